Context: an optimization exercise on an open-source flow, tuned for a short achievable clock period and few clock cycles per item. The choices shown serve that exercise and are no tape-out recipe. RTL that was checked went through simulation tests only; none was proved equivalent to the original. Order is by start time. A run may have started before the one above it ended, and the first run may already hold edits. The series may have gaps, and a smaller design here may also do less where the tests do not look. For runs 2 and 5 to 8, only the layout was checked, not whether the RTL still works. No driver is modelled on the clock port, so clocking that relies on it looks cheaper here than on a real chip. Power figures rest on the tool's default switching activity, not on a simulated workload.

File: design/flow/design.v
`timescale 1ns / 1ps
module regfile(
	input clk,
	input rst,
	input [2:0] address_a,
	input [2:0] address_b,
	input wire write_enable,
	input signed [15:0] write_data,
	output reg signed [15:0] data_a,
	output reg signed [15:0] data_b
	);
	reg signed [15:0] regs [7:0];
	integer i;
	always @ (posedge clk) begin
		if (rst) begin
			for (i = 0; i < 8; i = i + 1)
				regs[i] <= 0;
		end else if (write_enable == 1) begin
			regs[address_a] <= write_data;
		end
		data_a <= regs[address_a];
		data_b <= regs[address_b];
	end
endmodule
`timescale 1ns / 1ps
module alu(
	input clk,
	input [3:0] opcode,
	input signed [15:0] a,
	input signed [15:0] b,
	input signed [15:0] immediate,
	output reg zero,
	output reg signed [15:0] alu_result
   );
	reg signed [15:0] result_next;
	reg zero_next;
	always @ (posedge clk) begin
		zero_next = 0;
		result_next = alu_result;
		case (opcode) 
			4'b0010:begin
						result_next = a + b; 
					end
			4'b0011:begin
						result_next = a + (-b); 
						if (result_next == 0) begin
							zero_next = 1;
						end
					end
			4'b1010:begin
						result_next = a + immediate; 
					end
			4'b1011:begin
						result_next = a + (-immediate); 
						if (result_next == 0) begin
							zero_next = 1;
						end
					end
		endcase
		zero <= zero_next;
		alu_result <= result_next;
	end
endmodule
`timescale 1ns / 1ps
module processor(
	input clk,
	input rst,
	input [15:0] instruction,
	output reg [3:0] address,
	output reg [15:0] result,
	output reg retire
	);
	parameter rom_size = 16;
	parameter step_cycles = 4;
	reg [31:0] timer;
	reg zero;
	wire [3:0] opcode = instruction[15:12];
	wire [2:0] reg_a = instruction[11:9];
	wire [2:0] reg_b = instruction[8:6];
	wire signed [7:0] immediate = instruction[7:0];
	wire [3:0] jmp_addr = instruction[11:8];
	reg write_enable;
	reg signed [15:0] write_data;
	wire signed [15:0] data_a;
	wire signed [15:0] data_b;
	wire signed [15:0] alu_result;
	wire alu_zero;
	reg [31:0] timer_next;
	reg [3:0] address_next;
	reg zero_next;
	regfile _regfile(
		.clk(clk),
		.rst(rst),
		.address_a(reg_a),
		.address_b(reg_b),
		.write_enable(write_enable),
		.write_data(write_data),
		.data_a(data_a),
		.data_b(data_b)
	);
	alu _alu(
		.clk(clk),
		.opcode(opcode),
		.a(data_a),
		.b(data_b),
		.immediate(immediate),
		.zero(alu_zero),
		.alu_result(alu_result)
	);
	always @ (posedge clk) begin
		if (rst) begin
			timer <= 0;
			address <= 0;
			zero <= 0;
			write_enable <= 0;
			write_data <= 0;
			result <= 0;
			retire <= 0;
		end else begin
			timer_next = timer + 1;
			timer <= timer_next;
			retire <= 0;
			if (timer_next % step_cycles == 0) begin
				address_next = (address + 1) % rom_size;
				zero_next = zero;
				case (opcode) 
					4'b0001:begin
								write_data <= immediate;
								write_enable <= 1;
							end
					4'b0010:begin
								write_data <= alu_result; 
								write_enable <= 1;
							end
					4'b1010:begin
								write_data <= alu_result; 
								write_enable <= 1;
							end
					4'b0011:begin
								write_data <= alu_result;
								zero_next = alu_zero;
								write_enable <= 1;
							end
					4'b1011:begin
								write_data <= alu_result;
								zero_next = alu_zero;
								write_enable <= 1;
							end
					4'b1000:begin
								address_next = jmp_addr % rom_size;
							end
					4'b1100:begin
								if (zero == 1) begin
									address_next = jmp_addr % rom_size;
								end
							end
					4'b1110:begin
								write_data <= data_b;
								write_enable <= 1;
							end
					4'b1111:begin
							end
					default:begin
							end
				endcase
				address <= address_next;
				zero <= zero_next;
				result <= {address_next, 3'b000, zero_next, data_a[7:0]};
				retire <= 1;
			end
		end
	end
endmodule
File: design/flow/run.sh
#!/bin/bash
# synth_recipe.tcl (not shown) runs the flow's synth.tcl, then flattens the netlist and writes it again
# the make line also repeats each setting of config.mk as NAME=value (left out here)
make -C /OpenROAD-flow-scripts/flow DESIGN_CONFIG=/design/flow/config.mk WORK_HOME=/design/flow/orfs CLKGATE_MAP_FILE= SYNTH_SCRIPT=/design/flow/synth_recipe.tcl finish
File: design/flow/config.mk
export PLATFORM = sky130hd
export DESIGN_NAME = processor
export DESIGN_NICKNAME = processor
export VERILOG_FILES = /design/flow/design.v
export SDC_FILE = /design/flow/constraint.sdc
export NUM_CORES = 4
export LEC_CHECK = 0
export CAP_MARGIN = 20
export CORE_MARGIN = 2
export CORE_UTILIZATION = 40
export SLEW_MARGIN = 20
File: design/flow/constraint.sdc
create_clock -name core_clock -period 5.5 [get_ports {clk}]
set_input_delay 1.1000 -clock core_clock [delete_from_list [all_inputs] [get_ports {clk}]]
set_output_delay 1.1000 -clock core_clock [all_outputs]
set_load 0.01 [all_outputs]
==> results of run 1 <==
[cell usage after synthesis, types with 2 or more instances]
cell and n:
nor4_1 5, dfxtp_1 66, nor3_1 24, nand2b_1 12, a221oi_1 11, o211ai_1 3
ha_1 49, nor3b_1 3, nor4b_1 2, a31oi_1 5, mux2_2 18, nand3_1 10
mux4_2 32, and2_1 134, xnor2_1 24, xor2_1 14, nor2_1 69, inv_1 40
fa_1 3, o21ai_0 31, buf_1 3, a211oi_1 14, nand2_1 65, o41ai_1 4
or2_2 10, and3_1 9, edfxtp_1 144, mux2i_1 15, a21o_1 12, o21a_1 5
o31ai_1 3, a311oi_1 8, a21oi_1 33, clkbuf_1 50, o31a_1 2, nor2b_1 11
o21bai_1 8, nand4_1 20, a22oi_1 74, buf_4 8, or3_1 3, a2111o_1 2
[worst max-delay path, cell delays in order]
cell             delay, ns
clkdlybuf4s50_1       0.54
nor2b_1               0.23
nand2_1               0.44
o21ai_0               0.34
ha_1                  0.30
and3_1                0.20
a2111o_1              0.47
a221oi_1              0.42
o31ai_1               0.19
o41ai_1               0.34
xnor2_1               0.12
nand2_1               0.07
o21ai_0               0.07
[metal layers]
layer  wire, µm  global-route usage (%)
met1      15100                    30.0
met2      15300                    35.2
met3       1990                    3.42
met4        835                    5.92
met5          0                       0
[cell type report]
type / count / share of cell area [%]
multi-input cells: 768 / 43.4
inverters: 41 / 1.16
clock inverters: 6 / 0.338
well taps: 384 / 3.61
flip-flops and latches: 210 / 42.4
clock buffers: 35 / 5.21
repair buffers: 57 / 3.85
[metrics by stage]
stage	instances	hold slack (ns)	utilization, %	area, µm²
2_1_floorplan	1082	0.399	-	11800
4_1_cts	1500	0.425	46.1	13300
6_report	1501	0.421	46.1	13300
5_1_grt	1501	0.464	46.1	13300
3_5_place_dp	1459	0.415	43.5	12600
3_3_place_gp	1459	0.407	43.5	12600
[flip-flops by register name (all words and copies together), names as in the netlist]
register / count
_alu.alu_result: 16
_regfile.regs: 128
timer: 2
write_enable: 1
result: 10
_regfile.data_b: 16
_regfile.data_a: 16
address: 3
_alu.zero: 1
write_data: 16
retire: 1
[worst paths after layout]
kind,startpoint,endpoint,cells past startpoint
worst max-delay path,instruction[12],_alu.alu_result[15],13
worst min-delay path,timer[0],timer[0],1
worst max register to register,_regfile.data_a[1],_alu.zero,10
worst min register to register,timer[0],timer[0],1
[report_power, final]
group | switching, W | internal [W]
combinational | 0.000455 | 0.000330
clock | 0.000620 | 0.000872
sequential | 0.0000769 | 0.00178
[cell families after synthesis]
family | Yosys count
AO/OA/AOI/OAI | 225
XOR/XNOR | 38
adder cells (fa/ha/maj) | 52
buffers and inverters | 104
flip-flops | 210
multiplexers | 65
other | 1
AND/OR/NAND/NOR | 385
==> flow_summary.ini, run 1 <==
[run_status]
run_status = no timing/DRC/antenna violations

[route]
wl_per_cell_um = 22.2
drtAntennaViolNets = 0
wirelength_um = 33300
vias = 8634
drc_errors = 0
first_pass_iters = 6
vias_per_cell = 5.75
drtIter0Drc = 824

[clock_network]
cts_buffers = 24
cts.sinks = 210
cts_max_level = 1
ctsResizeCount = 0
cts-root-buf = clkbuf_16
cts_tree = built
clk_pin_slew_ns = 0.06
insertion_delay_ns = 0.53
cts_buffer_depth = 3
post_cts_buffers = 0
hold_buffers = 0

[power]
power_w = 0.00413
leakage_nw = 5.04
power.density_nw_per_um2 = 310
irDropWorstVdd_v = 0.000174

[synthesis]
synth_cells = 1080
synth_xor_area_share_pct = 2.82
yosysWarnings = 4
ys_seq_elements = 210
synth_top_area_cell = edfxtp_1
synth_top_family_by_area = simple AND/OR/NAND/NOR gates
synth_compound_gate_area_share_pct = 13.5
muxShareOfSynthArea_pct = 9.10
yosys.area_share.simple_pct = 17.4
synth.area.top_cells = edfxtp_1, dfxtp_1, and2_1
synth.distinct_cells = 64
synth_area_um2 = 11800
synth_flop_cell = edfxtp_1
synthArstFlopShare_pct = 0
synth_edf_count = 144
syn_area_per_cell_um2 = 10.9
yosysSeqAreaShare_pct = 47.8
yosys.area_share.adder_pct = 5.70
synth_top_area_share_pct = 36.6

[finish]
layout_commonest_cell = edfxtp_1
regArea_um2 = 5650
num-fill-cells = 2686
final_cell_mix = edfxtp_1, and2_1, a22oi_1
area_growth_pct = 12.8
n_antenna_cell = 0
finalNetCount = 1172
drive_gt1_share_pct = 12.1
multi_input_area_um2 = 5790

[job]
maxCapViolCount = 0

[sta]
worst_slack_ns = 0.902
fin_crit_sh_pct = 83.6
drv_slew = 0
finClkSkew_ns = 0.0187
max_freq_mhz = 218
maxSlewHeadroom_pct = 30.9
tightestPinTransition_ns = 1.04
finalHoldViolCount = 0
finalSetupTns_ns = 0
rsz0062_at_grt = no
setup-violations-final = 0
period_needed_ns = 4.60

[floorplanning]
dieArea_um2 = 30900
fp-row-count = 62
die_h_um = 176
start_util_pct = 40.9
core_area_um2 = 28900
ios = 39
fp.dieW_um = 176

[placed_design]
post-dp-hpwl_um = 22100
dp_slack_ns = 0.379
portBuffers = 35
globalplace.congestion = 0.886

[global_routing]
grt_pass1_wl_um = 50800
grtUsageTotal_pct = 21.6
antenna_found_initial = 0
grt_start_max_net_pins = 43
grt_pass1_vias = 8467
grt_overflow = 0

[worst_setup_path]
path_max_fanout = 22
critical_path_arrival_ns = 4.85
setup.worst_path.end_class = flop
path_class = primary input to flop
required_ns = 5.75
rrSetupSlack_ns = 1.96
cp-start-kind = primary input

[hold_path]
hold_class = flop to flop
Testbench counts, summed over its fixed seeds: cycles 76,896, instrs 19,200.
==> inputs of run 2 (changes only) <==
==> design/flow/design.v (replaced) <==
`timescale 1ns / 1ps
module regfile(
	input clk,
	input rst,
	input [2:0] waddr,
	input [15:0] wdata,
	input [2:0] raddr,
	output [15:0] rdata
	);
	reg [15:0] regs [7:0];
	integer i;
	always @ (posedge clk) begin
		if (rst) begin
			for (i = 0; i < 8; i = i + 1)
				regs[i] <= 0;
		end else begin
			regs[waddr] <= wdata;
		end
	end
	assign rdata = regs[raddr];
endmodule
`timescale 1ns / 1ps
module alu(
	input [15:0] wd,
	input [15:0] x,
	input cin,
	input [15:0] k,
	input s_sum,
	input s_shl,
	input s_k,
	input s_hold,
	input z,
	input z_cmp,
	input z_one,
	output [15:0] wd_next,
	output z_next
	);
	wire [15:0] sum = wd + x + {15'd0, cin};
	wire eq = &(wd ^ x);
	assign wd_next = ({16{s_sum}} & sum) |
	                 ({16{s_shl}} & {wd[14:0], 1'b0}) |
	                 ({16{s_k}} & k) |
	                 ({16{s_hold}} & wd);
	assign z_next = z_one | (z_cmp & eq) | (~z_one & ~z_cmp & z);
endmodule
`timescale 1ns / 1ps
module processor(
	input clk,
	input rst,
	input [15:0] instruction,
	output reg [3:0] address,
	output reg [15:0] result,
	output reg retire
	);
	wire [3:0] opcode = instruction[15:12];
	wire [2:0] reg_a = instruction[11:9];
	wire [2:0] reg_b = instruction[8:6];
	wire [15:0] immediate = {{8{instruction[7]}}, instruction[7:0]};
	wire [3:0] jmp_addr = instruction[11:8];
	reg [15:0] wd;
	reg zero;
	reg e_valid;
	reg [15:0] e_x;
	reg e_cin;
	reg [15:0] e_k;
	reg e_sum, e_shl, e_k_sel, e_hold;
	reg e_zcmp, e_zone;
	wire [15:0] wd_next;
	wire zero_next;
	wire [15:0] data_b;
	regfile _regfile(
		.clk(clk),
		.rst(rst),
		.waddr(reg_a),
		.wdata(wd_next),
		.raddr(reg_b),
		.rdata(data_b)
	);
	alu _alu(
		.wd(wd),
		.x(e_x),
		.cin(e_cin),
		.k(e_k),
		.s_sum(e_sum),
		.s_shl(e_shl),
		.s_k(e_k_sel),
		.s_hold(e_hold),
		.z(zero),
		.z_cmp(e_zcmp),
		.z_one(e_zone),
		.wd_next(wd_next),
		.z_next(zero_next)
	);
	wire same = (reg_a == reg_b);
	reg [15:0] d_x;
	reg d_cin;
	reg [15:0] d_k;
	reg d_sum, d_shl, d_k_sel, d_hold;
	reg d_zcmp, d_zone;
	reg d_jump;
	always @(*) begin
		d_x = data_b;
		d_cin = 0;
		d_k = immediate;
		d_sum = 0;
		d_shl = 0;
		d_k_sel = 0;
		d_hold = 0;
		d_zcmp = 0;
		d_zone = 0;
		d_jump = 0;
		case (opcode)
			4'b0001: d_k_sel = 1;
			4'b0010: begin
				if (same) d_shl = 1;
				else d_sum = 1;
			end
			4'b1010: begin
				d_x = immediate;
				d_sum = 1;
			end
			4'b0011: begin
				d_x = ~data_b;
				d_cin = 1;
				if (same) begin
					d_k = 0;
					d_k_sel = 1;
					d_zone = 1;
				end else begin
					d_sum = 1;
					d_zcmp = 1;
				end
			end
			4'b1011: begin
				d_x = ~immediate;
				d_cin = 1;
				d_sum = 1;
				d_zcmp = 1;
			end
			4'b1000: begin
				d_hold = 1;
				d_jump = 1;
			end
			4'b1100: begin
				d_hold = 1;
				d_jump = zero_next;
			end
			4'b1110: begin
				d_k = data_b;
				if (same) d_hold = 1;
				else d_k_sel = 1;
			end
			default: d_hold = 1;
		endcase
	end
	always @(posedge clk) begin
		if (rst) begin
			address <= 0;
			wd <= 0;
			zero <= 0;
			e_valid <= 0;
			e_x <= 0;
			e_cin <= 0;
			e_k <= 0;
			e_sum <= 0;
			e_shl <= 0;
			e_k_sel <= 0;
			e_hold <= 1;
			e_zcmp <= 0;
			e_zone <= 0;
			result <= 0;
			retire <= 0;
		end else begin
			address <= d_jump ? jmp_addr : address + 4'd1;
			wd <= wd_next;
			zero <= zero_next;
			e_valid <= 1;
			e_x <= d_x;
			e_cin <= d_cin;
			e_k <= d_k;
			e_sum <= d_sum;
			e_shl <= d_shl;
			e_k_sel <= d_k_sel;
			e_hold <= d_hold;
			e_zcmp <= d_zcmp;
			e_zone <= d_zone;
			result <= {address, 3'b000, zero_next, wd[7:0]};
			retire <= e_valid;
		end
	end
endmodule
--- a/design/flow/config.mk
+++ b/design/flow/config.mk
@@ -5,7 +5,9 @@
 export SDC_FILE = /design/flow/constraint.sdc
 export NUM_CORES = 4
 export LEC_CHECK = 0
+export ABC_CLOCK_PERIOD_IN_PS = 1800
 export CAP_MARGIN = 20
 export CORE_MARGIN = 2
 export CORE_UTILIZATION = 40
+export SETUP_SLACK_MARGIN = 3.6
 export SLEW_MARGIN = 20
==> run 2 against run 1 <==
Still clean on timing, DRC and antenna. Sequential power down 6%. Hold slack improved by 0.017 ns. Die area is 20% lower. Sequential share of layout area fell by 2.0 points. First-iteration DRC count shrank 22%. Cell count shrank 15%. Non-clock buffer count is 85 higher. Largest cell class is now registers.
==> flow_summary.ini, run 2 <==
[sta]
maxSlewHeadroom_pct = 44.9
max_freq_mhz = 387
fin_crit_sh_pct = 47.0
finalSetupTns_ns = 0
finClkSkew_ns = 0.0308
tightestPinTransition_ns = 0.825
setup-violations-final = 0
fin_hold_ws_ns = 0.438
rsz0062_at_grt = yes
period_needed_ns = 2.59
finalHoldViolCount = 0
drv_slew = 0

[power]
irDropWorstVdd_v = 0.000179
leakage_nw = 4.99
power.density_nw_per_um2 = 296

[finish]
final_cell_mix = edfxtp_1, nor2_1, buf_4
num-fill-cells = 1894
n_antenna_cell = 0
top_register = _regfile.regs
postLayoutCellArea_um2 = 13300
drive_gt1_share_pct = 42.7
finalNetCount = 972
largest_reg_flops = 128
area_growth_pct = 41.4
layout_commonest_cell = edfxtp_1
final_cells = 1272

[clock_network]
cts.sinks = 202
cts-root-buf = clkbuf_16
cts_buffer_depth = 3
cts_tree = built
hold_buffers = 0
insertion_delay_ns = 0.54
cts_max_level = 1
cts_buffers = 24
clk_pin_slew_ns = 0.06

[floorplanning]
fp-row-count = 56
fp.dieW_um = 157
start_util_pct = 40.4
ios = 39
core_area_um2 = 23300
dieArea_um2 = 24700
die_h_um = 157

[global_routing]
antenna_found_initial = 0
grt_pass1_wl_um = 40900
grt_overflow = 0
grtUsageTotal_pct = 22.0
grt_pass1_vias = 6877
grt_start_max_net_pins = 45

[worst_setup_path]
required_ns = 5.80
cp_slowest_stage_delay_ns = 0.40
critPathTopFamily = compound AO/OA/AOI/OAI gates
crit_cells = 12
critical_path_arrival_ns = 2.88
cp_common_cell = fa_2
setup.worst_path.end_class = flop
cp-start-kind = flop
crit_path_top_delay_cell = fa_2
path_cells = fa_2, inv_2, fa_2, nor2b_4, o2111ai_4, buf_6, nand2_4, a31o_4, a211oi_4, buf_4, clkbuf_16, nor2_1
r2r_cells = 12
path_class = flop to flop
path_buf_inv = 4
path_max_fanout = 4

[hold_path]
hold_class = flop to flop
hold-path-cell-count = 1

[synthesis]
synth_top_area_share_pct = 40.9
yosysWarnings = 2
syn_area_per_cell_um2 = 11.6
ys_seq_elements = 202
synth.distinct_cells = 63
synth_flop_cell = edfxtp_1
synth_top_area_cell = edfxtp_1
synth_edf_count = 128
synth_area_um2 = 9400
yosysMostFrequentCell = nor2_1
synthArstFlopShare_pct = 0
synth_cells = 810
synth.area.top_cells = edfxtp_1, dfxtp_1, mux4_2
synthTopCellsByCount = nor2_1, edfxtp_1, dfxtp_1, a21oi_1, nand2_1
yosysSeqAreaShare_pct = 56.6

[route]
drtAntennaViolNets = 0
drtIter0Drc = 642
wl_per_cell_um = 21.7
vias = 7062
drc_errors = 0
first_pass_iters = 5
vias_per_cell = 5.55
wirelength_um = 27600

[run_status]
run_status = no timing/DRC/antenna violations

[placed_design]
post-dp-hpwl_um = 16300
portBuffers = 35
placed_cells = 1119
globalplace.congestion = 0.823
place_area_um2 = 10500

[job]
maxCapViolCount = 0
run 2: changes by cell type in the layout (fill, tap and decap cells not counted), sizes merged, moves of 19 or more:
| cell | delta |
|---|---|
| a21oi | +32 |
| buf | +106 |
| nor2 | +73 |
| nor3 | -20 |
| ha | -33 |
| a22oi | -59 |
| and2 | -131 |
| xnor2 | -19 |
| clkdlybuf4s50 | -27 |
run 2: what timing repair did:
action / 4_1_cts / 5_1_grt
hold endpoints to repair: 0 / 0
pin swaps: 47 / 41
setup endpoints to repair: 343 / 241
buffers inserted: 62 / 33
gates cloned: 11 / 4
resized for setup: 244 / 83
run 2: cell families (layout without fill, tap and decap cells):
group | Yosys count | after routing | share of synthesized area [%]
AO/OA/AOI/OAI | 151 | 152 | 11.1
XOR/XNOR | 17 | 17 | 1.58
adder cells (fa/ha/maj) | 18 | 18 | 2.55
buffers and inverters | 80 | 212 | 3.62
flip-flops | 202 | 202 | 56.6
multiplexers | 60 | 60 | 10.9
other | 1 | 3 | 0.0399
AND/OR/NAND/NOR | 281 | 289 | 13.6
run 2: final timing paths:
path	startpoint	to	slack, ns
setup / recovery	e_x[0]	_regfile.regs[3][8]	2.91
setup reg to reg	e_x[0]	_regfile.regs[3][8]	2.91
hold / removal	e_valid	retire	0.44
hold reg to reg	e_valid	retire	0.44
run 2: layer usage:
layer	part of all wire, %	up-vias	global-route usage [%]
met4	2.0	0	6.19
met3	6.6	40	3.44
met2	48	255	35.6
met1	44	3537	30.8
met5	0	-	0
li1	-	3230	-
run 2: stage by stage:
stage,utilization [%],power (W),setup slack (ns)
6_report,57.2,0.00393,2.91
5_1_grt,57.2,0.00405,2.84
4_1_cts,54.3,0.00389,2.99
3_5_place_dp,45.0,0.00215,1.80
3_3_place_gp,45.0,0.00215,1.77
2_1_floorplan,-,0.00205,3.02
run 2: area by class of cell:
cell class                      instances  area, µm²  share of cell area [%]
Timing Repair Buffer                  142       1570                    11.8
Sequential cell                       202       5370                    40.4
Inverter                               27        114                   0.856
Clock buffer                           34        668                    5.03
Clock inverter                          9        156                    1.18
Multi-Input combinational cell        539       5030                    37.8
Tap cell                              319        399                    3.00
run 2: power by group:
| part | switching (W) | internal (W) | total, W |
|---|---|---|---|
| registers | 0.0000399 | 0.00169 | 0.00173 |
| clock network | 0.000639 | 0.000996 | 0.00163 |
| logic | 0.000305 | 0.000266 | 0.000571 |
| total | 0.000984 | 0.00295 | 0.00393 |
run 2: worst reg2reg max path, cell delays in order, from the launching register on:
cell and delay (ns):
dfxtp_2 0.33, fa_2 0.40, inv_2 0.07, fa_2 0.23, nor2b_4 0.06, o2111ai_4 0.23, buf_6 0.14, nand2_4 0.05
a31o_4 0.29, a211oi_4 0.22, buf_4 0.17, clkbuf_16 0.14, nor2_1 0.04
==> inputs of run 3 (changes only) <==
--- a/design/flow/design.v
+++ b/design/flow/design.v
@@ -35,8 +35,29 @@
 	output [15:0] wd_next,
 	output z_next
 	);
-	wire [15:0] sum = wd + x + {15'd0, cin};
-	wire eq = &(wd ^ x);
+	wire [15:0] p = wd ^ x;
+	reg [16:0] g_l, p_l;
+	reg [16:0] g_n, p_n;
+	integer i, d;
+	always @(*) begin
+		g_l = {wd & x, cin};
+		p_l = {p, 1'b0};
+		for (d = 1; d < 17; d = d * 2) begin
+			for (i = 0; i < 17; i = i + 1) begin
+				if (i >= d) begin
+					g_n[i] = g_l[i] | (p_l[i] & g_l[i - d]);
+					p_n[i] = p_l[i] & p_l[i - d];
+				end else begin
+					g_n[i] = g_l[i];
+					p_n[i] = p_l[i];
+				end
+			end
+			g_l = g_n;
+			p_l = p_n;
+		end
+	end
+	wire [15:0] sum = p ^ g_l[15:0];
+	wire eq = &p;
 	assign wd_next = ({16{s_sum}} & sum) |
 	                 ({16{s_shl}} & {wd[14:0], 1'b0}) |
 	                 ({16{s_k}} & k) |
@@ -67,14 +88,15 @@
 	reg e_zcmp, e_zone;
 	wire [15:0] wd_next;
 	wire zero_next;
-	wire [15:0] data_b;
+	wire [15:0] rf_b;
+	reg [2:0] e_ra;
 	regfile _regfile(
 		.clk(clk),
 		.rst(rst),
-		.waddr(reg_a),
-		.wdata(wd_next),
+		.waddr(e_ra),
+		.wdata(wd),
 		.raddr(reg_b),
-		.rdata(data_b)
+		.rdata(rf_b)
 	);
 	alu _alu(
 		.wd(wd),
@@ -91,6 +113,7 @@
 		.wd_next(wd_next),
 		.z_next(zero_next)
 	);
+	wire [15:0] data_b = (reg_b == e_ra) ? wd : rf_b;
 	wire same = (reg_a == reg_b);
 	reg [15:0] d_x;
 	reg d_cin;
@@ -159,6 +182,7 @@
 			wd <= 0;
 			zero <= 0;
 			e_valid <= 0;
+			e_ra <= 0;
 			e_x <= 0;
 			e_cin <= 0;
 			e_k <= 0;
@@ -175,6 +199,7 @@
 			wd <= wd_next;
 			zero <= zero_next;
 			e_valid <= 1;
+			e_ra <= reg_a;
 			e_x <= d_x;
 			e_cin <= d_cin;
 			e_k <= d_k;
--- a/design/flow/config.mk
+++ b/design/flow/config.mk
@@ -5,7 +5,7 @@
 export SDC_FILE = /design/flow/constraint.sdc
 export NUM_CORES = 4
 export LEC_CHECK = 0
-export ABC_CLOCK_PERIOD_IN_PS = 1800
+export ABC_CLOCK_PERIOD_IN_PS = 1000
 export CAP_MARGIN = 20
 export CORE_MARGIN = 2
 export CORE_UTILIZATION = 40
==> run 3 against run 2 <==
Still clean. Via count decreased by 9.0%. Final area decreased by 5.7%. Synthesized cell count shrank 3.2%. Area after synthesis stayed put. Utilization is 3.3 points lower. Worst setup slack improved by 0.52 ns. Sequential share of layout area increased by 3.2 points. Total power decreased by 4.9%. Clock-buffer cell count increased by 4. Maximum frequency increased by 25%. Register-to-register slack improved by 0.56 ns.
==> flow_summary.ini, run 3 <==
[worst_setup_path]
cp-start-kind = flop
r2r-start = e_x[6]
crit_path_top_delay_cell = dfxtp_2
required_ns = 4.40
setup.worst_path.end_class = primary output
cp-startpoint = address[3]
critPathTopFamily = flip-flops
r2r_cells = 9
path_buf_inv = 1
crit_path_end = address[3]
path_class = flop to primary output
critical_path_arrival_ns = 0.97
cp_slowest_stage_delay_ns = 0.35
crit_cells = 1
path_max_fanout = 3
rrSetupSlack_ns = 3.47
reg2reg_to = wd[15]
path_cells = buf_6

[global_routing]
grt_pass1_vias = 6468
grt_overflow = 0
antenna_found_initial = 0
grt_pass1_wl_um = 37400
grt_start_max_net_pins = 24
grtUsageTotal_pct = 19.6

[route]
drc_errors = 0
vias = 6426
drtIter0Drc = 533
drtAntennaViolNets = 0
first_pass_iters = 6
wirelength_um = 23800
wl_per_cell_um = 19.6
vias_per_cell = 5.28

[synthesis]
syn_area_per_cell_um2 = 12.0
synth_cells = 784
synthArstFlopShare_pct = 0
ys_seq_elements = 205
synth_flop_cell = edfxtp_1
synth.distinct_cells = 53
synth_edf_count = 128
synth_top_area_share_pct = 40.9
synthTopCellsByCount = edfxtp_1, nor2_1, dfxtp_1, and2_1, nand2_1
yosysMostFrequentCell = edfxtp_1
synth_area_um2 = 9400
synth_top_area_cell = edfxtp_1
synth.area.top_cells = edfxtp_1, dfxtp_1, mux4_2
yosysSeqAreaShare_pct = 57.3
yosysWarnings = 3

[placed_design]
post-dp-hpwl_um = 14600
globalplace.congestion = 0.800
portBuffers = 35

[sta]
rsz0062_at_grt = yes
finClkSkew_ns = 0.0241
tightestPinTransition_ns = 0.574
drv_slew = 0
finalHoldViolCount = 0
setup-violations-final = 0
finalSetupTns_ns = 0
fin_crit_sh_pct = 37.6
fin_hold_ws_ns = 0.441
period_needed_ns = 2.07
maxSlewHeadroom_pct = 61.7
max_freq_mhz = 484

[floorplanning]
ios = 39
die_h_um = 157
start_util_pct = 40.4
fp.dieW_um = 157
dieArea_um2 = 24700
fp-row-count = 56
core_area_um2 = 23300

[clock_network]
cts_tree = built
cts_buffer_depth = 3
cts-root-buf = clkbuf_16
clk_pin_slew_ns = 0.06
cts.sinks = 205
insertion_delay_ns = 0.53
cts_buffers = 23
cts_max_level = 1

[finish]
regArea_um2 = 5470
largest_reg_flops = 128
multi_input_area_um2 = 4660
n_antenna_cell = 0
drive_gt1_share_pct = 37.5
finalNetCount = 915
area_growth_pct = 33.3
num-fill-cells = 1972
layout_commonest_cell = edfxtp_1
final_cell_mix = edfxtp_1, nor2_1, and2_1
top_register = _regfile.regs

[power]
irDropWorstVdd_v = 0.000277
power.density_nw_per_um2 = 298
leakage_nw = 4.69

[run_status]
run_status = no timing/DRC/antenna violations

[job]
maxCapViolCount = 0

[hold_path]
hold_class = flop to flop
[run 3: how the worst min path moves through the flow]
stage                  from  endpoint  slack [ns]  depth (start not counted)
finish              e_valid    retire        0.44                          1
global route        e_valid    retire        0.46                          1
CTS                 e_valid    retire        0.45                          1
detailed placement  e_valid    retire        0.43                          1
global placement    e_valid    retire        0.43                          1
floorplan           e_valid    retire        0.41                          1
[run 3: cell families after synthesis]
| kind of cell | share of synthesized area [%] |
|---|---|
| other cells | 0.0399 |
| buf+inv | 3.18 |
| flops | 57.3 |
| mux | 10.6 |
| simple gates | 14.1 |
| compound gates | 9.55 |
| xor+xnor | 2.89 |
| fa+ha+maj | 2.34 |
[run 3: worst register-to-register path: cells and delay by family, from the launching register on]
family | cells | cell delay [ns]
AOI/OAI and AO/OA | 5 | 0.87
DFF | 1 | 0.34
buffers and inverters | 2 | 0.29
xor gates and xnor gates | 1 | 0.16
adders and majority gates | 1 | 0.27
[run 3: repair_timing]
item | 4_1_cts | 5_1_grt
buffers inserted | 33 | 35
gates resized for setup | 248 | 82
endpoints found under the setup margin | 306 | 229
hold buffers | 0 | 0
pin swaps | 44 | 45
gates cloned | 10 | 0
[run 3: routing by layer]
metal / up-vias / part of all wire [%] / routed length (µm) / track usage [%]
met1: 3140 / 46 / 10900 / 28.1
li1: 3092 / - / - / -
met2: 165 / 48 / 11400 / 31.4
met5: - / 0 / 0 / 0
met4: 0 / 1.4 / 338 / 4.16
met3: 29 / 4.6 / 1090 / 3.11
[run 3: stage by stage]
step                utilization, %  std cells  total power [W]  area, µm²  setup WS [ns]
CTS                           51.3       1181          0.00370      11900           3.42
detailed placement            43.9       1096          0.00217      10200           1.88
global placement              43.9       1096          0.00217      10200           1.82
global route                  53.9       1216          0.00387      12500           3.33
floorplan                        -        786          0.00207       9800           3.11
finish                        53.9       1216          0.00374      12500           3.43
[run 3: layout make-up]
cell class / instances / area share (%)
flip-flops and latches: 205 / 43.6
well taps: 319 / 3.18
clock buffers: 38 / 5.28
inverters: 16 / 0.579
clock inverters: 4 / 0.309
multi-input cells: 518 / 37.2
repair buffers: 116 / 9.87
[run 3: report_power, final]
part,internal [W],switching (W)
registers,0.00171,0.0000508
clock network,0.000827,0.000616
logic,0.000258,0.000277
total,0.00280,0.000944
Testbench counts for the RTL of run 3, summed over its fixed seeds: cycles 19,392, instrs 19,200.
==> inputs of run 4 (changes only) <==
--- a/design/flow/config.mk
+++ b/design/flow/config.mk
@@ -5,7 +5,7 @@
 export SDC_FILE = /design/flow/constraint.sdc
 export NUM_CORES = 4
 export LEC_CHECK = 0
-export ABC_CLOCK_PERIOD_IN_PS = 1000
+export ABC_CLOCK_PERIOD_IN_PS = 1800
 export CAP_MARGIN = 20
 export CORE_MARGIN = 2
 export CORE_UTILIZATION = 40
==> run 4 against run 3 <==
Highest routed layer unchanged. Cell count is the same. Utilization is the same. Area after synthesis is the same. Clock skew is the same. Die area is the same. Combinational power is essentially flat. Sequential power is essentially flat. Sequential share of layout area is the same.
==> flow_summary.ini, run 4 <==
[worst_setup_path]
crit_path_top_delay_cell = dfxtp_2
reg2reg_to = wd[15]
cp_slowest_stage_delay_ns = 0.35
critical_path_arrival_ns = 0.97
setup.worst_path.end_class = primary output
r2r-start = e_x[6]
rrSetupSlack_ns = 3.47
path_class = flop to primary output
cp-start-kind = flop
path_buf_inv = 1
required_ns = 4.40
path_max_fanout = 3
path_cells = buf_6
r2r_cells = 9
critPathTopFamily = flip-flops

[synthesis]
syn_area_per_cell_um2 = 12.0
synth_edf_count = 128
yosysWarnings = 3
synth.distinct_cells = 53
yosysMostFrequentCell = edfxtp_1
ys_seq_elements = 205
synth_flop_cell = edfxtp_1
synth_top_area_cell = edfxtp_1
synth.area.top_cells = edfxtp_1, dfxtp_1, mux4_2
synth_top_area_share_pct = 40.9
yosysSeqAreaShare_pct = 57.3
synthArstFlopShare_pct = 0
synth_area_um2 = 9400
synth_cells = 784
synthTopCellsByCount = edfxtp_1, nor2_1, dfxtp_1, and2_1, nand2_1

[clock_network]
cts-root-buf = clkbuf_16
cts_buffers = 23
hold_buffers = 0
cts_buffer_depth = 3
insertion_delay_ns = 0.53
cts_tree = built
cts_max_level = 1
clk_pin_slew_ns = 0.06
cts.sinks = 205

[floorplanning]
fp-row-count = 56
dieArea_um2 = 24700
fp.dieW_um = 157
die_h_um = 157
ios = 39
start_util_pct = 40.4
core_area_um2 = 23300

[sta]
finalHoldViolCount = 0
rsz0062_at_grt = yes
finClkSkew_ns = 0.0241
max_freq_mhz = 484
period_needed_ns = 2.07
setup-violations-final = 0
maxSlewHeadroom_pct = 61.7
finalSetupTns_ns = 0
tightestPinTransition_ns = 0.574
fin_hold_ws_ns = 0.441
fin_crit_sh_pct = 37.6
drv_slew = 0

[route]
vias_per_cell = 5.28
drtAntennaViolNets = 0
wirelength_um = 23800
drc_errors = 0
vias = 6426
wl_per_cell_um = 19.6
first_pass_iters = 6
drtIter0Drc = 533

[power]
leakage_nw = 4.69
irDropWorstVdd_v = 0.000277
power.density_nw_per_um2 = 298

[finish]
postLayoutCellArea_um2 = 12500
layout_commonest_cell = edfxtp_1
drive_gt1_share_pct = 37.5
largest_reg_flops = 128
final_cell_mix = edfxtp_1, nor2_1, and2_1
n_antenna_cell = 0
finalNetCount = 915
top_register = _regfile.regs
fin_util_pct = 53.9
area_growth_pct = 33.3

[global_routing]
grt_start_max_net_pins = 24
grtUsageTotal_pct = 19.6
grt_pass1_wl_um = 37400
grt_overflow = 0
grt_pass1_vias = 6468
antenna_found_initial = 0

[placed_design]
globalplace.congestion = 0.800
post-dp-hpwl_um = 14600
portBuffers = 35
place_area_um2 = 10200

[hold_path]
hold-path-cell-count = 1
hold_path_end = retire
hold_class = flop to flop
holdCritStartpoint = e_valid

[job]
maxCapViolCount = 0

[run_status]
run_status = no timing/DRC/antenna violations
[run 4: per-stage QoR]
stage               power (W)  cells  setup slack (ns)
CTS                   0.00370   1181              3.42
global placement      0.00217   1096              1.82
floorplan             0.00207    786              3.11
detailed placement    0.00217   1096              1.88
global route          0.00387   1216              3.33
finish                0.00374   1216              3.43
[run 4: layout make-up]
class / instances / area (µm²)
Fill cell: 1972 / 10700
Tap cell: 319 / 399
Inverter: 16 / 72.6
Multi-Input combinational cell: 518 / 4660
Sequential cell: 205 / 5470
Clock buffer: 38 / 662
Clock inverter: 4 / 38.8
Timing Repair Buffer: 116 / 1240
[run 4: how the worst max path moves through the flow]
stage,from,end,slack (ns),depth (start not counted)
floorplan,instruction[6],e_x[2],3.11,7
global placement,instruction[12],e_x[2],1.82,5
detailed placement,instruction[12],e_x[2],1.88,5
CTS,address[3],address[3],3.42,1
global route,wd[6],address[2],3.33,7
finish,address[3],address[3],3.43,1
[run 4: kinds of logic (layout without fill, tap and decap cells)]
family	Yosys count	in the layout	share of synthesized area (%)
simple gates	275	276	14.1
flops	205	205	57.3
compound gates	130	131	9.55
buf+inv	65	174	3.18
mux	60	60	10.6
xor+xnor	31	31	2.89
fa+ha+maj	17	17	2.34
other cells	1	3	0.0399
[run 4: report_power, final]
group | internal (W) | leakage (nW) | switching [W] | total [W]
Clock | 0.000827 | 0.341 | 0.000616 | 0.00144
Combinational | 0.000258 | 2.35 | 0.000277 | 0.000535
Sequential | 0.00171 | 2.00 | 0.0000508 | 0.00176
Total | 0.00280 | 4.69 | 0.000944 | 0.00374
[run 4: what timing repair did]
item | in CTS | in global routing
endpoints found under the setup margin | 306 | 229
setup buffers | 33 | 35
resized for setup | 248 | 82
pin swaps | 44 | 45
gates cloned | 10 | 0
[run 4: per-layer routing]
| layer | vias to the layer above | track usage, % | part of all wire [%] |
|---|---|---|---|
| met5 | - | 0 | 0 |
| met4 | 0 | 4.16 | 1.4 |
| met3 | 29 | 3.11 | 4.6 |
| li1 | 3092 | - | - |
| met1 | 3140 | 28.1 | 46 |
| met2 | 165 | 31.4 | 48 |
==> inputs of run 5 (changes only) <==
--- a/design/flow/design.v
+++ b/design/flow/design.v
@@ -2,6 +2,7 @@
 module regfile(
 	input clk,
 	input rst,
+	input write_enable,
 	input [2:0] waddr,
 	input [15:0] wdata,
 	input [2:0] raddr,
@@ -13,7 +14,7 @@
 		if (rst) begin
 			for (i = 0; i < 8; i = i + 1)
 				regs[i] <= 0;
-		end else begin
+		end else if (write_enable) begin
 			regs[waddr] <= wdata;
 		end
 	end
@@ -73,14 +74,19 @@
 	output reg [15:0] result,
 	output reg retire
 	);
-	wire [3:0] opcode = instruction[15:12];
-	wire [2:0] reg_a = instruction[11:9];
-	wire [2:0] reg_b = instruction[8:6];
-	wire [15:0] immediate = {{8{instruction[7]}}, instruction[7:0]};
-	wire [3:0] jmp_addr = instruction[11:8];
+	wire [3:0] f_op = instruction[15:12];
+	wire f_jmp = (f_op == 4'b1000);
+	wire f_br = (f_op == 4'b1100);
+	wire [3:0] f_tgt = instruction[11:8];
+	reg [15:0] ir;
+	reg d_valid;
+	reg d_pend;		 
+	reg [3:0] d_pcn;	 
 	reg [15:0] wd;
 	reg zero;
 	reg e_valid;
+	reg [2:0] e_ra;
+	reg [3:0] e_pcn;
 	reg [15:0] e_x;
 	reg e_cin;
 	reg [15:0] e_k;
@@ -88,11 +94,20 @@
 	reg e_zcmp, e_zone;
 	wire [15:0] wd_next;
 	wire zero_next;
+	wire [3:0] opcode = ir[15:12];
+	wire [2:0] reg_a = ir[11:9];
+	wire [2:0] reg_b = ir[8:6];
+	wire [15:0] immediate = {{8{ir[7]}}, ir[7:0]};
+	wire [3:0] jmp_addr = ir[11:8];
+	wire d_subop = d_valid & ((opcode == 4'b0011) | (opcode == 4'b1011));
+	wire mispredict = d_valid & d_pend & zero_next;
+	wire f_taken = f_jmp | (f_br & ~d_subop & zero_next);
+	wire [3:0] f_next = f_taken ? f_tgt : address + 4'd1;
 	wire [15:0] rf_b;
-	reg [2:0] e_ra;
 	regfile _regfile(
 		.clk(clk),
 		.rst(rst),
+		.write_enable(e_valid),
 		.waddr(e_ra),
 		.wdata(wd),
 		.raddr(reg_b),
@@ -113,14 +128,13 @@
 		.wd_next(wd_next),
 		.z_next(zero_next)
 	);
-	wire [15:0] data_b = (reg_b == e_ra) ? wd : rf_b;
+	wire [15:0] data_b = (e_valid && reg_b == e_ra) ? wd : rf_b;
 	wire same = (reg_a == reg_b);
 	reg [15:0] d_x;
 	reg d_cin;
 	reg [15:0] d_k;
 	reg d_sum, d_shl, d_k_sel, d_hold;
 	reg d_zcmp, d_zone;
-	reg d_jump;
 	always @(*) begin
 		d_x = data_b;
 		d_cin = 0;
@@ -131,58 +145,57 @@
 		d_hold = 0;
 		d_zcmp = 0;
 		d_zone = 0;
-		d_jump = 0;
-		case (opcode)
-			4'b0001: d_k_sel = 1;
-			4'b0010: begin
-				if (same) d_shl = 1;
-				else d_sum = 1;
-			end
-			4'b1010: begin
-				d_x = immediate;
-				d_sum = 1;
-			end
-			4'b0011: begin
-				d_x = ~data_b;
-				d_cin = 1;
-				if (same) begin
-					d_k = 0;
-					d_k_sel = 1;
-					d_zone = 1;
-				end else begin
+		if (!d_valid) begin
+			d_hold = 1;
+		end else begin
+			case (opcode)
+				4'b0001: d_k_sel = 1;
+				4'b0010: begin
+					if (same) d_shl = 1;
+					else d_sum = 1;
+				end
+				4'b1010: begin
+					d_x = immediate;
+					d_sum = 1;
+				end
+				4'b0011: begin
+					d_x = ~data_b;
+					d_cin = 1;
+					if (same) begin
+						d_k = 0;
+						d_k_sel = 1;
+						d_zone = 1;
+					end else begin
+						d_sum = 1;
+						d_zcmp = 1;
+					end
+				end
+				4'b1011: begin
+					d_x = ~immediate;
+					d_cin = 1;
 					d_sum = 1;
 					d_zcmp = 1;
 				end
-			end
-			4'b1011: begin
-				d_x = ~immediate;
-				d_cin = 1;
-				d_sum = 1;
-				d_zcmp = 1;
-			end
-			4'b1000: begin
-				d_hold = 1;
-				d_jump = 1;
-			end
-			4'b1100: begin
-				d_hold = 1;
-				d_jump = zero_next;
-			end
-			4'b1110: begin
-				d_k = data_b;
-				if (same) d_hold = 1;
-				else d_k_sel = 1;
-			end
-			default: d_hold = 1;
-		endcase
+				4'b1110: begin
+					d_k = data_b;
+					if (same) d_hold = 1;
+					else d_k_sel = 1;
+				end
+				default: d_hold = 1;
+			endcase
+		end
 	end
 	always @(posedge clk) begin
 		if (rst) begin
 			address <= 0;
+			d_valid <= 0;
+			d_pend <= 0;
+			d_pcn <= 0;
 			wd <= 0;
 			zero <= 0;
 			e_valid <= 0;
 			e_ra <= 0;
+			e_pcn <= 0;
 			e_x <= 0;
 			e_cin <= 0;
 			e_k <= 0;
@@ -195,11 +208,13 @@
 			result <= 0;
 			retire <= 0;
 		end else begin
-			address <= d_jump ? jmp_addr : address + 4'd1;
-			wd <= wd_next;
-			zero <= zero_next;
-			e_valid <= 1;
+			address <= mispredict ? jmp_addr : f_next;
+			d_valid <= ~mispredict;
+			d_pend <= f_br & d_subop;
+			d_pcn <= f_next;
+			e_valid <= d_valid;
 			e_ra <= reg_a;
+			e_pcn <= (d_pend & zero_next) ? jmp_addr : d_pcn;
 			e_x <= d_x;
 			e_cin <= d_cin;
 			e_k <= d_k;
@@ -209,8 +224,12 @@
 			e_hold <= d_hold;
 			e_zcmp <= d_zcmp;
 			e_zone <= d_zone;
-			result <= {address, 3'b000, zero_next, wd[7:0]};
+			wd <= wd_next;
+			zero <= zero_next;
+			result <= {e_pcn, 3'b000, zero_next, wd[7:0]};
 			retire <= e_valid;
 		end
 	end
+	always @(posedge clk)
+		ir <= instruction;
 endmodule
==> run 5 against run 4 <==
Final area increased by 10%. Utilization down 2.1 points. Global-route usage is 2.3 points higher. Non-clock buffer count is 2 higher. Critical path type unchanged. Largest power group unchanged. Register-to-register slack better by 0.02 ns. Cell count grew 11%. Highest routed layer unchanged.
==> flow_summary.ini, run 5 <==
[worst_setup_path]
cp-startpoint = retire
path_max_fanout = 1
path_buf_inv = 1
r2r_cells = 6
cp_slowest_stage_delay_ns = 0.36
path_cells = buf_6
crit_path_top_delay_cell = dfxtp_2
r2r-start = ir[6]
critical_path_arrival_ns = 0.99
cp-start-kind = flop
rrSetupSlack_ns = 3.49
required_ns = 4.40
critPathTopFamily = flip-flops
path_class = flop to primary output
setup.worst_path.end_class = primary output
reg2reg_to = e_x[5]

[sta]
period_needed_ns = 2.09
finalSetupTns_ns = 0
worst_slack_ns = 3.41
finalHoldViolCount = 0
finClkSkew_ns = 0.0171
maxSlewHeadroom_pct = 51.6
setup-violations-final = 0
rsz0062_at_grt = yes
drv_slew = 0
fin_hold_ws_ns = 0.442
fin_crit_sh_pct = 38.0
tightestPinTransition_ns = 0.726
max_freq_mhz = 478

[placed_design]
place_area_um2 = 11300
globalplace.congestion = 0.822
dp_slack_ns = 2.16
post-dp-hpwl_um = 18400
portBuffers = 35

[synthesis]
synthArstFlopShare_pct = 0
yosysMostFrequentCell = edfxtp_1
synth_top_area_cell = edfxtp_1
syn_area_per_cell_um2 = 11.9
synth_edf_count = 128
synth.area.top_cells = edfxtp_1, dfxtp_1, and2_1
synth_area_um2 = 10800
synth_top_area_share_pct = 35.7
yosysSeqAreaShare_pct = 54.8
synth.distinct_cells = 66
synthTopCellsByCount = edfxtp_1, and2_1, dfxtp_1, nor2_1, a21oi_1
synth_flop_cell = edfxtp_1
yosysWarnings = 3
ys_seq_elements = 231
synth_cells = 902

[clock_network]
cts_buffer_depth = 3
clk_pin_slew_ns = 0.06
cts.sinks = 231
cts_max_level = 1
cts-root-buf = clkbuf_16
hold_buffers = 0
cts_buffers = 25
cts_tree = built
insertion_delay_ns = 0.53

[power]
irDropWorstVdd_v = 0.000177
p_switching_w = 0.000982
leakage_nw = 5.12
share_comb_of_total_power_pct = 11.0
p_int_w = 0.00306
clkPwrFrac_pct = 40.8
p_seq_share_pct = 48.2
switching_share_pct = 24.3
power.density_nw_per_um2 = 292

[hold_path]
holdCritStartpoint = e_pcn[1]
hold-path-cell-count = 1
hold_class = flop to flop
hold_path_end = result[13]

[finish]
finalNetCount = 1026
fin_util_pct = 51.8
postLayoutCellArea_um2 = 13800
n_antenna_cell = 0
area_growth_pct = 28.4
num-fill-cells = 2304
layout_commonest_cell = edfxtp_1
top_register = _regfile.regs
regArea_um2 = 6000
drive_gt1_share_pct = 34.4
multi_input_area_um2 = 5360
final_cell_mix = edfxtp_1, and2_1, dfxtp_1
largest_reg_flops = 128

[floorplanning]
die_h_um = 168
core_area_um2 = 26700
fp.dieW_um = 168
start_util_pct = 40.3
fp-row-count = 60
ios = 39
dieArea_um2 = 28300

[global_routing]
grt_pass1_vias = 7316
antenna_found_initial = 1
grt_start_max_net_pins = 59
grt_overflow = 0
grtUsageTotal_pct = 21.9
grt_pass1_wl_um = 46200

[route]
vias_per_cell = 5.76
drtIter0Drc = 773
drc_errors = 0
wirelength_um = 32400
wl_per_cell_um = 24.0
drtAntennaViolNets = 0
vias = 7782
first_pass_iters = 6

[job]
maxCapViolCount = 0

[run_status]
run_status = no timing/DRC/antenna violations
[run 5: changes by cell type after synthesis, moves of 13 or more]
cell	delta
dfxtp_1	+26
nor2_1	-30
and2_1	+55
o21ai_1	-39
o21ai_0	+21
nand2_1	-16
o22ai_1	-13
a21oi_1	+30
clkbuf_1	+14
[run 5: metal layers]
metal	vias up	GRT usage [%]	wire (µm)
li1	3515	-	-
met1	3840	31.8	13900
met2	360	33.5	14700
met3	67	3.46	2740
met4	0	7.27	1020
met5	-	0	0
[run 5: what timing repair did]
action,4_1_cts,5_1_grt
setup buffers,62,14
endpoints found under the setup margin,346,177
pin swaps,45,32
gates cloned,8,9
gates resized for setup,245,75
[run 5: power groups by stage]
stage | clock (W) | sequential (W) | combinational [W]
3_3_place_gp | 0 | 0.00200 | 0.000284
2_1_floorplan | 0 | 0.00195 | 0.000239
6_report | 0.00165 | 0.00195 | 0.000443
4_1_cts | 0.00166 | 0.00195 | 0.000402
3_5_place_dp | 0 | 0.00200 | 0.000286
5_1_grt | 0.00173 | 0.00195 | 0.000470
[run 5: logic make-up (layout without fill, tap and decap cells)]
group	count (synthesis)	in the layout	synth area share (%)
other	1	3	0.0348
adders and majority gates	17	17	2.04
xor gates and xnor gates	20	20	1.63
muxes	64	64	10.5
and+or+nand+nor	327	340	16.5
buffers and inverters	81	173	3.64
DFF	231	231	54.8
AOI/OAI and AO/OA	161	161	10.8
[run 5: how the worst max path moves through the flow]
stage | endpoint | slack (ns) | cells past startpoint
after global routing | address[3] | 3.38 | 8
after global placement | _regfile.regs[6][9] | 2.24 | 5
final | retire | 3.41 | 1
after detailed placement | _regfile.regs[6][12] | 2.16 | 5
after floorplan | _regfile.regs[0][0] | 3.31 | 5
after CTS | retire | 3.39 | 1
[run 5: stage by stage]
step                      std cells  total power (W)
after CTS                      1327          0.00401
after global routing           1350          0.00415
final                          1350          0.00404
after global placement         1212          0.00229
after floorplan                 904          0.00219
after detailed placement       1212          0.00229
[run 5: final cells by class]
cell class                      count  share of cell area [%]
Clock inverter                      5                   0.353
Multi-Input combinational cell    605                    38.8
Sequential cell                   231                    43.4
Tap cell                          341                    3.08
Clock buffer                       40                    5.36
Timing Repair Buffer              118                    8.70
Inverter                           10                   0.326
==> inputs of run 6 (changes only) <==
--- a/design/flow/config.mk
+++ b/design/flow/config.mk
@@ -8,6 +8,8 @@
 export ABC_CLOCK_PERIOD_IN_PS = 1800
 export CAP_MARGIN = 20
 export CORE_MARGIN = 2
-export CORE_UTILIZATION = 40
+export CORE_UTILIZATION = 60
+export CTS_CLUSTER_DIAMETER = 80
+export CTS_CLUSTER_SIZE = 25
 export SETUP_SLACK_MARGIN = 3.6
 export SLEW_MARGIN = 20
==> run 6 against run 5 <==
Still clean. Total power decreased by 16%. Final area decreased by 2.6%. Sequential cell count unchanged. Maximum frequency increased by 1.5%. Clock-buffer cell count decreased by 24. Hold slack improved by 0.0022 ns. Clock power decreased by 39%. Worst setup slack improved by 0.030 ns. Register-to-register slack about the same. First-iteration DRC count increased by 35%. Wire length decreased by 4.0%. Die area decreased by 33%. Largest cell class unchanged.
==> flow_summary.ini, run 6 <==
[clock_network]
clk_pin_slew_ns = 0.11
cts_buffers = 13
cts.sinks = 231
hold_buffers = 0
cts_max_level = 1
cts_tree = built
cts_buffer_depth = 3
insertion_delay_ns = 0.48
cts-root-buf = clkbuf_16

[finish]
multi_input_area_um2 = 5270
top_register = _regfile.regs
postLayoutCellArea_um2 = 13500
num-fill-cells = 1042
drive_gt1_share_pct = 34.7
largest_reg_flops = 128
final_cells = 1231
n_antenna_cell = 0
layout_commonest_cell = edfxtp_1
finalNetCount = 1036
area_growth_pct = 25.1
final_cell_mix = edfxtp_1, and2_1, buf_4
regArea_um2 = 6010

[placed_design]
place_area_um2 = 11200
globalplace.congestion = 0.869
portBuffers = 35
post-dp-hpwl_um = 18300
placed_cells = 1097

[sta]
rsz0062_at_grt = yes
fin_hold_ws_ns = 0.444
tightestPinTransition_ns = 0.726
finalHoldViolCount = 0
maxSlewHeadroom_pct = 51.5
period_needed_ns = 2.06
fin_crit_sh_pct = 37.5
setup-violations-final = 0
max_freq_mhz = 485
finClkSkew_ns = 0.0237
finalSetupTns_ns = 0
drv_slew = 0

[synthesis]
synthTopCellsByCount = edfxtp_1, and2_1, dfxtp_1, nor2_1, a21oi_1
synthArstFlopShare_pct = 0
synth_top_area_cell = edfxtp_1
synth_flop_cell = edfxtp_1
synth.distinct_cells = 66
synth_cells = 902
yosysSeqAreaShare_pct = 54.8
synth_area_um2 = 10800
synth.area.top_cells = edfxtp_1, dfxtp_1, and2_1
yosysMostFrequentCell = edfxtp_1
yosysWarnings = 3
synth_top_area_share_pct = 35.7
ys_seq_elements = 231
syn_area_per_cell_um2 = 11.9
synth_edf_count = 128

[job]
maxCapViolCount = 0

[worst_setup_path]
critPathTopFamily = flip-flops
setup.worst_path.end_class = primary output
rrSetupSlack_ns = 3.49
cp_slowest_stage_delay_ns = 0.38
critical_path_arrival_ns = 0.96
path_buf_inv = 1
path_max_fanout = 2
path_class = flop to primary output
required_ns = 4.40
crit_path_top_delay_cell = dfxtp_2
path_cells = buf_6
cp-start-kind = flop

[floorplanning]
start_util_pct = 61.8
ios = 39
core_area_um2 = 17400
fp-row-count = 48
fp.dieW_um = 138
die_h_um = 138
dieArea_um2 = 19000

[route]
drtIter0Drc = 1042
drc_errors = 0
vias = 8017
wl_per_cell_um = 25.2
vias_per_cell = 6.51
drtAntennaViolNets = 0
first_pass_iters = 7
wirelength_um = 31100

[run_status]
run_status = no timing/DRC/antenna violations

[global_routing]
grtUsageTotal_pct = 31.9
grt_pass1_wl_um = 44600
grt_pass1_vias = 7349
antenna_found_initial = 0
grt_overflow = 0
grt_start_max_net_pins = 47

[power]
power.density_nw_per_um2 = 253
leakage_nw = 5.07
irDropWorstVdd_v = 0.000272

[hold_path]
hold_class = flop to flop
run 6: cell counts after synthesis:
Identical to the previous run, type by type.
run 6: area by class of cell:
cell class	instances	area share (%)
clock inverter	4	0.195
inverter	10	0.372
multi-input combinational	601	39.1
sequential	231	44.6
clock buffer	16	2.57
timing repair buffer	144	11.0
tap	225	2.09
run 6: metrics by stage:
step                total power [W]  util [%]  worst slack [ns]
CTS                         0.00334      73.3              3.44
global route                0.00350      77.3              3.42
global placement            0.00227      64.3              2.31
detailed placement          0.00228      64.3              2.23
finish                      0.00341      77.3              3.44
floorplan                   0.00219         -              3.31
run 6: what timing repair did:
action	in CTS	in global routing
setup endpoints to repair	328	245
pin swaps	30	38
resized for setup	245	76
buffers inserted	49	47
gates cloned	10	8
run 6: path summary, 6_finish.rpt:
path | cells past startpoint | startpoint | to
worst min register to register | 1 | e_pcn[3] | result[15]
worst max register to register | 8 | wd[0] | wd[11]
worst max-delay path | 1 | result[8] | result[8]
worst min-delay path | 1 | e_pcn[3] | result[15]
run 6: where the power goes:
part	switching, W	internal, W
clock network	0.000556	0.000456
registers	0.0000626	0.00188
logic	0.000229	0.000221
run 6: layer usage:
layer	vias up	wire, µm	GRT usage, %
met2	483	14100	48.8
met3	69	3380	5.15
met1	3954	12700	48.3
li1	3511	-	-
met4	0	857	7.20
met5	-	0	0
run 6: cells by family (layout without fill, tap and decap cells):
family,count (synthesis),count (layout),synth area share (%)
compound gates,161,161,10.8
xor+xnor,20,20,1.63
fa+ha+maj,17,17,2.04
buf+inv,81,174,3.64
flops,231,231,54.8
mux,64,64,10.5
other cells,1,3,0.0348
simple gates,327,336,16.5
==> inputs of run 7 (changes only) <==
--- a/design/flow/config.mk
+++ b/design/flow/config.mk
@@ -8,8 +8,9 @@
 export ABC_CLOCK_PERIOD_IN_PS = 1800
 export CAP_MARGIN = 20
 export CORE_MARGIN = 2
-export CORE_UTILIZATION = 60
-export CTS_CLUSTER_DIAMETER = 80
-export CTS_CLUSTER_SIZE = 25
+export CORE_UTILIZATION = 50
+export CTS_BUF_LIST = sky130_fd_sc_hd__clkbuf_16
+export CTS_CLUSTER_DIAMETER = 200
+export CTS_CLUSTER_SIZE = 30
 export SETUP_SLACK_MARGIN = 3.6
 export SLEW_MARGIN = 20
==> run 7 against run 6 <==
Utilization is 15 points lower. Final area decreased by 2.2%. Global-route usage down 5.5 points. Clock-buffer cell count decreased by 5.
==> flow_summary.ini, run 7 <==
[hold_path]
hold_class = flop to flop
holdCritStartpoint = e_pcn[0]
hold-path-cell-count = 1
hold_path_end = result[12]

[power]
power_w = 0.00328
p_int_w = 0.00246
power.density_nw_per_um2 = 249
share_comb_of_total_power_pct = 13.2
p_switching_w = 0.000816
leakage_nw = 4.86
p_seq_share_pct = 59.2
irDropWorstVdd_v = 0.000216
clkPwrFrac_pct = 27.7
switching_share_pct = 24.9

[synthesis]
yosysWarnings = 3
synthTopCellsByCount = edfxtp_1, and2_1, dfxtp_1, nor2_1, a21oi_1
syn_area_per_cell_um2 = 11.9
synth_area_um2 = 10800
synth_cells = 902
synth.distinct_cells = 66
yosysMostFrequentCell = edfxtp_1
yosysSeqAreaShare_pct = 54.8
synth_edf_count = 128
ys_seq_elements = 231
synthArstFlopShare_pct = 0
synth.area.top_cells = edfxtp_1, dfxtp_1, and2_1
synth_top_area_share_pct = 35.7
synth_flop_cell = edfxtp_1
synth_top_area_cell = edfxtp_1

[route]
wl_per_cell_um = 24.0
drc_errors = 0
wirelength_um = 29900
first_pass_iters = 7
wl_met3_um = 1990
top_layer = met4
drtIter0Drc = 839
vias_per_cell = 6.04
wl_met1_um = 13500
drtAntennaViolNets = 0
vias = 7527
wl_met2_um = 13700

[global_routing]
grt_start_max_net_pins = 57
antenna_found_initial = 0
grtUsageTotal_pct = 26.4
grt_pass1_vias = 7298
grt_overflow = 0
grt_pass1_wl_um = 44300

[worst_setup_path]
path_buf_inv = 1
path_max_fanout = 1
critical_path_arrival_ns = 0.98
cp_slowest_stage_delay_ns = 0.38
critPathTopFamily = flip-flops
path_class = flop to primary output
r2r-start = ir[6]
path_cells = buf_6
reg2reg_to = e_x[1]
r2r_cells = 7
crit_path_top_delay_cell = dfxtp_4
required_ns = 4.40
rrSetupSlack_ns = 3.48
setup.worst_path.end_class = primary output
cp-start-kind = flop

[finish]
regArea_um2 = 6010
num-fill-cells = 1588
largest_reg_flops = 128
multi_input_area_um2 = 5270
finalNetCount = 1002
postLayoutCellArea_um2 = 13200
layout_commonest_cell = edfxtp_1
area_growth_pct = 22.3
drive_gt1_share_pct = 32.5
final_cell_mix = edfxtp_1, and2_1, dfxtp_1
fin_util_pct = 62.5
n_antenna_cell = 0
top_register = _regfile.regs

[floorplanning]
fp.dieW_um = 151
start_util_pct = 51.1
core_area_um2 = 21100
fp-row-count = 53
ios = 39
die_h_um = 151
dieArea_um2 = 22700

[sta]
finalSetupTns_ns = 0
tightestPinTransition_ns = 0.675
finalHoldViolCount = 0
period_needed_ns = 2.08
max_freq_mhz = 482
setup-violations-final = 0
fin_crit_sh_pct = 37.7
worst_slack_ns = 3.42
maxSlewHeadroom_pct = 55.0
drv_slew = 0
rsz0062_at_grt = yes
finClkSkew_ns = 0.0202

[clock_network]
cts.sinks = 231
insertion_delay_ns = 0.48
cts_max_level = 1
clk_pin_slew_ns = 0.12
cts_buffers = 11
cts_tree = built
cts-root-buf = clkbuf_16
cts_buffer_depth = 3
hold_buffers = 0

[placed_design]
post-dp-hpwl_um = 19000
place_area_um2 = 11300
globalplace.congestion = 0.874
dp_slack_ns = 2.12
portBuffers = 35

[run_status]
run_status = no timing/DRC/antenna violations

[job]
maxCapViolCount = 0
run 7: cell counts after synthesis:
No cell type changed its count.
run 7: cells by family (layout without fill, tap and decap cells):
group	count (synthesis)	after routing	share of synthesized area, %
and+or+nand+nor	327	333	16.5
DFF	231	231	54.8
AOI/OAI and AO/OA	161	161	10.8
buffers and inverters	81	142	3.64
muxes	64	64	10.5
xor gates and xnor gates	20	20	1.63
adders and majority gates	17	17	2.04
other	1	3	0.0348
run 7: per-layer routing:
metal | up-vias | track usage (%)
li1 | 3430 | -
met3 | 37 | 4.33
met1 | 3815 | 39.3
met2 | 245 | 40.8
met5 | - | 0
met4 | 0 | 5.98
run 7: timing repair:
action	in CTS	in global routing
buffers inserted	55	16
pin swaps	43	18
gates cloned	7	4
resized for setup	255	68
endpoints found under the setup margin	345	188
run 7: stage by stage:
stage	hold slack [ns]	std cells
floorplan	0.414	904
global placement	0.430	1147
detailed placement	0.432	1147
CTS	0.458	1226
global route	0.469	1246
finish	0.445	1246
run 7: worst max-delay path by stage:
stage / cells past startpoint / slack (ns) / end / start
detailed placement: 5 / 2.12 / _regfile.regs[7][12] / rst
global route: 1 / 3.41 / retire / retire
CTS: 1 / 3.42 / retire / retire
floorplan: 5 / 3.31 / _regfile.regs[0][0] / rst
finish: 1 / 3.42 / retire / retire
global placement: 5 / 2.22 / _regfile.regs[7][13] / rst
run 7: final cells by class:
type	instances	area share (%)
multi-input cells	598	40.0
clock buffers	11	2.09
inverters	10	0.380
flip-flops and latches	231	45.6
well taps	275	2.61
clock inverters	6	0.228
repair buffers	115	9.09
run 7: power by group through the flow:
stage	clock (W)	combinational, W	sequential [W]
after global placement	0	0.000286	0.00199
final	0.000907	0.000432	0.00194
after global routing	0.000977	0.000458	0.00195
after detailed placement	0	0.000291	0.00200
after floorplan	0	0.000239	0.00195
after CTS	0.000928	0.000390	0.00194
==> inputs of run 8 (changes only) <==
==> design/flow/design.v (replaced) <==
`timescale 1ns / 1ps
module regfile(
	input clk,
	input rst,
	input write_enable,
	input [2:0] waddr,
	input [15:0] wdata,
	input [2:0] raddr,
	output [15:0] rdata,
	output [127:0] all
	);
	reg [15:0] regs [7:0];
	integer i;
	always @ (posedge clk) begin
		if (rst) begin
			for (i = 0; i < 8; i = i + 1)
				regs[i] <= 0;
		end else if (write_enable) begin
			regs[waddr] <= wdata;
		end
	end
	assign rdata = regs[raddr];
	genvar j;
	generate
		for (j = 0; j < 8; j = j + 1) begin : flat
			assign all[16*j +: 16] = regs[j];
		end
	endgenerate
endmodule
`timescale 1ns / 1ps
module alu(
	input [15:0] wd,
	input [15:0] x,
	input [15:0] xn,
	input t0,
	input u0,
	input s_sum,
	input s_shl,
	input s_x,
	input s_hold,
	input z,
	input z_cmp,
	input z_one,
	output [15:0] wd_next,
	output z_next
	);
	wire [15:0] p = wd ^ x;
	reg [15:0] g_l, p_l, g_n, p_n;
	integer i, d;
	always @(*) begin
		g_l = wd & ~xn;
		p_l = wd | ~xn;
		g_l[0] = u0 | (wd[0] & t0);
		p_l[0] = 1'b0;
		for (d = 1; d < 16; d = d * 2) begin
			for (i = 0; i < 16; i = i + 1) begin
				if (i >= d) begin
					g_n[i] = g_l[i] | (p_l[i] & g_l[i - d]);
					p_n[i] = p_l[i] & p_l[i - d];
				end else begin
					g_n[i] = g_l[i];
					p_n[i] = p_l[i];
				end
			end
			g_l = g_n;
			p_l = p_n;
		end
	end
	wire [15:0] c = {g_l[14:0], 1'b0};
	wire [15:0] h = {p[15:1], wd[0] ^ (t0 & ~u0)};
	wire [15:0] sum = h ^ c;
	wire eq = &p;
	wire [15:0] other = ({16{s_shl}} & {wd[14:0], 1'b0}) |
	                    ({16{s_x}} & x) |
	                    ({16{s_hold}} & wd);
	assign wd_next = s_sum ? sum : other;
	assign z_next = z_one | (z_cmp & eq) | (~z_one & ~z_cmp & z);
endmodule
`timescale 1ns / 1ps
module processor(
	input clk,
	input rst,
	input [15:0] instruction,
	output reg [3:0] address,
	output reg [15:0] result,
	output reg retire
	);
	wire [3:0] f_op = instruction[15:12];
	wire f_jmp = (f_op == 4'b1000);
	wire f_br = (f_op == 4'b1100);
	wire [3:0] f_tgt = instruction[11:8];
	reg [15:0] ir;
	reg d_valid;
	reg d_pend;		 
	reg [3:0] d_pcn;	 
	reg [15:0] wd;
	reg zero;
	reg e_valid;
	reg [2:0] e_ra;
	reg [3:0] e_pcn;
	reg [15:0] e_x;
	reg [15:0] e_xn;
	reg e_t0, e_u0;
	reg e_sum, e_shl, e_xsel, e_hold;
	reg e_zcmp, e_zone;
	wire [15:0] wd_next;
	wire zero_next;
	wire [3:0] opcode = ir[15:12];
	wire [2:0] reg_a = ir[11:9];
	wire [2:0] reg_b = ir[8:6];
	wire [15:0] immediate = {{8{ir[7]}}, ir[7:0]};
	wire [3:0] jmp_addr = ir[11:8];
	wire op_load = (opcode == 4'b0001);
	wire op_add = (opcode == 4'b0010);
	wire op_addi = (opcode == 4'b1010);
	wire op_sub = (opcode == 4'b0011);
	wire op_subi = (opcode == 4'b1011);
	wire op_mov = (opcode == 4'b1110);
	wire d_subop = d_valid & (op_sub | op_subi);
	wire mispredict = d_valid & d_pend & zero_next;
	wire f_taken = f_jmp | (f_br & ~d_subop & zero_next);
	wire [3:0] f_next = f_taken ? f_tgt : address + 4'd1;
	wire [15:0] rf_b;
	wire [127:0] rf_all;
	regfile _regfile(
		.clk(clk),
		.rst(rst),
		.write_enable(e_valid),
		.waddr(e_ra),
		.wdata(wd),
		.raddr(reg_b),
		.rdata(rf_b),
		.all(rf_all)
	);
	alu _alu(
		.wd(wd),
		.x(e_x),
		.xn(e_xn),
		.t0(e_t0),
		.u0(e_u0),
		.s_sum(e_sum),
		.s_shl(e_shl),
		.s_x(e_xsel),
		.s_hold(e_hold),
		.z(zero),
		.z_cmp(e_zcmp),
		.z_one(e_zone),
		.wd_next(wd_next),
		.z_next(zero_next)
	);
	wire same = (reg_a == reg_b);
	wire bypass = e_valid & (reg_b == e_ra);
	reg [15:0] data_b;
	integer k;
	always @(*) begin
		data_b = {16{bypass}} & wd;
		for (k = 0; k < 8; k = k + 1)
			data_b = data_b | ({16{~bypass & (reg_b == k)}} & rf_all[16*k +: 16]);
	end
	wire use_b = (op_add | op_mov) & ~same | op_sub & ~same;
	wire use_i = op_load | op_addi | op_subi;
	wire neg = op_sub & ~same | op_subi;
	wire [15:0] d_x = (({16{use_b}} & data_b) | ({16{use_i}} & immediate)) ^ {16{neg}};
	always @(posedge clk) begin
		if (rst) begin
			address <= 0;
			d_valid <= 0;
			d_pend <= 0;
			d_pcn <= 0;
			wd <= 0;
			zero <= 0;
			e_valid <= 0;
			e_ra <= 0;
			e_pcn <= 0;
			e_x <= 0;
			e_xn <= 16'hffff;
			e_t0 <= 0;
			e_u0 <= 0;
			e_sum <= 0;
			e_shl <= 0;
			e_xsel <= 0;
			e_hold <= 1;
			e_zcmp <= 0;
			e_zone <= 0;
			result <= 0;
			retire <= 0;
		end else begin
			address <= mispredict ? jmp_addr : f_next;
			d_valid <= ~mispredict;
			d_pend <= f_br & d_subop;
			d_pcn <= f_next;
			e_valid <= d_valid;
			e_ra <= reg_a;
			e_pcn <= (d_pend & zero_next) ? jmp_addr : d_pcn;
			e_x <= d_x;
			e_xn <= ~d_x;
			e_t0 <= d_x[0] | neg;
			e_u0 <= d_x[0] & neg;
			e_sum <= d_valid & (op_add & ~same | op_addi | op_sub & ~same | op_subi);
			e_shl <= d_valid & op_add & same;
			e_xsel <= d_valid & (op_load | op_mov & ~same | op_sub & same);
			e_hold <= ~d_valid | ~(op_load | op_add | op_addi | op_sub | op_subi | op_mov) | op_mov & same;
			e_zcmp <= d_valid & (op_sub & ~same | op_subi);
			e_zone <= d_valid & op_sub & same;
			wd <= wd_next;
			zero <= zero_next;
			result <= {e_pcn, 3'b000, zero_next, wd[7:0]};
			retire <= e_valid;
		end
	end
	always @(posedge clk)
		ir <= instruction;
endmodule
==> run 8 against run 7 <==
Still clean. Clock skew decreased by 0.0036 ns. Utilization grew 9.2 points. Synthesized cell count increased by 3.0%. Final area up 9.7%. Critical endpoint is now e_xn[10]. Largest cell class unchanged.
==> flow_summary.ini, run 8 <==
[run_status]
run_status = no timing/DRC/antenna violations

[placed_design]
place_area_um2 = 11000
portBuffers = 35
placed_cells = 1171
post-dp-hpwl_um = 17000
globalplace.congestion = 0.861

[floorplanning]
core_area_um2 = 20200
fp-row-count = 52
dieArea_um2 = 21600
ios = 39
die_h_um = 147
fp.dieW_um = 147
start_util_pct = 50.7

[sta]
maxSlewHeadroom_pct = 47.1
tightestPinTransition_ns = 0.793
drv_slew = 0
rsz0062_at_grt = yes
finClkSkew_ns = 0.0166
max_freq_mhz = 402
finalHoldViolCount = 0
period_needed_ns = 2.49
setup-violations-final = 0
finalSetupTns_ns = 0
fin_crit_sh_pct = 45.2

[global_routing]
grt_start_max_net_pins = 71
grt_pass1_vias = 7988
grtUsageTotal_pct = 28.1
grt_overflow = 0
antenna_found_initial = 0
grt_pass1_wl_um = 46900

[clock_network]
clk_pin_slew_ns = 0.12
cts_tree = built
cts-root-buf = clkbuf_16
cts_buffers = 11
hold_buffers = 0
cts_buffer_depth = 3
insertion_delay_ns = 0.48
cts.sinks = 230
cts_max_level = 1

[route]
wl_per_cell_um = 23.5
drc_errors = 0
vias = 8263
first_pass_iters = 7
drtIter0Drc = 750
vias_per_cell = 6.06
wirelength_um = 32100
drtAntennaViolNets = 0

[power]
irDropWorstVdd_v = 0.000270
leakage_nw = 5.53
power_w = 0.00341
power.density_nw_per_um2 = 236

[hold_path]
hold_path_end = result[13]
holdCritStartpoint = e_pcn[1]
hold-path-cell-count = 1
hold_class = flop to flop

[synthesis]
synth_edf_count = 128
synth.distinct_cells = 62
synthTopCellsByCount = edfxtp_1, dfxtp_1, nor2_1, nor3_1, and2_1
synth_area_um2 = 10200
syn_area_per_cell_um2 = 11.0
yosysMostFrequentCell = edfxtp_1
synth_flop_cell = edfxtp_1
ys_seq_elements = 230
synth.area.top_cells = edfxtp_1, dfxtp_1, mux2i_1
synth_cells = 929
synth_top_area_share_pct = 37.6
synthArstFlopShare_pct = 0
synth_top_area_cell = edfxtp_1
yosysSeqAreaShare_pct = 57.6
yosysWarnings = 3

[worst_setup_path]
reg2reg_to = e_xn[10]
r2r_cells = 14
cp_common_cell = buf_12
rrSetupSlack_ns = 3.01
path_cells = buf_12, xnor2_4, nand4_1, buf_6, buf_12, nand2_8, nor3_4, buf_12, buf_12, a221o_1, a21oi_2, o21ai_1, xnor2_1, or2_4
crit_path_top_delay_cell = dfxtp_4
required_ns = 5.88
r2r-start = ir[6]
path_buf_inv = 5
critical_path_arrival_ns = 2.87
setup.worst_path.end_class = flop
cp-startpoint = ir[6]
cp-start-kind = flop
critPathTopFamily = buffers and inverters
path_class = flop to flop
cp_slowest_stage_delay_ns = 0.37
path_max_fanout = 6

[finish]
largest_reg_flops = 128
top_register = _regfile.regs
area_growth_pct = 41.4
layout_commonest_cell = edfxtp_1
final_cell_mix = edfxtp_1, buf_4, dfxtp_1
num-fill-cells = 1369
n_antenna_cell = 0
final_cells = 1363
postLayoutCellArea_um2 = 14500
finalNetCount = 1110
drive_gt1_share_pct = 39.8

[job]
maxCapViolCount = 0
run 8: worst max path at each step:
stage,endpoint,slack (ns),cells past startpoint
floorplan,_regfile.regs[2][0],3.18,5
CTS,e_xn[7],3.05,13
global route,wd[14],2.94,10
detailed placement,e_xn[8],2.00,9
finish,e_xn[10],3.01,14
global placement,e_xn[8],2.03,9
run 8: layout make-up:
| type | count | area [µm²] | share of cell area, % |
|---|---|---|---|
| flip-flops and latches | 230 | 5980 | 41.4 |
| clock buffers | 11 | 275 | 1.90 |
| well taps | 270 | 338 | 2.34 |
| clock inverters | 6 | 30.0 | 0.208 |
| inverters | 22 | 101 | 0.701 |
| repair buffers | 219 | 2570 | 17.8 |
| multi-input cells | 605 | 5160 | 35.7 |
run 8: worst reg2reg max path: stages (launching register included):
cell and delay [ns]:
dfxtp_4 0.37, buf_12 0.12, xnor2_4 0.14, nand4_1 0.11, buf_6 0.16, buf_12 0.14, nand2_8 0.07, nor3_4 0.06
buf_12 0.13, buf_12 0.13, a221o_1 0.33, a21oi_2 0.13, o21ai_1 0.10, xnor2_1 0.16, or2_4 0.23
run 8: kinds of logic (layout without fill, tap and decap cells):
kind of cell               Yosys count  count (layout)  share of synthesized area, %
DFF                                230             230                          57.6
and+or+nand+nor                    333             336                          17.2
xor gates and xnor gates            52              52                          4.46
buffers and inverters               99             258                          3.97
adders and majority gates            8               8                         0.918
AOI/OAI and AO/OA                  162             162                          11.5
other                                1               3                        0.0367
muxes                               44              44                          4.35
run 8: repair_timing:
item                                    CTS  global route
gates resized for setup                 259           127
cloned                                   13             3
endpoints found under the setup margin  329           260
setup buffers                           117            42
pin swaps                                73            69
run 8: report_power, final:
group          switching, W  internal, W
Combinational      0.000283     0.000262
Clock              0.000554     0.000375
Sequential        0.0000538      0.00188
run 8: through the flow:
step | utilization, % | setup WS (ns) | hold WS [ns]
3_5_place_dp | 54.6 | 2.00 | 0.425
3_3_place_gp | 54.6 | 2.03 | 0.421
5_1_grt | 71.7 | 2.94 | 0.467
6_report | 71.7 | 3.01 | 0.451
2_1_floorplan | - | 3.18 | 0.414
4_1_cts | 66.5 | 3.05 | 0.451
run 8: routing by layer:
layer / global-route usage [%] / vias to the layer above / wire length (µm)
met5: 0 / - / 0
met4: 8.80 / 0 / 1080
met3: 3.98 / 78 / 2380
met2: 47.5 / 397 / 15700
met1: 37.8 / 4096 / 13000
li1: - / 3692 / -
==> inputs of run 9 (changes only) <==
==> design/flow/design.v (replaced) <==
`timescale 1ns / 1ps
module regfile(
	input clk,
	input rst,
	input write_enable,
	input [2:0] waddr,
	input [15:0] wdata,
	output [127:0] all,
	output reg [7:0] written
	);
	reg [15:0] regs [7:0];
	always @ (posedge clk) begin
		if (rst)
			written <= 0;
		else if (write_enable)
			written[waddr] <= 1'b1;
	end
	always @ (posedge clk) begin
		if (write_enable)
			regs[waddr] <= wdata;
	end
	genvar j;
	generate
		for (j = 0; j < 8; j = j + 1) begin : flat
			assign all[16*j +: 16] = regs[j];
		end
	endgenerate
endmodule
`timescale 1ns / 1ps
module alu(
	input [7:0] wd,
	input [7:0] x,
	input cin,
	input shift_in,
	input s_sum,
	input s_shl,
	input s_x,
	input s_hold,
	output [7:0] wd_next,
	output cout,
	output eq
	);
	wire [7:0] p = wd ^ x;
	reg [8:0] g_l, p_l, g_n, p_n;
	integer i, d;
	always @(*) begin
		g_l = {wd & x, cin};
		p_l = {p, 1'b0};
		for (d = 1; d < 9; d = d * 2) begin
			for (i = 0; i < 9; i = i + 1) begin
				if (i >= d) begin
					g_n[i] = g_l[i] | (p_l[i] & g_l[i - d]);
					p_n[i] = p_l[i] & p_l[i - d];
				end else begin
					g_n[i] = g_l[i];
					p_n[i] = p_l[i];
				end
			end
			g_l = g_n;
			p_l = p_n;
		end
	end
	wire [7:0] sum = p ^ g_l[7:0];
	assign cout = g_l[8];
	assign eq = &(wd ^ x);
	wire [7:0] other = ({8{s_shl}} & {wd[6:0], shift_in}) |
	                   ({8{s_x}} & x) |
	                   ({8{s_hold}} & wd);
	assign wd_next = s_sum ? sum : other;
endmodule
`timescale 1ns / 1ps
module processor(
	input clk,
	input rst,
	input [15:0] instruction,
	output reg [3:0] address,
	output reg [15:0] result,
	output reg retire
	);
	reg [7:0] wd_lo;	 
	reg [7:0] wd_hi;	 
	reg zero;		 
	reg pred;		 
	reg [3:0] pc_n;		 
	wire [3:0] f_op = instruction[15:12];
	wire [2:0] f_ra = instruction[11:9];
	wire [2:0] f_rb = instruction[8:6];
	wire [3:0] f_tgt = instruction[11:8];
	wire f_jmp = (f_op == 4'b1000);
	wire f_br = (f_op == 4'b1100);
	reg d_valid;
	reg [15:0] d_ir;
	reg d_pend, d_pred;
	reg [3:0] d_pc1;
	reg d_tk;		 
	reg d_load, d_add, d_addi, d_sub, d_subi, d_mov, d_same;
	reg d_byp;		 
	reg d_byp2;		 
	reg [7:0] d_sel;	 
	reg [7:0] d_selh;	 
	reg e_valid;
	reg [2:0] e_ra;
	reg [7:0] e_x;
	reg e_cin;
	reg e_sum, e_shl, e_xsel, e_hold;
	reg e_zcmp, e_zone;
	reg e_pend, e_pred;
	reg [3:0] e_pc1, e_pcn, e_tgt;
	reg e_byp;
	reg [7:0] e_sel;
	reg e_use_b, e_use_i, e_neg, e_sign;
	reg h_valid;
	reg [2:0] h_ra;
	reg [7:0] h_x;
	reg h_c8, h_b7, h_eqlo;
	reg [7:0] h_a;
	reg h_sum, h_shl, h_xsel, h_hold;
	reg h_zcmp, h_zone;
	reg h_pend, h_pred;
	reg [3:0] h_pc1, h_pcn, h_tgt;
	wire [127:0] rf_all;
	wire [7:0] rf_written;
	reg mis_q;
	reg [3:0] fix_q;
	wire mispredict = mis_q;
	wire [3:0] fix_h = zero ? h_tgt : h_pc1;
	wire d_live = d_valid & ~mispredict;
	wire e_live = e_valid & ~mispredict;
	wire f_unknown = d_valid & (d_sub | d_subi) | e_zcmp | e_zone | h_zcmp | h_zone;
	wire [3:0] pc = ~pc_n;
	wire f_guess = pred;
	wire f_taken = f_jmp | (f_br & (f_unknown ? f_guess : zero));
	wire [3:0] f_pc1 = pc + 4'd1;
	wire [3:0] f_next = f_taken ? f_tgt : f_pc1;
	wire f_byp = d_valid & (f_rb == d_ir[11:9]);
	wire f_byp2 = ~f_byp & e_valid & (f_rb == e_ra);
	reg [7:0] f_wr_lo, f_wr_hi;
	integer m;
	always @(*) begin
		for (m = 0; m < 8; m = m + 1) begin
			f_wr_lo[m] = rf_written[m] | (h_valid & (h_ra == m));
			f_wr_hi[m] = f_wr_lo[m] | (e_valid & (e_ra == m));
		end
	end
	wire [7:0] wd_lo_next, wd_hi_next;
	wire c8, eq_lo, eq_hi;
	regfile _regfile(
		.clk(clk),
		.rst(rst),
		.write_enable(h_valid),
		.waddr(h_ra),
		.wdata({wd_hi, h_a}),
		.all(rf_all),
		.written(rf_written)
	);
	wire [7:0] imm = d_ir[7:0];
	wire [3:0] d_pcn = d_tk ? d_ir[11:8] : d_pc1;
	wire d_use_b = (d_add | d_sub | d_mov) & ~d_same;
	wire d_use_i = d_load | d_addi | d_subi;
	wire d_neg = d_sub & ~d_same | d_subi;
	reg [7:0] d_b;
	integer k;
	always @(*) begin
		d_b = ({8{d_byp}} & wd_lo) | ({8{d_byp2}} & h_a);
		for (k = 0; k < 8; k = k + 1)
			d_b = d_b | ({8{d_sel[k]}} & rf_all[16*k +: 8]);
	end
	wire [7:0] d_x = (({8{d_use_b}} & d_b) | ({8{d_use_i}} & imm)) ^ {8{d_neg}};
	alu _alu_lo(
		.wd(wd_lo),
		.x(e_x),
		.cin(e_cin),
		.shift_in(1'b0),
		.s_sum(e_sum & ~mispredict),
		.s_shl(e_shl & ~mispredict),
		.s_x(e_xsel & ~mispredict),
		.s_hold(e_hold | mispredict),
		.wd_next(wd_lo_next),
		.cout(c8),
		.eq(eq_lo)
	);
	reg [7:0] e_b;
	always @(*) begin
		e_b = {8{e_byp}} & wd_hi;
		for (k = 0; k < 8; k = k + 1)
			e_b = e_b | ({8{e_sel[k]}} & rf_all[16*k+8 +: 8]);
	end
	wire [7:0] e_xh = (({8{e_use_b}} & e_b) | ({8{e_use_i & e_sign}})) ^ {8{e_neg}};
	alu _alu_hi(
		.wd(wd_hi),
		.x(h_x),
		.cin(h_c8),
		.shift_in(h_b7),
		.s_sum(h_sum),
		.s_shl(h_shl),
		.s_x(h_xsel),
		.s_hold(h_hold),
		.wd_next(wd_hi_next),
		.cout(),
		.eq(eq_hi)
	);
	wire zero_next = h_zone | (h_zcmp & h_eqlo & eq_hi) | (~h_zone & ~h_zcmp & zero);
	always @(posedge clk) begin
		if (rst) begin
			address <= 0;
			pc_n <= 4'hf;
			wd_lo <= 0;
			wd_hi <= 0;
			zero <= 0;
			pred <= 0;
			d_valid <= 0;
			d_pend <= 0;
			e_valid <= 0;
			e_sum <= 0;
			e_shl <= 0;
			e_xsel <= 0;
			e_hold <= 1;
			e_zcmp <= 0;
			e_zone <= 0;
			e_pend <= 0;
			h_valid <= 0;
			h_sum <= 0;
			h_shl <= 0;
			h_xsel <= 0;
			h_hold <= 1;
			h_zcmp <= 0;
			h_zone <= 0;
			h_pend <= 0;
			mis_q <= 0;
			retire <= 0;
		end else begin
			address <= mispredict ? fix_q : f_next;
			pc_n <= ~(mispredict ? fix_q : f_next);
			d_valid <= ~mispredict;
			d_pend <= f_br & f_unknown;
			e_valid <= d_live;
			e_sum <= d_live & ((d_add | d_sub) & ~d_same | d_addi | d_subi);
			e_shl <= d_live & d_add & d_same;
			e_xsel <= d_live & (d_load | d_mov & ~d_same | d_sub & d_same);
			e_hold <= ~d_live | ~(d_load | d_add | d_addi | d_sub | d_subi | d_mov) | d_mov & d_same;
			e_zcmp <= d_live & (d_sub & ~d_same | d_subi);
			e_zone <= d_live & d_sub & d_same;
			e_pend <= d_live & d_pend;
			wd_lo <= wd_lo_next;
			h_valid <= e_live;
			h_sum <= e_sum & ~mispredict;
			h_shl <= e_shl & ~mispredict;
			h_xsel <= e_xsel & ~mispredict;
			h_hold <= e_hold | mispredict;
			h_zcmp <= e_zcmp & ~mispredict;
			h_zone <= e_zone & ~mispredict;
			h_pend <= e_pend & ~mispredict;
			mis_q <= e_pend & ~mispredict & (zero_next ^ e_pred);
			wd_hi <= wd_hi_next;
			zero <= zero_next;
			if (h_pend)
				pred <= zero;
			retire <= h_valid;
		end
	end
	always @(posedge clk) begin
		d_ir <= instruction;
		d_pred <= f_guess;
		d_pc1 <= f_pc1;
		d_tk <= f_taken;
		d_load <= (f_op == 4'b0001);
		d_add <= (f_op == 4'b0010);
		d_addi <= (f_op == 4'b1010);
		d_sub <= (f_op == 4'b0011);
		d_subi <= (f_op == 4'b1011);
		d_mov <= (f_op == 4'b1110);
		d_same <= (f_ra == f_rb);
		d_byp <= f_byp;
		d_byp2 <= f_byp2;
		for (k = 0; k < 8; k = k + 1)
			d_sel[k] <= ~f_byp & ~f_byp2 & (f_rb == k) & f_wr_lo[k];
		for (k = 0; k < 8; k = k + 1)
			d_selh[k] <= ~f_byp & (f_rb == k) & f_wr_hi[k];
		e_ra <= d_ir[11:9];
		e_x <= d_x;
		e_cin <= d_neg;
		e_pred <= d_pred;
		e_pc1 <= d_pc1;
		e_pcn <= d_pcn;
		e_tgt <= d_ir[11:8];
		e_byp <= d_byp;
		e_sel <= d_selh;
		e_use_b <= d_use_b;
		e_use_i <= d_use_i;
		e_neg <= d_neg;
		e_sign <= d_ir[7];
		h_ra <= e_ra;
		h_x <= e_xh;
		h_c8 <= c8;
		h_b7 <= wd_lo[7];
		h_eqlo <= eq_lo;
		h_a <= wd_lo;
		h_pred <= e_pred;
		h_pc1 <= e_pc1;
		h_pcn <= e_pcn;
		fix_q <= zero_next ? e_tgt : e_pc1;
		h_tgt <= e_tgt;
		result <= {h_pend ? fix_h : h_pcn, 3'b000, zero_next, h_a};
	end
endmodule
==> design/flow/flow/run.sh (new file) <==
#!/bin/bash
# Standard ORFS layout with two changes:
#  1. synthesis and the later repair steps are not allowed some slow cells
#     (4-input OR/NOR stacks, 4:1 muxes, adder cells and similar); the list in
#     flow/dont_use.txt is added to the platform's don't-use list;
#  2. after CTS the root buffer is removed and each first-level buffer is
#     split in two (flow/drop_root.tcl), so the clock port drives the
#     tree's first level (four buffers) directly. Every register keeps the same
#     number of buffer levels.
set -euo pipefail
here=$(pwd)
du="$(make -s -C "$FLOW_HOME" DESIGN_CONFIG="$here/config.mk" WORK_HOME="$here/orfs_du" print-DONT_USE_CELLS | sed 's/^DONT_USE_CELLS: //') $(tr '\n' ' ' < "$here/flow/dont_use.txt")"
echo "DONT_USE_CELLS=$du" > "$here/dont_use_cells.log"
bash standard.sh cts "DONT_USE_CELLS=$du" > "$here/standard_cts.log" 2>&1
openroad -no_init -exit "$here/flow/drop_root.tcl" > "$here/drop_root.log" 2>&1
bash standard.sh finish "DONT_USE_CELLS=$du" > "$here/standard_finish.log" 2>&1
==> design/flow/flow/dont_use.txt (new file) <==
sky130_fd_sc_hd__or4_*
sky130_fd_sc_hd__or4b_*
sky130_fd_sc_hd__or4bb_*
sky130_fd_sc_hd__nor4_*
sky130_fd_sc_hd__nor4b_*
sky130_fd_sc_hd__nor4bb_*
sky130_fd_sc_hd__o41a_*
sky130_fd_sc_hd__o41ai_*
sky130_fd_sc_hd__o2111a_*
sky130_fd_sc_hd__o2111ai_*
sky130_fd_sc_hd__a2111o_*
sky130_fd_sc_hd__a2111oi_*
sky130_fd_sc_hd__or3_*
sky130_fd_sc_hd__or3b_*
sky130_fd_sc_hd__nor3_*
sky130_fd_sc_hd__nor3b_*
sky130_fd_sc_hd__o311a_*
sky130_fd_sc_hd__o311ai_*
sky130_fd_sc_hd__o32a_*
sky130_fd_sc_hd__o32ai_*
sky130_fd_sc_hd__o31a_*
sky130_fd_sc_hd__o31ai_*
sky130_fd_sc_hd__maj3_*
sky130_fd_sc_hd__mux4_*
sky130_fd_sc_hd__fa_*
sky130_fd_sc_hd__ha_*
==> design/flow/flow/drop_root.tcl (new file) <==
set base [file join [pwd] orfs results sky130hd bench base]
set P $::env(FLOW_HOME)/platforms/sky130hd
read_liberty $P/lib/sky130_fd_sc_hd__tt_025C_1v80.lib
read_db [file join $base 4_cts.odb]
read_sdc [file join $base 4_cts.sdc]
set block [ord::get_db_block]
set db [ord::get_db]

# 1. remove the root buffer
set root [$block findInst clkbuf_0_clk]
if {$root eq "NULL"} { error "no root buffer clkbuf_0_clk" }
set innet [[$root findITerm A] getNet]
set onet [[$root findITerm X] getNet]
set firsts {}
foreach it [$onet getITerms] {
  if {[$it getInst] == $root} { continue }
  $it disconnect
  $it connect $innet
  lappend firsts [$it getInst]
}
[$root findITerm A] disconnect
[$root findITerm X] disconnect
odb::dbInst_destroy $root
odb::dbNet_destroy $onet
puts "root buffer removed; clock port now drives [llength $firsts] cells"

# 2. split each first-level buffer that drives 4 or more leaf buffers
set nfirst [llength $firsts]
set i 0
foreach buf $firsts {
  if {$nfirst >= 4} { break }
  set bnet [[$buf findITerm X] getNet]
  set loads {}
  foreach it [$bnet getITerms] {
    if {[$it getInst] == $buf} { continue }
    if {[$it isInputSignal] || [$it getIoType] eq "INPUT"} { lappend loads $it }
  }
  if {[llength $loads] < 4} { continue }
  # split along the wider spread of the loads
  set xs {}; set ys {}
  foreach it $loads { set b [[$it getInst] getBBox]; lappend xs [$b xMin]; lappend ys [$b yMin] }
  set dx [expr {[tcl::mathfunc::max {*}$xs] - [tcl::mathfunc::min {*}$xs]}]
  set dy [expr {[tcl::mathfunc::max {*}$ys] - [tcl::mathfunc::min {*}$ys]}]
  set keyed {}
  foreach it $loads x $xs y $ys { lappend keyed [list [expr {$dx >= $dy ? $x : $y}] $it $x $y] }
  set keyed [lsort -integer -index 0 $keyed]
  set half [expr {[llength $keyed] / 2}]
  set moved [lrange $keyed $half end]
  set master [$db findMaster sky130_fd_sc_hd__clkbuf_16]
  set name "clkbuf_split_$i"
  set new [odb::dbInst_create $block $master $name]
  set nnet [odb::dbNet_create $block "clknet_split_$i"]
  $nnet setSigType CLOCK
  [$new findITerm A] connect $innet
  [$new findITerm X] connect $nnet
  set sx 0; set sy 0
  foreach m $moved {
    set it [lindex $m 1]
    $it disconnect
    $it connect $nnet
    incr sx [lindex $m 2]; incr sy [lindex $m 3]
  }
  set n [llength $moved]
  $new setLocation [expr {$sx / $n}] [expr {$sy / $n}]
  $new setPlacementStatus PLACED
  incr nfirst
  incr i
  puts "split [$buf getName]: $n of [llength $loads] leaf buffers moved to $name"
}
if {$nfirst > 4} { error "the clock port would drive $nfirst cells" }
global_connect
detailed_placement
check_placement -verbose

source $P/setRC.tcl
set_propagated_clock [all_clocks]
estimate_parasitics -placement
report_clock_latency
report_worst_slack -max
report_worst_slack -min
write_db [file join $base 4_cts.odb]
==> design/flow/standard.sh (new file) <==
#!/bin/bash
# synth_recipe.tcl (not shown) runs the flow's synth.tcl, then flattens the netlist and writes it again
# the make line also repeats each setting of config.mk as NAME=value (left out here)
make -C /OpenROAD-flow-scripts/flow DESIGN_CONFIG=/design/flow/config.mk WORK_HOME=/design/flow/orfs CLKGATE_MAP_FILE= SYNTH_SCRIPT=/design/flow/synth_recipe.tcl "${@:-finish}"
--- a/design/flow/config.mk
+++ b/design/flow/config.mk
@@ -11,6 +11,6 @@
 export CORE_UTILIZATION = 50
 export CTS_BUF_LIST = sky130_fd_sc_hd__clkbuf_16
 export CTS_CLUSTER_DIAMETER = 200
-export CTS_CLUSTER_SIZE = 30
+export CTS_CLUSTER_SIZE = 25
 export SETUP_SLACK_MARGIN = 3.6
 export SLEW_MARGIN = 20
removed: design/flow/run.sh
==> run 9 against run 8 <==
Hold slack got worse by 0.12 ns. Global-route usage fell by 5.5 points. Critical path depth is 7 lower. Wire length down 16%. Clock-buffer cell count up 5. Utilization decreased by 15 points. Worst setup slack better by 0.52 ns. Via count decreased by 14%. Sequential cell count up 76. Clock power grew about 40%. Sequential share of layout area rose by 19 points. Total power grew 18%.
==> flow_summary.ini, run 9 <==
[clock_network]
cts.sinks = 306
insertion_delay_ns = 0.33
cts_buffers = 16
cts_tree = built
cts_buffer_depth = 3
cts_max_level = 1
cts-root-buf = clkbuf_16
clk_pin_slew_ns = 0.09

[worst_setup_path]
path_class = primary input to flop
rrSetupSlack_ns = 3.67
r2r-start = wd_hi[1]
setup.worst_path.end_class = flop
r2r_cells = 4
required_ns = 5.70
path_max_fanout = 6
reg2reg_to = fix_q[2]
cp-startpoint = instruction[12]
cp-start-kind = primary input
critical_path_arrival_ns = 2.17

[sta]
finalHoldViolCount = 0
maxSlewHeadroom_pct = 57.8
finalSetupTns_ns = 0
worst_slack_ns = 3.54
period_needed_ns = 1.96
fin_hold_ws_ns = 0.333
setup-violations-final = 0
tightestPinTransition_ns = 0.633
drv_slew = 0
finClkSkew_ns = 0.0259
max_freq_mhz = 509
fin_crit_sh_pct = 35.7
rsz0062_at_grt = yes

[placed_design]
globalplace.congestion = 0.871
dp_slack_ns = 2.57
portBuffers = 35
placed_cells = 1152
post-dp-hpwl_um = 17800

[finish]
reg.largest.list = _regfile.regs x128, result x13, d_ir x12
regArea_um2 = 7440
num-fill-cells = 1827
area_growth_pct = 10.2
layout_commonest_cell = dfxtp_1
multi_input_area_um2 = 3570
drive_gt1_share_pct = 13.4
top_register = _regfile.regs
finalNetCount = 915
final_cell_mix = dfxtp_1, edfxtp_1, nor2_1
largest_reg_flops = 128
final_cells = 1183
n_antenna_cell = 0

[synthesis]
synth_flop_cell = dfxtp_1
synth_cells = 889
synth.area.top_cells = edfxtp_1, dfxtp_1, a22oi_1
synth_area_um2 = 11200
yosysWarnings = 3
yosysSeqAreaShare_pct = 66.1
synth_edf_count = 128
synthTopCellsByCount = dfxtp_1, edfxtp_1, nor2_1, a22oi_1, a21oi_1
synth.distinct_cells = 62
synth_top_area_share_pct = 34.3
syn_area_per_cell_um2 = 12.6
yosysMostFrequentCell = dfxtp_1
synthArstFlopShare_pct = 0
synth_top_area_cell = edfxtp_1
ys_seq_elements = 306

[global_routing]
grt_pass1_vias = 7086
antenna_found_initial = 0
grt_start_max_net_pins = 27
grt_pass1_wl_um = 41400
grt_overflow = 0
grtUsageTotal_pct = 22.6

[route]
first_pass_iters = 5
drtAntennaViolNets = 0
drtIter0Drc = 440
wirelength_um = 27000
wl_per_cell_um = 22.8
vias = 7119
drc_errors = 0
vias_per_cell = 6.02

[power]
leakage_nw = 4.63
power.density_nw_per_um2 = 326
p_int_w = 0.00314
switching_share_pct = 22.1
share_comb_of_total_power_pct = 5.5
p_switching_w = 0.000890
irDropWorstVdd_v = 0.000274
clkPwrFrac_pct = 32.2
power_w = 0.00403
p_seq_share_pct = 62.4

[hold_path]
hold_path_end = h_pcn[1]
hold_class = flop to flop
hold-path-cell-count = 0
holdCritStartpoint = e_pcn[1]

[floorplanning]
dieArea_um2 = 23600
start_util_pct = 51.2
fp-row-count = 54
ios = 39
core_area_um2 = 21900
die_h_um = 154
fp.dieW_um = 154

[job]
maxCapViolCount = 0

[run_status]
run_status = no timing/DRC/antenna violations
[run 9: changes by cell type after synthesis, sizes merged, moves of 10 or more]
cell | before | now
a221oi | 11 | 26
a22o | 0 | 19
a22oi | 8 | 45
and2 | 56 | 16
and3 | 1 | 16
and3b | 1 | 11
clkbuf | 49 | 34
dfxtp | 102 | 178
mux2i | 41 | 6
nand3b | 13 | 1
nor2b | 20 | 9
nor3 | 66 | 0
nor4 | 21 | 0
o21ai | 44 | 24
[run 9: per-layer routing]
layer  share of wire [%]  up-vias  global-route usage [%]  wire [µm]
met2                  49      220                    38.0      13300
met3                 5.1       41                    2.99       1380
met5                   0        -                       0          0
met4                 2.1        0                    5.68        579
met1                  43     3559                    31.2      11700
li1                    -     3299                       -          -
[run 9: cell type report]
| cell class | count | area share, % |
|---|---|---|
| plain buffers | 2 | 0.405 |
| clock buffers | 16 | 3.24 |
| clock inverters | 7 | 0.344 |
| inverters | 16 | 0.527 |
| multi-input cells | 506 | 28.9 |
| flip-flops and latches | 306 | 60.2 |
| well taps | 280 | 2.84 |
| repair buffers | 50 | 3.53 |
[run 9: cell families after synthesis]
family                    Yosys count  synth area share [%]
muxes                              17                  1.64
and+or+nand+nor                   213                  9.96
xor gates and xnor gates           54                  4.22
AOI/OAI and AO/OA                 219                  14.9
DFF                               306                  66.1
buffers and inverters              79                  3.15
other                               1                0.0335
[run 9: timing repair]
action	in CTS	in global routing
setup buffers	4	1
hold buffers	0	0
gates resized for setup	121	39
gates cloned	1	0
pin swaps	1	6
endpoints found under the setup margin	75	43
[run 9: critical path, stage by stage]
cell and delay [ns]:
buf_8 0.11, nor2_4 0.11, nand2_2 0.07, a31oi_4 0.17, buf_12 0.14, mux2_4 0.30
o21a_1 0.17
[run 9: power groups by stage]
stage / clock network (W) / registers (W) / logic (W)
global route: 0.00141 / 0.00252 / 0.000240
finish: 0.00130 / 0.00251 / 0.000220
floorplan: 0 / 0.00252 / 0.000167
CTS: 0.00130 / 0.00251 / 0.000215
global placement: 0 / 0.00256 / 0.000208
detailed placement: 0 / 0.00256 / 0.000212
[run 9: worst max-delay path by stage]
stage | end | depth (start not counted)
2_1_floorplan | address[2] | 5
3_3_place_gp | d_sel[3] | 7
3_5_place_dp | d_sel[3] | 7
4_1_cts | result[13] | 1
5_1_grt | address[2] | 7
6_report | address[2] | 7
[run 9: stage by stage]
| stage | utilization (%) | area, µm² |
|---|---|---|
| after global placement | 53.7 | 11800 |
| after floorplan | - | 11300 |
| after detailed placement | 53.7 | 11800 |
| after CTS | 56.1 | 12300 |
| after global routing | 56.4 | 12400 |
| final | 56.4 | 12400 |
Testbench counts for the RTL of run 9, summed over its fixed seeds: cycles 20,127, instrs 19,200.

re-timing with driven ports:
The results above use ideal ports. As a check the final layouts listed here were re-extracted and re-timed, cells and wires unchanged.
Step 1 sets driving cells, clkbuf_16 on the clock port and buf_2 on the other inputs (assumed; they add their load-dependent delay and slew).
Step 2, shift: input delay + t, output delay - t, t = (earliest + latest rising clock arrival at the registers) / 2. This alone moves slack from input paths to output paths.
Three values: no drivers, after step 1, after step 2; two values: the first two.
| run | t (ns) | setup slack, ns | worst setup path at the end | slew at the worst register clock pin (ns) |
|---|---|---|---|---|
| run 1 | 0.570 | 0.902 / 0.932 / 0.362 | input to register | 0.07 / 0.07 |
| run 2 | 0.576 | 2.913 / 2.913 / 2.611 | input to register | 0.06 / 0.06 |
| run 3 | 0.565 | 3.435 / 3.214 / 2.650 | input to register | 0.07 / 0.07 |
| run 4 | 0.565 | 3.435 / 3.214 / 2.650 | input to register | 0.07 / 0.07 |
| run 5 | 0.564 | 3.409 / 3.362 / 2.986 | input to register | 0.06 / 0.06 |
| run 6 | 0.516 | 3.439 / 3.390 / 2.934 | input to register | 0.11 / 0.11 |
| run 7 | 0.520 | 3.424 / 3.375 / 3.074 | input to register | 0.12 / 0.12 |
| run 8 | 0.518 | 3.015 / 3.015 / 2.776 | input to register | 0.12 / 0.12 |
| run 9 | 0.399 | 3.536 / 3.547 / 3.187 | input to register | 0.10 / 0.10 |
After both steps every run listed still meets setup and hold.
